From an optimization exercise on the open Yosys and OpenROAD flow, aimed at small area; shortcuts taken in it are not production practice.
Function was checked by simulation only, so behaviour that the tests miss may differ from the original.
Runs are listed by start time; runs that overlapped did not see each other's results, and the first one shown may already differ from the original design.
Not every run is shown, and edits may drop behaviour that the tests do not exercise.
The clock cells of runs 5 to 9 come from the design's own scripts or RTL, not from TritonCTS.
The clock input has no modelled driver; a real chip could not lean on it and would need a root buffer or a full tree.
Power figures rest on the tool's default switching activity, not on a simulated workload.

File: design.v
module FPGA (
	input  wire       MAX10_CLK1_50,  
   input  wire       rst,            
   input  wire       uart_rx,        
   output wire [3:0] VGA_R,          
   output wire [3:0] VGA_G,          
   output wire [3:0] VGA_B,          
   output wire       VGA_HS,         
   output wire       VGA_VS,         
   output wire [9:0] LEDR            
);
   reg pixclk;  
   wire pix_ce = ~pixclk;  
	always @(posedge MAX10_CLK1_50)
	begin
       if (rst)
          pixclk <= 1'b0;
       else
          pixclk <= ~pixclk;
   end
   wire [9:0] hcount;  
   wire [9:0] vcount;  
   wire       hsync, vsync, visible;
   vga_sync_640x480_60 u_sync (
        .clk    (MAX10_CLK1_50),  
        .rst    (rst),
        .ce     (pix_ce),
        .hcount (hcount),  
        .vcount (vcount),  
        .hsync  (hsync),   
        .vsync  (vsync),   
        .visible(visible)  
   );
   assign VGA_HS = hsync;
   assign VGA_VS = vsync;
   wire       rx_dv;    
   wire [7:0] rx_byte;  
   uart_rx_simple #(
       .CLKS_PER_BIT(434)           
   ) u_rx (
       .i_Clock    (MAX10_CLK1_50),
       .i_Reset    (rst),
       .i_Rx_Serial(uart_rx),
       .o_Rx_DV    (rx_dv),
       .o_Rx_Byte  (rx_byte)
   );
   localparam S_IDLE  = 2'd0;  
   localparam S_DATA  = 2'd1;  
   localparam S_END   = 2'd2;  
   reg [1:0]  pkt_state;  
   reg [3:0]  byte_idx;    
   reg [15:0] p1_y_next;
   reg [15:0] p2_y_next;
   reg [15:0] ball_x_next;
   reg [15:0] ball_y_next;
	reg [15:0] score;
   reg [9:0]  p1_y_reg;
   reg [9:0]  p2_y_reg;
   reg [9:0]  ball_x_reg;
   reg [9:0]  ball_y_reg;
   reg [7:0] last_rx_byte;
   function [9:0] clamp_y;
      input [15:0] val;  
      reg   [15:0] tmp;  
   begin
		tmp = val;  
		if (tmp[15])
		begin
			tmp = 16'd0;
		end
		if (tmp > 16'd479)
		begin
			tmp = 16'd479;
		end
      clamp_y = tmp[9:0];
	end
   endfunction
   function [9:0] clamp_x;
      input [15:0] val;
      reg   [15:0] tmp;
   begin
      tmp = val;
      if (tmp[15])
		begin
			tmp = 16'd0;
		end
      if (tmp > 16'd639)
		begin
			tmp = 16'd639;
		end
      clamp_x = tmp[9:0];
   end
   endfunction
   always @(posedge MAX10_CLK1_50)  
	begin
      if (rst)
      begin
         pkt_state    <= S_IDLE;
         byte_idx     <= 4'd0;
         p1_y_next    <= 16'd0;
         p2_y_next    <= 16'd0;
         ball_x_next  <= 16'd0;
         ball_y_next  <= 16'd0;
         score        <= 16'd0;
         p1_y_reg     <= 10'd200;
         p2_y_reg     <= 10'd200;
         ball_x_reg   <= 10'd320;
         ball_y_reg   <= 10'd240;
         last_rx_byte <= 8'd0;
      end
      else if (rx_dv)
		begin
         last_rx_byte <= rx_byte;
         case (pkt_state)
            S_IDLE:
				begin
					if (rx_byte == 8'hA5)
					begin
						pkt_state <= S_DATA;
                  byte_idx  <= 4'd0;  
               end
            end
            S_DATA:
				begin
					case (byte_idx)
                  4'd0: p1_y_next[15:8]   <= rx_byte;  
                  4'd1: p1_y_next[7:0]    <= rx_byte;  
                  4'd2: p2_y_next[15:8]   <= rx_byte;  
                  4'd3: p2_y_next[7:0]    <= rx_byte;  
                  4'd4: ball_x_next[15:8] <= rx_byte;  
                  4'd5: ball_x_next[7:0]  <= rx_byte;  
                  4'd6: ball_y_next[15:8] <= rx_byte;  
                  4'd7: ball_y_next[7:0]  <= rx_byte;  
						4'd8: score[15:8]       <= rx_byte;  
                  4'd9: score[7:0]  <= rx_byte;  
					default: ;
					endcase
					if (byte_idx == 4'd9)
					begin
						pkt_state <= S_END;
					end
						byte_idx <= byte_idx + 1'b1;
				end
				S_END:
				begin
					if (rx_byte == 8'h5A)
					begin
						p1_y_reg   <= clamp_y(p1_y_next);
						p2_y_reg   <= clamp_y(p2_y_next);
						ball_x_reg <= clamp_x(ball_x_next);
						ball_y_reg <= clamp_y(ball_y_next);
					end
					pkt_state <= S_IDLE;
				end
				default: pkt_state <= S_IDLE;
			endcase
		end
	end
   localparam PADDLE_W   = 10;  
   localparam PADDLE_H   = 60;  
   localparam BALL_SIZE  = 8;   
	localparam tick_W = 3;
	localparam tick_H = 10;
   localparam P1_X = 20;                
   localparam P2_X = 640-20-PADDLE_W;   
	localparam tickp1_x1 = 20;
	localparam tickp1_x2 = tickp1_x1 + 8;
	localparam tickp1_x3 = tickp1_x2 + 8;
	localparam tickp1_x4 = tickp1_x3 + 8;
	localparam tickp2_x1 = 640-20-tick_W;
	localparam tickp2_x2 = tickp2_x1 - 8;
	localparam tickp2_x3 = tickp2_x2 - 8;
	localparam tickp2_x4 = tickp2_x3 - 8;
	localparam tick_y = 20;
   wire paddle1_on = (hcount >= P1_X) &&
                     (hcount <  P1_X + PADDLE_W) &&
                     (vcount >= p1_y_reg) &&
                     (vcount <  p1_y_reg + PADDLE_H);
   wire paddle2_on = (hcount >= P2_X) &&
                     (hcount <  P2_X + PADDLE_W) &&
                     (vcount >= p2_y_reg) &&
                     (vcount <  p2_y_reg + PADDLE_H);
   wire ball_on    = (hcount >= ball_x_reg) &&
                     (hcount <  ball_x_reg + BALL_SIZE) &&
                     (vcount >= ball_y_reg) &&
                     (vcount <  ball_y_reg + BALL_SIZE);
	wire score_on = (hcount >= tickp1_x1) &&
                    (hcount <  tickp1_x1 + tick_W) &&
                    (vcount >= tick_y) &&
                    (vcount <  tick_y + tick_H) && (score[7:0] < 8'd4) 
						  ||
						  (hcount >= tickp1_x2) &&
                    (hcount <  tickp1_x2 + tick_W) &&
                    (vcount >= tick_y) &&
                    (vcount <  tick_y + tick_H) && (score[7:0] < 8'd3) 
						  ||
						  (hcount >= tickp1_x3) &&
                    (hcount <  tickp1_x3 + tick_W) &&
                    (vcount >= tick_y) &&
                    (vcount <  tick_y + tick_H) && (score[7:0] < 8'd2) 
						  ||
						  (hcount >= tickp1_x4) &&
                    (hcount <  tickp1_x4 + tick_W) &&
                    (vcount >= tick_y) &&
                    (vcount <  tick_y + tick_H) && (score[7:0] < 8'd1) 
						  ||
						  (hcount >= tickp2_x1) &&
                    (hcount <  tickp2_x1 + tick_W) &&
                    (vcount >= tick_y) &&
                    (vcount <  tick_y + tick_H) && (score[15:8] < 8'd4)
						  ||
						  (hcount >= tickp2_x2) &&
                    (hcount <  tickp2_x2 + tick_W) &&
                    (vcount >= tick_y) &&
                    (vcount <  tick_y + tick_H) && (score[15:8] < 8'd3)
						  ||
						  (hcount >= tickp2_x3) &&
                    (hcount <  tickp2_x3 + tick_W) &&
                    (vcount >= tick_y) &&
                    (vcount <  tick_y + tick_H) && (score[15:8] < 8'd2)
						  ||
						  (hcount >= tickp2_x4) &&
                    (hcount <  tickp2_x4 + tick_W) &&
                    (vcount >= tick_y) &&
                    (vcount <  tick_y + tick_H) && (score[15:8] < 8'd1);
   reg [3:0] r, g, b;
   always @(posedge MAX10_CLK1_50)  
	begin
      if (rst)
      begin
         r <= 0;
         g <= 0;
         b <= 0;
      end
      else if (!pix_ce)
      begin
      end
      else if (!visible)
		begin
			r <= 0;
         g <= 0;
         b <= 0;
      end
		else if (paddle1_on || paddle2_on || ball_on)
		begin
         r <= 4'hF;
         g <= 4'hF;
         b <= 4'hF;
      end
		else if (score_on)
		begin
			r <= (4'hF) / 2;
			g <= (4'hF) / 2;
			b <= (4'hF) / 2;
		end
		else
		begin
         r <= 0;
         g <= 0;
         b <= 0;
      end
   end
   assign VGA_R = r;
   assign VGA_G = g;
   assign VGA_B = b;
   assign LEDR[7:0] = last_rx_byte;
   assign LEDR[9:8] = 2'b0;
endmodule
module vga_sync_640x480_60(
   input  wire       clk,         
   input  wire       rst,         
   input  wire       ce,          
   output reg  [9:0] hcount,      
   output reg  [9:0] vcount,      
   output wire       hsync,       
   output wire       vsync,       
   output wire       visible      
);
	localparam H_VISIBLE = 640;  
   localparam H_FP      = 16;   
   localparam H_SYNC    = 96;   
   localparam H_BP      = 48;   
   localparam H_TOTAL   = H_VISIBLE + H_FP + H_SYNC + H_BP;  
   localparam V_VISIBLE = 480;  
   localparam V_FP      = 10;   
   localparam V_SYNC    = 2;    
   localparam V_BP      = 33;   
   localparam V_TOTAL   = V_VISIBLE + V_FP + V_SYNC + V_BP;  
   always @(posedge clk)
	begin
      if (rst)
      begin
         hcount <= 0;
         vcount <= 0;
      end
      else if (!ce)
      begin
      end
		else if (hcount == H_TOTAL-1)  
		begin
			hcount <= 0;  
         if (vcount == V_TOTAL-1)  
			begin
				vcount <= 0;  
			end
			else
			begin
				vcount <= vcount + 1;
			end
	   end
	   else
	   begin
			hcount <= hcount + 1;
      end
	end
   assign hsync   = ~((hcount >= (H_VISIBLE + H_FP)) &&
                      (hcount <  (H_VISIBLE + H_FP + H_SYNC)));
   assign vsync   = ~((vcount >= (V_VISIBLE + V_FP)) &&
                      (vcount <  (V_VISIBLE + V_FP + V_SYNC)));
   assign visible = (hcount < H_VISIBLE) && (vcount < V_VISIBLE);
endmodule
module uart_rx_simple
#(
	parameter CLKS_PER_BIT = 434  
)
(
   input  wire       i_Clock,           
   input  wire       i_Reset,           
   input  wire       i_Rx_Serial,       
   output reg        o_Rx_DV,           
   output reg [7:0]  o_Rx_Byte          
);
   localparam s_IDLE         = 3'b000;  
   localparam s_RX_START_BIT = 3'b001;  
   localparam s_RX_DATA_BITS = 3'b010;  
   localparam s_RX_STOP_BIT  = 3'b011;  
   localparam s_CLEANUP      = 3'b100;  
   reg [2:0] r_SM_Main;  
   reg [8:0] r_Clock_Count;    
   reg [2:0] r_Bit_Index;    
   reg       r_Rx_Data;    
   always @(posedge i_Clock) 
	begin
      if (i_Reset)
         r_Rx_Data <= 1'b1;
      else
		   r_Rx_Data <= i_Rx_Serial;
   end
   always @(posedge i_Clock)
	begin
      if (i_Reset)
      begin
         r_SM_Main     <= s_IDLE;
         r_Clock_Count <= 9'd0;
         r_Bit_Index   <= 3'd0;
         o_Rx_DV       <= 1'b0;
         o_Rx_Byte     <= 8'd0;
      end
      else
		case (r_SM_Main)
			s_IDLE:
			begin
				o_Rx_DV       <= 1'b0;  
            r_Clock_Count <= 0;     
            r_Bit_Index   <= 0;     
            if (r_Rx_Data == 1'b0)
				begin
					r_SM_Main <= s_RX_START_BIT;
            end
				else
				begin
					r_SM_Main <= s_IDLE;
            end
         end
         s_RX_START_BIT:
			begin
				if (r_Clock_Count == (CLKS_PER_BIT-1)/2)
				begin
					if (r_Rx_Data == 1'b0)
					begin
						r_Clock_Count <= 0;
                  r_SM_Main     <= s_RX_DATA_BITS;
               end
					else
					begin
						r_SM_Main <= s_IDLE;
					end
				end
				else
				begin
					r_Clock_Count <= r_Clock_Count + 1;
               r_SM_Main     <= s_RX_START_BIT;
            end
         end
         s_RX_DATA_BITS:
			begin
				if (r_Clock_Count == CLKS_PER_BIT-1)
				begin
					r_Clock_Count <= 0;
               o_Rx_Byte[r_Bit_Index] <= r_Rx_Data;
               if (r_Bit_Index == 3'd7)
					begin
						r_Bit_Index <= 0;
                  r_SM_Main   <= s_RX_STOP_BIT;
               end
					else
					begin
						r_Bit_Index <= r_Bit_Index + 1;
						r_SM_Main   <= s_RX_DATA_BITS;
					end
				end
				else
				begin
					r_Clock_Count <= r_Clock_Count + 1;
               r_SM_Main     <= s_RX_DATA_BITS;
            end
         end
         s_RX_STOP_BIT:
			begin
				if (r_Clock_Count == CLKS_PER_BIT-1)
				begin
					o_Rx_DV       <= 1'b1;
					r_Clock_Count <= 0;
					r_SM_Main     <= s_CLEANUP;
				end
				else
				begin
					r_Clock_Count <= r_Clock_Count + 1;
					r_SM_Main     <= s_RX_STOP_BIT;
            end
         end
			s_CLEANUP:
			begin
				r_SM_Main <= s_IDLE;
				o_Rx_DV   <= 1'b0;
			end
			default: r_SM_Main <= s_IDLE;
		endcase
   end
endmodule
File: run.sh
#!/bin/bash
# synth_recipe.tcl (not shown) runs the flow's synth.tcl, then flattens the netlist and writes it again
# the make line also repeats each setting of config.mk as NAME=value (left out here)
make -C /OpenROAD-flow-scripts/flow DESIGN_CONFIG=/design/flow/config.mk WORK_HOME=/design/flow/orfs CLKGATE_MAP_FILE= SYNTH_SCRIPT=/design/flow/synth_recipe.tcl finish
File: config.mk
export PLATFORM = sky130hd
export DESIGN_NAME = FPGA
export DESIGN_NICKNAME = FPGA
export VERILOG_FILES = /design/flow/design.v
export SDC_FILE = /design/flow/constraint.sdc
export NUM_CORES = 4
export LEC_CHECK = 0
export CAP_MARGIN = 20
export CORE_MARGIN = 2
export CORE_UTILIZATION = 40
export SLEW_MARGIN = 20
File: constraint.sdc
create_clock -name core_clock -period 10.0 [get_ports {MAX10_CLK1_50}]
set_input_delay 2.0000 -clock core_clock [delete_from_list [all_inputs] [get_ports {MAX10_CLK1_50}]]
set_output_delay 2.0000 -clock core_clock [all_outputs]
set_load 0.01 [all_outputs]
==> run_results.csv, run 1 <==
group,metric,value,unit
logic_synthesis,synth_edf_count,0,
clocking,cts_tree,"yes",
logic_synthesis,yosys.area.top_type,"dfxtp_1",
placement,place_ws,5970,ps
clocking,clk_latency,440,ps
timing,setup_viol,0,
floorplan,core,24200,µm²
min_path,min_to,"score[6]",
clocking,clockBufferDepth,2,
floorplan,die_width,161,µm
logic_synthesis,yosysMostFrequentCell,"dfxtp_1",
timing,fmax,223,MHz
drt,wl_per_cell,15.1,µm
clocking,clkTransAtPathRegs,70,ps
placement,numPortBuffers,24,
run,cap_violations,0,
cells_and_area,antennaDiodeCount,0,
grt,grt-ovfl-total,0,
clocking,hold_buffers,0,
cells_and_area,multiInputGateArea,5630,µm²
placement,dp_hpwl,15800,µm
cells_and_area,syn2layout_area_growth,9.26,%
drt,via_count,8220,
logic_synthesis,synth_top_area_share,36.9,%
clocking,cts_resized,0,
placement,place_congestion,0.796,
drt,drtIter0Drc,608,
grt,grt_pass1_wl,38900,µm
timing,clock_skew,10.6,ps
critical_path,cp-end-kind,"output port",
drt,final_antenna_net_count,0,
min_path,hold_start,"score[6]",
clocking,cts_made_buffers,17,
timing,setup_tns,0,ps
critical_path,critPathRequiredTime,8000,ps
logic_synthesis,synth_cell_type_count,66,
timing,timing.final.crit_share,44.9,%
timing,hold_viol,0,
logic_synthesis,yosys_warnings,3,
critical_path,setup.worst_path.class,"reg -> out",
critical_path,r2r_cells,6,
cells_and_area,final_util,44.5,%
pwr,p_per_area,132,nW/µm²
logic_synthesis,synth_seq_cells,182,
timing,period_minus_slack,4490,ps
floorplan,die_h,161,µm
critical_path,ff2ff_setup_slack,7120,ps
critical_path,r2r_end,"p1_y_reg[5]",
cells_and_area,layout-drive-gt1-share,4.49,%
floorplan,row_count,57,
cells_and_area,finalNetCount,1306,
logic_synthesis,synthArstFlopShare,0,%
clocking,cts_htree_levels,4,
logic_synthesis,synth_common_cells,"182 x dfxtp_1, 146 x nand2_1, 144 x a21oi_1, 134 x nor2_1, 117 x nand3_1",
clocking,post-cts-setup-buffers,0,
logic_synthesis,yosysSeqAreaShare,36.9,%
outcome,status,"timing/DRC/antenna clean",
pwr,cellLeakagePower,3.92,nW
floorplan,start_util,40.7,%
logic_synthesis,synth_area_leaders,"dfxtp_1 37%, ha_1 12%, a21oi_1 7.3%",
cells_and_area,final-seq-area,3640,µm²
critical_path,cp_max_fo,8,
critical_path,worstSetupStartpointType,"register",
timing,tightestPinTransition,1020,ps
floorplan,dieArea,25900,µm²
critical_path,reg2reg_from,"u_rx.o_Rx_DV",
logic_synthesis,syn_avg_cell_area,7.94,µm²
logic_synthesis,synth_area,9870,µm²
min_path,min_path_type,"reg -> reg",
logic_synthesis,ys.flop_type,"dfxtp_1",
drt,remaining_drc_errors,0,
drt,vias_per_cell,5.31,
grt,grt_max_degree,99,
floorplan,ios,27,
timing,maxSlewHeadroom,31.8,%
critical_path,critPathArrivalTime,2490,ps
timing,rsz0062_at_grt,"false",
logic_synthesis,synth_cells,1242,
clocking,root_buffer,"clkbuf_16",
grt,antenna_found_initial,0,
timing,layout_setup_ws,5510,ps
cells_and_area,nFillCells,2459,
grt,grt_usage,18.3,%
drt,routed_wl,23300,µm
min_path,hold_depth,2,
pwr,peakVddDrop,75.2,µV
drt,dr.pass1.iters,5,
clocking,cts_sinks,182,
grt,grt_pass1_vias,7563,
timing,report.final.slew_viol_count,0,
## through the flow
stage / power [mW] / instance area (µm²) / std cells / hold WS, ps
floorplan: 0.773 / 9870 / 1243 / 431
global placement: 0.780 / 10200 / 1516 / 441
detailed placement: 0.780 / 10200 / 1516 / 447
CTS: 1.44 / 10800 / 1548 / 457
global route: 1.48 / 10800 / 1548 / 474
finish: 1.43 / 10800 / 1548 / 454
## layer usage
| metal | share of wire, % | up-vias | track usage [%] |
|---|---|---|---|
| met5 | 0 | - | 0 |
| met4 | 0.92 | 0 | 4.71 |
| met3 | 3.4 | 18 | 3.49 |
| met2 | 44 | 123 | 28.0 |
| met1 | 51 | 3816 | 26.5 |
| li1 | - | 4263 | - |
## worst max-delay path by stage
stage | startpoint | depth (start not counted) | endpoint
floorplan | u_sync.vcount[2] | 3 | VGA_VS
global placement | u_sync.vcount[1] | 4 | VGA_VS
detailed placement | u_sync.vcount[1] | 4 | VGA_VS
CTS | u_sync.vcount[1] | 4 | VGA_VS
global route | u_sync.vcount[1] | 4 | VGA_VS
finish | u_sync.vcount[1] | 4 | VGA_VS
## cell families (layout without fill, tap and decap cells)
group                    count (synthesis)  count (layout)  share of synthesized area, %
AND/OR/NAND/NOR                        520             520                          24.8
XOR/XNOR                                47              47                          4.17
buffers and inverters                  142             123                          6.16
adder cells (fa/ha/maj)                 92              92                          11.7
multiplexers                            13              13                          1.32
AO/OA/AOI/OAI                          245             245                          14.9
other                                    1               2                        0.0380
flip-flops                             182             182                          36.9
## power breakdown
part / total [mW] / leakage (nW) / switching, mW / internal [mW]
registers: 0.732 / 1.47 / 0.00552 / 0.727
logic: 0.0310 / 2.17 / 0.0219 / 0.00912
clock network: 0.664 / 0.289 / 0.328 / 0.336
## critical path, stage by stage, from the launching register on
cell             delay, ps
dfxtp_1                490
inv_1                  100
or4b_2                 670
or3_1                  320
clkdlybuf4s50_1        490
## final cells by class
type                    instances  area share (%)
inverters                      60            2.11
repair buffers                 31            2.69
flip-flops and latches        182            33.8
clock buffers                  17            3.95
well taps                     324            3.76
multi-input cells             919            52.2
clock inverters                15            1.46
## placed cells by master, fill, tap and decap left out, types with 23 or more instances in the layout
cell type          n
a21oi_1          144
clkdlybuf4s50_1   23
dfxtp_1          182
ha_1              92
inv_1             59
nand2_1          146
nand3_1          117
nor2_1           134
nor3_1            41
o21ai_0           25
xnor2_1           33
==> run 2: changes to the inputs <==
==> design.v (replaced) <==
module FPGA (
   input  wire       MAX10_CLK1_50,
   input  wire       rst,
   input  wire       uart_rx,
   output wire [3:0] VGA_R,
   output wire [3:0] VGA_G,
   output wire [3:0] VGA_B,
   output wire       VGA_HS,
   output wire       VGA_VS,
   output wire [9:0] LEDR
);
   wire clk = MAX10_CLK1_50;
   reg  [10:0] hc;
   reg  [9:0]  vc;
   wire [9:0]  h  = hc[10:1];
   wire        ce = hc[0];
   wire        hend = hc[10] & hc[9] & (&hc[5:0]);    
   wire        vend = vc[9] & vc[3] & vc[2];           
   always @(posedge clk) begin
      if (rst) begin
         hc <= 11'd1;
         vc <= 10'd0;
      end else begin
         hc <= hend ? 11'd0 : hc + 11'd1;
         if (hend) vc <= vend ? 10'd0 : vc + 10'd1;
      end
   end
   assign VGA_HS = ~((h >= 10'd656) && (h < 10'd752));
   assign VGA_VS = ~((vc >= 10'd490) && (vc < 10'd492));
   wire visible = (h < 10'd640) && (vc < 10'd480);
   reg       rxs;
   reg       mode;
   reg [8:0] cnt;
   reg [8:0] sr;
   wire c216 = ~cnt[8] & cnt[7] & cnt[6] & cnt[4] & cnt[3];
   wire c433 = cnt[8] & cnt[7] & cnt[5] & cnt[4] & cnt[0];
   wire c434 = cnt[8] & cnt[7] & cnt[5] & cnt[4] & cnt[1];
   wire rx_dv = mode & c434;
   wire [7:0] rb = sr[8:1];
   always @(posedge clk) begin
      if (rst) begin
         rxs  <= 1'b1;
         mode <= 1'b0;
         cnt  <= 9'd511;
      end else begin
         rxs <= uart_rx;
         if (!mode) begin
            if (cnt[8]) begin
               if (!rxs) cnt <= 9'd0;
            end else if (c216) begin
               if (!rxs) begin
                  mode <= 1'b1;
                  cnt  <= 9'd0;
               end else
                  cnt <= 9'd511;
            end else
               cnt <= cnt + 9'd1;
         end else begin
            if (c434) begin
               mode <= 1'b0;
               cnt  <= 9'd511;
            end else if (c433 && !sr[0])
               cnt <= 9'd0;
            else
               cnt <= cnt + 9'd1;
         end
      end
   end
   always @(posedge clk) begin
      if (!mode && !cnt[8] && c216 && !rxs)
         sr <= 9'h100;
      else if (mode && c433 && !sr[0])
         sr <= {rxs, sr[8:1]};
   end
   reg [3:0] ps;
   reg [8:0] p1s, p2s, bys;
   reg [9:0] bxs;
   reg [8:0] p1y, p2y, by;
   reg [9:0] bx;
   reg [2:0] sa, sb;
   reg [7:0] led;
   wire hi_ge2 = |rb[6:1];
   wire y8   = ~rb[7] & (hi_ge2 | rb[0]);
   wire ysat = rb[7] | hi_ge2;
   wire x9   = ~rb[7] & hi_ge2;
   wire x8   = ~rb[7] & ~hi_ge2 & rb[0];
   wire xsat = rb[7] | (|rb[6:2]) | (rb[1] & rb[0]);
   function [7:0] ylo;
      input       top, sat;
      input [7:0] lo;
   begin
      if (sat) ylo = top ? 8'hDF : 8'h00;
      else if (top && lo[7] && lo[6] && lo[5]) ylo = 8'hDF;
      else ylo = lo;
   end
   endfunction
   function [7:0] xlo;
      input       top, sat;
      input [7:0] lo;
   begin
      if (sat) xlo = top ? 8'h7F : 8'h00;
      else if (top && lo[7]) xlo = 8'h7F;
      else xlo = lo;
   end
   endfunction
   always @(posedge clk) begin
      if (rst)
         ps <= 4'd0;
      else if (rx_dv) begin
         if (ps == 4'd0)
            ps <= (rb == 8'hA5) ? 4'd1 : 4'd0;
         else if (ps == 4'd11)
            ps <= 4'd0;
         else
            ps <= ps + 4'd1;
      end
   end
   always @(posedge clk) begin
      if (rx_dv) begin
         case (ps)
            4'd1: begin p1s[8] <= y8; p1s[7] <= ysat; end
            4'd2: p1s[7:0] <= ylo(p1s[8], p1s[7], rb);
            4'd3: begin p2s[8] <= y8; p2s[7] <= ysat; end
            4'd4: p2s[7:0] <= ylo(p2s[8], p2s[7], rb);
            4'd5: begin bxs[9] <= x9; bxs[8] <= x8; bxs[7] <= xsat; end
            4'd6: bxs[7:0] <= xlo(bxs[9], bxs[7], rb);
            4'd7: begin bys[8] <= y8; bys[7] <= ysat; end
            4'd8: bys[7:0] <= ylo(bys[8], bys[7], rb);
            default: ;
         endcase
      end
   end
   always @(posedge clk) begin
      if (rst) begin
         p1y <= 9'd200;
         p2y <= 9'd200;
         bx  <= 10'd320;
         by  <= 9'd240;
         sa  <= 3'd0;
         sb  <= 3'd0;
         led <= 8'd0;
      end else if (rx_dv) begin
         led <= rb;
         if (ps == 4'd9)  sa <= {|rb[7:2], rb[1:0]};
         if (ps == 4'd10) sb <= {|rb[7:2], rb[1:0]};
         if (ps == 4'd11 && rb == 8'h5A) begin
            p1y <= p1s;
            p2y <= p2s;
            bx  <= bxs;
            by  <= bys;
         end
      end
   end
   wire [9:0] v = vc;
   wire [10:0] d1 = {1'b0, v} - {2'b0, p1y};
   wire [10:0] d2 = {1'b0, v} - {2'b0, p2y};
   wire [10:0] dbx = {1'b0, h} - {1'b0, bx};
   wire [10:0] dby = {1'b0, v} - {2'b0, by};
   wire paddle1_on = (h >= 10'd20)  && (h < 10'd30)  && !d1[10] && (d1[9:0] < 10'd60);
   wire paddle2_on = (h >= 10'd610) && (h < 10'd620) && !d2[10] && (d2[9:0] < 10'd60);
   wire ball_on    = (dbx[10:3] == 8'd0) && (dby[10:3] == 8'd0);
   wire b_lt4 = ~sb[2];
   wire b_lt3 = ~sb[2] & ~(sb[1] & sb[0]);
   wire b_lt2 = ~sb[2] & ~sb[1];
   wire b_lt1 = ~sb[2] & ~sb[1] & ~sb[0];
   wire a_lt4 = ~sa[2];
   wire a_lt3 = ~sa[2] & ~(sa[1] & sa[0]);
   wire a_lt2 = ~sa[2] & ~sa[1];
   wire a_lt1 = ~sa[2] & ~sa[1] & ~sa[0];
   wire tick_row = (v >= 10'd20) && (v < 10'd30);
   wire score_on = tick_row && (
        ((h >= 10'd20)  && (h < 10'd23)  && b_lt4) ||
        ((h >= 10'd28)  && (h < 10'd31)  && b_lt3) ||
        ((h >= 10'd36)  && (h < 10'd39)  && b_lt2) ||
        ((h >= 10'd44)  && (h < 10'd47)  && b_lt1) ||
        ((h >= 10'd617) && (h < 10'd620) && a_lt4) ||
        ((h >= 10'd609) && (h < 10'd612) && a_lt3) ||
        ((h >= 10'd601) && (h < 10'd604) && a_lt2) ||
        ((h >= 10'd593) && (h < 10'd596) && a_lt1));
   reg white, lit;
   always @(posedge clk) begin
      if (rst) begin
         white <= 1'b0;
         lit   <= 1'b0;
      end else if (ce) begin
         white <= visible & (paddle1_on | paddle2_on | ball_on);
         lit   <= visible & (paddle1_on | paddle2_on | ball_on | score_on);
      end
   end
   assign VGA_R = {white, lit, lit, lit};
   assign VGA_G = {white, lit, lit, lit};
   assign VGA_B = {white, lit, lit, lit};
   assign LEDR  = {2'b00, led};
endmodule
==> run_results.csv, run 2 <==
group,metric,value,unit
floorplan,row_count,49,
min_path,min_path_type,"reg -> reg",
clocking,clockBufferDepth,2,
pwr,p_sw_share,23.7,%
logic_synthesis,yosys.area.top_type,"dfxtp_1",
drt,vias_per_cell,5.33,
clocking,cts_tree,"yes",
clocking,clk_latency,420,ps
clocking,cts_sinks,135,
pwr,p_per_area,157,nW/µm²
floorplan,die_width,140,µm
pwr,power.switching,0.309,mW
cells_and_area,layout-drive-gt1-share,5.97,%
logic_synthesis,synth_seq_cells,135,
cells_and_area,mostFrequentLayoutCells,"126 x nand2_1, 112 x nor2_1, 98 x dfxtp_1, 84 x a21oi_1, 59 x inv_1",
placement,dp_hpwl,11800,µm
placement,numPortBuffers,24,
run,cap_violations,0,
timing,period_minus_slack,4030,ps
timing,clock_skew,12.8,ps
cells_and_area,syn2layout_area_growth,12.1,%
floorplan,ios,27,
clocking,root_buffer,"clkbuf_16",
clocking,clkTransAtPathRegs,60,ps
pwr,p_int,0.993,mW
timing,tightestPinTransition,1090,ps
logic_synthesis,synth_area,7390,µm²
cells_and_area,nFillCells,1771,
pwr,peakVddDrop,119,µV
floorplan,dieArea,19600,µm²
drt,remaining_drc_errors,0,
drt,drtIter0Drc,428,
grt,grt_pass1_vias,5734,
drt,routed_wl,17100,µm
grt,grt_pass1_wl,28700,µm
clocking,hold_buffers,0,
critical_path,critPathRequiredTime,8000,ps
timing,rsz0062_at_grt,"false",
cells_and_area,multiInputGateArea,3830,µm²
pwr,cellLeakagePower,3.04,nW
drt,wl_per_cell,15.1,µm
clocking,cts_made_buffers,17,
logic_synthesis,synth_top_area_share,26.5,%
grt,grt_usage,18.0,%
cells_and_area,final-seq-area,3070,µm²
logic_synthesis,synth_cell_type_count,70,
floorplan,start_util,41.0,%
outcome,status,"timing/DRC/antenna clean",
timing,maxSlewHeadroom,26.7,%
logic_synthesis,synth_edf_count,37,
grt,grt_max_degree,72,
grt,grt-ovfl-total,0,
cells_and_area,final_util,46.0,%
clocking,cts_resized,0,
critical_path,setup.worst_path.class,"reg -> out",
pwr,pwr-share-clk,48.4,%
grt,antenna_found_initial,0,
timing,fmax,248,MHz
cells_and_area,largest_reg_flops,11,
placement,place_congestion,0.859,
logic_synthesis,syn_avg_cell_area,8.20,µm²
logic_synthesis,yosys_warnings,1,
cells_and_area,largest-register,"hc",
floorplan,core,18000,µm²
cells_and_area,layout_commonest_cell,"nand2_1",
timing,report.final.slew_viol_count,0,
cells_and_area,antennaDiodeCount,0,
timing,hold_viol,0,
logic_synthesis,yosysSeqAreaShare,41.6,%
logic_synthesis,synth_cells,901,
drt,via_count,6039,
drt,dr.pass1.iters,6,
floorplan,die_h,140,µm
drt,final_antenna_net_count,0,
timing,setup_viol,0,
clocking,cts_htree_levels,4,
timing,setup_tns,0,ps
logic_synthesis,synthArstFlopShare,0,%
timing,layout_setup_ws,5970,ps
cells_and_area,finalNetCount,936,
timing,timing.final.crit_share,40.3,%
logic_synthesis,ys.flop_type,"dfxtp_1",
critical_path,cp_max_fo,8,
critical_path,worstSetupStartpointType,"register",
clocking,post-cts-setup-buffers,0,
logic_synthesis,synth_common_cells,"126 x nand2_1, 113 x nor2_1, 98 x dfxtp_1, 84 x a21oi_1, 59 x inv_1",
critical_path,cp-end-kind,"output port",
logic_synthesis,synth_area_leaders,"dfxtp_1 27%, edfxtp_1 15%, ha_1 7.1%",
pwr,pwr-share-comb,6.2,%
critical_path,critPathArrivalTime,2030,ps
logic_synthesis,yosysMostFrequentCell,"nand2_1",
pwr,seqPwrFrac,45.4,%
placement,place_ws,6400,ps
## run 2: cell count changes after synthesis, moves of 29 or more
cell,change
edfxtp_1,+37
nor3_1,-29
a21oi_1,-60
dfxtp_1,-84
nand3_1,-87
ha_1,-50
## run 2: per-layer routing
metal / GRT usage, % / up-vias / routed length (µm)
met3: 3.56 / 18 / 527
li1: - / 3121 / -
met5: 0 / - / 0
met1: 24.9 / 2792 / 8560
met4: 5.05 / 0 / 231
met2: 28.9 / 108 / 7780
## run 2: power groups by stage
stage	Combinational, mW	Clock, mW	Sequential [mW]
after floorplan	0.0678	0	0.593
after global placement	0.0791	0	0.602
after detailed placement	0.0799	0	0.602
after CTS	0.0804	0.644	0.591
after global routing	0.0915	0.668	0.593
final	0.0804	0.630	0.591
## run 2: through the flow
stage,cells,area (µm²),hold WS (ps),power [mW]
floorplan,902,7400,428,0.661
global placement,1100,7660,434,0.681
detailed placement,1100,7660,440,0.682
CTS,1132,8270,454,1.31
global route,1133,8280,467,1.35
finish,1133,8280,449,1.30
## run 2: cells by family after synthesis
kind of cell	Yosys count	synth area share, %
other	1	0.0507
buffers and inverters	116	6.79
muxes	7	0.965
AOI/OAI and AO/OA	214	18.3
adders and majority gates	42	7.11
DFF	135	41.6
and+or+nand+nor	368	23.1
xor gates and xnor gates	18	2.13
## run 2: worst max-delay path, cell delays in order, from the launching register on
cell and delay (ps):
dfxtp_1 500, nand4_1 230, nor4_1 250, o21ai_0 140, clkdlybuf4s50_1 500
## run 2: final timing paths
kind | depth (start not counted) | startpoint | slack (ps) | endpoint
hold / removal | 1 | p2s[3] | 450 | p2y[3]
hold reg to reg | 1 | p2s[3] | 450 | p2y[3]
setup reg to reg | 7 | cnt[4] | 7060 | p1y[7]
setup / recovery | 4 | vc[6] | 5970 | VGA_VS
## run 2: layout make-up
cell class,count,area share [%]
Inverter,59,2.67
Tap cell,229,3.46
Timing Repair Buffer,27,3.20
Multi-Input combinational cell,651,46.2
Clock inverter,9,1.04
Clock buffer,23,6.30
Sequential cell,135,37.1
==> run 3: changes to the inputs <==
--- a/design.v
+++ b/design.v
@@ -9,25 +9,57 @@
    output wire       VGA_VS,
    output wire [9:0] LEDR
 );
-   wire clk = MAX10_CLK1_50;
+   wire       clk = MAX10_CLK1_50;
+   wire [9:0] h, v;
+   wire       ce, visible;
+   wire       rx_dv;
+   wire [7:0] rb;
+   wire [8:0] p1y, p2y, by;
+   wire [9:0] bx;
+   wire [2:0] sa, sb;
+   wire       white, lit;
+   pv_timing u_t (.clk(clk), .rst(rst), .h(h), .v(v), .ce(ce),
+                  .hs(VGA_HS), .vs(VGA_VS), .visible(visible));
+   pv_uart   u_u (.clk(clk), .rst(rst), .rx(uart_rx), .dv(rx_dv), .rb(rb));
+   pv_parser u_p (.clk(clk), .rst(rst), .dv(rx_dv), .rb(rb), .p1y(p1y), .p2y(p2y),
+                  .bx(bx), .by(by), .sa(sa), .sb(sb), .led(LEDR[7:0]));
+   pv_render u_r (.clk(clk), .rst(rst), .ce(ce), .visible(visible), .h(h), .v(v),
+                  .p1y(p1y), .p2y(p2y), .bx(bx), .by(by), .sa(sa), .sb(sb),
+                  .white(white), .lit(lit));
+   assign VGA_R = {white, lit, lit, lit};
+   assign VGA_G = {white, lit, lit, lit};
+   assign VGA_B = {white, lit, lit, lit};
+   assign LEDR[9:8] = 2'b00;
+endmodule
+module pv_timing (
+   input  wire       clk, rst,
+   output wire [9:0] h,
+   output reg  [9:0] v,
+   output wire       ce, hs, vs, visible
+);
    reg  [10:0] hc;
-   reg  [9:0]  vc;
-   wire [9:0]  h  = hc[10:1];
-   wire        ce = hc[0];
-   wire        hend = hc[10] & hc[9] & (&hc[5:0]);    
-   wire        vend = vc[9] & vc[3] & vc[2];           
+   assign h  = hc[10:1];
+   assign ce = hc[0];
+   wire hend = hc[10] & hc[9] & (&hc[5:0]);    
+   wire vend = v[9] & v[3] & v[2];             
    always @(posedge clk) begin
       if (rst) begin
          hc <= 11'd1;
-         vc <= 10'd0;
+         v  <= 10'd0;
       end else begin
          hc <= hend ? 11'd0 : hc + 11'd1;
-         if (hend) vc <= vend ? 10'd0 : vc + 10'd1;
-      end
-   end
-   assign VGA_HS = ~((h >= 10'd656) && (h < 10'd752));
-   assign VGA_VS = ~((vc >= 10'd490) && (vc < 10'd492));
-   wire visible = (h < 10'd640) && (vc < 10'd480);
+         if (hend) v <= vend ? 10'd0 : v + 10'd1;
+      end
+   end
+   assign hs = ~((h >= 10'd656) && (h < 10'd752));
+   assign vs = ~((v >= 10'd490) && (v < 10'd492));
+   assign visible = (h < 10'd640) && (v < 10'd480);
+endmodule
+module pv_uart (
+   input  wire       clk, rst, rx,
+   output wire       dv,
+   output wire [7:0] rb
+);
    reg       rxs;
    reg       mode;
    reg [8:0] cnt;
@@ -35,15 +67,15 @@
    wire c216 = ~cnt[8] & cnt[7] & cnt[6] & cnt[4] & cnt[3];
    wire c433 = cnt[8] & cnt[7] & cnt[5] & cnt[4] & cnt[0];
    wire c434 = cnt[8] & cnt[7] & cnt[5] & cnt[4] & cnt[1];
-   wire rx_dv = mode & c434;
-   wire [7:0] rb = sr[8:1];
+   assign dv = mode & c434;
+   assign rb = sr[8:1];
    always @(posedge clk) begin
       if (rst) begin
          rxs  <= 1'b1;
          mode <= 1'b0;
          cnt  <= 9'd511;
       end else begin
-         rxs <= uart_rx;
+         rxs <= rx;
          if (!mode) begin
             if (cnt[8]) begin
                if (!rxs) cnt <= 9'd0;
@@ -72,13 +104,18 @@
       else if (mode && c433 && !sr[0])
          sr <= {rxs, sr[8:1]};
    end
+endmodule
+module pv_parser (
+   input  wire       clk, rst, dv,
+   input  wire [7:0] rb,
+   output reg  [8:0] p1y, p2y, by,
+   output reg  [9:0] bx,
+   output reg  [2:0] sa, sb,
+   output reg  [7:0] led
+);
    reg [3:0] ps;
    reg [8:0] p1s, p2s, bys;
    reg [9:0] bxs;
-   reg [8:0] p1y, p2y, by;
-   reg [9:0] bx;
-   reg [2:0] sa, sb;
-   reg [7:0] led;
    wire hi_ge2 = |rb[6:1];
    wire y8   = ~rb[7] & (hi_ge2 | rb[0]);
    wire ysat = rb[7] | hi_ge2;
@@ -106,7 +143,7 @@
    always @(posedge clk) begin
       if (rst)
          ps <= 4'd0;
-      else if (rx_dv) begin
+      else if (dv) begin
          if (ps == 4'd0)
             ps <= (rb == 8'hA5) ? 4'd1 : 4'd0;
          else if (ps == 4'd11)
@@ -116,7 +153,7 @@
       end
    end
    always @(posedge clk) begin
-      if (rx_dv) begin
+      if (dv) begin
          case (ps)
             4'd1: begin p1s[8] <= y8; p1s[7] <= ysat; end
             4'd2: p1s[7:0] <= ylo(p1s[8], p1s[7], rb);
@@ -139,7 +176,7 @@
          sa  <= 3'd0;
          sb  <= 3'd0;
          led <= 8'd0;
-      end else if (rx_dv) begin
+      end else if (dv) begin
          led <= rb;
          if (ps == 4'd9)  sa <= {|rb[7:2], rb[1:0]};
          if (ps == 4'd10) sb <= {|rb[7:2], rb[1:0]};
@@ -151,14 +188,46 @@
          end
       end
    end
-   wire [9:0] v = vc;
-   wire [10:0] d1 = {1'b0, v} - {2'b0, p1y};
-   wire [10:0] d2 = {1'b0, v} - {2'b0, p2y};
-   wire [10:0] dbx = {1'b0, h} - {1'b0, bx};
-   wire [10:0] dby = {1'b0, v} - {2'b0, by};
-   wire paddle1_on = (h >= 10'd20)  && (h < 10'd30)  && !d1[10] && (d1[9:0] < 10'd60);
-   wire paddle2_on = (h >= 10'd610) && (h < 10'd620) && !d2[10] && (d2[9:0] < 10'd60);
-   wire ball_on    = (dbx[10:3] == 8'd0) && (dby[10:3] == 8'd0);
+endmodule
+module pv_render (
+   input  wire       clk, rst, ce, visible,
+   input  wire [9:0] h, v,
+   input  wire [8:0] p1y, p2y, by,
+   input  wire [9:0] bx,
+   input  wire [2:0] sa, sb,
+   output reg        white, lit
+);
+   function [9:0] sub10;
+      input [9:0] a, b;
+      integer i;
+      reg c;
+   begin
+      c = 1'b1;
+      for (i = 0; i < 10; i = i + 1) begin
+         sub10[i] = a[i] ^ ~b[i] ^ c;
+         c = (a[i] & ~b[i]) | (c & (a[i] | ~b[i]));
+      end
+   end
+   endfunction
+   function [8:0] sub9;
+      input [8:0] a, b;
+      integer i;
+      reg c;
+   begin
+      c = 1'b1;
+      for (i = 0; i < 9; i = i + 1) begin
+         sub9[i] = a[i] ^ ~b[i] ^ c;
+         c = (a[i] & ~b[i]) | (c & (a[i] | ~b[i]));
+      end
+   end
+   endfunction
+   wire [8:0] py  = h[9] ? p2y : p1y;
+   wire [9:0] dp  = sub10({1'b0, v[8:0]}, {1'b0, py});
+   wire [9:0] dbx = sub10(h, bx);
+   wire [8:0] dby = sub9(v[8:0], by);
+   wire pcol = ((h >= 10'd20) && (h < 10'd30)) || ((h >= 10'd610) && (h < 10'd620));
+   wire paddle_on = pcol && (dp[9:6] == 4'd0) && (dp[5:2] != 4'hF);
+   wire ball_on   = (dbx[9:3] == 7'd0) && (dby[8:3] == 6'd0);
    wire b_lt4 = ~sb[2];
    wire b_lt3 = ~sb[2] & ~(sb[1] & sb[0]);
    wire b_lt2 = ~sb[2] & ~sb[1];
@@ -177,18 +246,13 @@
         ((h >= 10'd609) && (h < 10'd612) && a_lt3) ||
         ((h >= 10'd601) && (h < 10'd604) && a_lt2) ||
         ((h >= 10'd593) && (h < 10'd596) && a_lt1));
-   reg white, lit;
    always @(posedge clk) begin
       if (rst) begin
          white <= 1'b0;
          lit   <= 1'b0;
       end else if (ce) begin
-         white <= visible & (paddle1_on | paddle2_on | ball_on);
-         lit   <= visible & (paddle1_on | paddle2_on | ball_on | score_on);
-      end
-   end
-   assign VGA_R = {white, lit, lit, lit};
-   assign VGA_G = {white, lit, lit, lit};
-   assign VGA_B = {white, lit, lit, lit};
-   assign LEDR  = {2'b00, led};
-endmodule
+         white <= visible & (paddle_on | ball_on);
+         lit   <= visible & (paddle_on | ball_on | score_on);
+      end
+   end
+endmodule
==> flow/run.sh (new file) <==
#!/bin/bash
# Standard ORFS flow (standard.sh, unchanged synthesis, floorplan and power
# grid), with smaller port buffers and a clock tree without dummy loads.
set -euo pipefail
bash standard.sh \
  "BUFFER_PORTS_ARGS=-buffer_cell sky130_fd_sc_hd__buf_1" \
  "CTS_ARGS=-sink_clustering_enable -repair_clock_nets -dont_use_dummy_load -buf_list sky130_fd_sc_hd__clkbuf_8" \
  finish > flow_make.log 2>&1
==> standard.sh (new file) <==
#!/bin/bash
# synth_recipe.tcl (not shown) runs the flow's synth.tcl, then flattens the netlist and writes it again
# the make line also repeats each setting of config.mk as NAME=value (left out here)
make -C /OpenROAD-flow-scripts/flow DESIGN_CONFIG=/design/flow/config.mk WORK_HOME=/design/flow/orfs CLKGATE_MAP_FILE= SYNTH_SCRIPT=/design/flow/synth_recipe.tcl "${@:-finish}"
removed: run.sh
==> run_results.csv, run 3 <==
group,metric,value,unit
floorplan,core,16400,µm²
grt,antenna_found_initial,0,
logic_synthesis,yosysMostFrequentCell,"nand2_1",
logic_synthesis,synth_area_leaders,"dfxtp_1 30%, edfxtp_1 17%, nand2_1 7.1%",
floorplan,start_util,40.5,%
pwr,p_sw_share,24.4,%
critical_path,path_delay_family,"adder cells",
min_path,min_path_type,"reg -> reg",
pwr,cellLeakagePower,2.39,nW
cells_and_area,nFillCells,1600,
clocking,cts_resized,0,
logic_synthesis,synth_common_cells,"125 x nand2_1, 98 x dfxtp_1, 60 x a21oi_1, 56 x nor2_1, 41 x o21ai_0",
critical_path,critPathRequiredTime,10370,ps
grt,use_met1,22.7,%
cells_and_area,postLayoutCellArea,6950,µm²
clocking,cts_tree,"yes",
clocking,clkTransAtPathRegs,60,ps
grt,grt_use_met2,26.5,%
timing,hold_ws,453,ps
critical_path,worstSetupStartpointType,"register",
timing,report.final.slew_viol_count,0,
grt,gr-max-usage-layer,"met2",
logic_synthesis,synth_cell_type_count,56,
grt,grt-ovfl-total,0,
placement,numPortBuffers,24,
pwr,p_int,0.757,mW
critical_path,cp-end-kind,"register",
timing,rsz0062_at_grt,"false",
critical_path,worstPathCellList,"mux2_2 -> maj3_1 -> fa_1 -> inv_1 -> fa_1 -> fa_1 -> fa_1 -> inv_1 -> fa_1 -> fa_1 -> inv_1 -> fa_1 -> nand4b_1 -> a2111oi_0 -> o21bai_1 -> nand3_1",
min_path,hold_depth,2,
grt,grt_max_degree,70,
grt,grt_pass1_vias,4778,
critical_path,worst-path-buf-inv,3,
critical_path,cp_common_cell,"fa_1",
timing,fmax,217,MHz
logic_synthesis,yosys.area.top_type,"dfxtp_1",
run,cap_violations,0,
critical_path,r2r_end,"u_r.lit",
pwr,seqPwrFrac,59.8,%
pwr,peakVddDrop,80.1,µV
timing,setup_viol,0,
critical_path,cp_max_fo,17,
timing,maxSlewHeadroom,37.8,%
grt,grt_usage,16.9,%
timing,timing.final.crit_share,46.1,%
clocking,hold_buffers,0,
logic_synthesis,synth_area,6640,µm²
placement,postPlaceCellArea,6710,µm²
logic_synthesis,syn_avg_cell_area,9.01,µm²
floorplan,ios,27,
floorplan,row_count,47,
pwr,power.switching,0.245,mW
pwr,pwr-share-comb,8.0,%
logic_synthesis,synth_top_area_share,29.6,%
critical_path,setup.worst_path.class,"reg -> reg",
critical_path,slowest_delay,800,ps
floorplan,die_width,133,µm
drt,vias_per_cell,5.27,
timing,clock_skew,25.0,ps
logic_synthesis,synth_cells,737,
floorplan,dieArea,17600,µm²
min_path,min_to,"u_p.p1y[0]",
critical_path,reg2reg_from,"u_t.hc[10]",
grt,grt_pass1_wl,23800,µm
logic_synthesis,yosys_warnings,4,
cells_and_area,largest_reg_flops,11,
outcome,status,"timing/DRC/antenna clean",
drt,routed_wl,14200,µm
critical_path,critPathArrivalTime,4980,ps
logic_synthesis,synth_seq_cells,135,
critical_path,ff2ff_setup_slack,5390,ps
cells_and_area,layout-drive-gt1-share,5.12,%
floorplan,die_h,133,µm
drt,remaining_drc_errors,0,
logic_synthesis,synthArstFlopShare,0,%
critical_path,r2r_cells,16,
drt,via_count,4964,
grt,grt.met3_usage,4.37,%
clocking,cts_htree_levels,4,
drt,drtIter0Drc,291,
pwr,pwr-share-clk,32.2,%
logic_synthesis,ys.flop_type,"dfxtp_1",
timing,tightestPinTransition,925,ps
cells_and_area,antennaDiodeCount,0,
drt,dr.pass1.iters,5,
cells_and_area,layout_commonest_cell,"nand2_1",
clocking,root_buffer,"clkbuf_8",
timing,period_minus_slack,4610,ps
timing,hold_viol,0,
clocking,post-cts-setup-buffers,0,
clocking,clk_latency,440,ps
critical_path,cpMaxStageDelayCell,"dfxtp_1",
clocking,cts_made_buffers,17,
cells_and_area,finalNetCount,753,
pwr,p_per_area,144,nW/µm²
clocking,cts_sinks,135,
cells_and_area,mostFrequentLayoutCells,"125 x nand2_1, 98 x dfxtp_1, 60 x a21oi_1, 56 x nor2_1, 41 x o21ai_0",
clocking,clockBufferDepth,2,
min_path,hold_start,"u_p.p1y[0]",
placement,place_congestion,0.815,
cells_and_area,syn2layout_area_growth,4.66,%
timing,setup_tns,0,ps
placement,dp_hpwl,10100,µm
logic_synthesis,yosysSeqAreaShare,46.3,%
drt,final_antenna_net_count,0,
drt,wl_per_cell,15.0,µm
logic_synthesis,synth_edf_count,37,
cells_and_area,largest-register,"u_t.hc",
run 3: area by class of cell:
class                           instances  area (µm²)  share of cell area, %
Tap cell                              220         275                   3.96
Timing Repair Buffer                   26         106                   1.53
Clock buffer                           17         234                   3.37
Sequential cell                       135        3070                   44.2
Inverter                               40         150                   2.16
Multi-Input combinational cell        504        3110                   44.8
run 3: power groups by stage:
stage                     sequential, mW  combinational (mW)  clock [mW]
after CTS                          0.598              0.0792       0.331
after detailed placement           0.610              0.0788           0
after global routing               0.601              0.0879       0.355
final                              0.599              0.0800       0.322
after floorplan                    0.594              0.0755           0
after global placement             0.610              0.0750           0
run 3: through the flow:
step / total power [mW] / worst slack, ps / std cells / util (%)
3_5_place_dp: 0.689 / 5390 / 925 / 40.9
4_1_cts: 1.01 / 5380 / 942 / 42.3
2_1_floorplan: 0.670 / 5880 / 738 / -
3_3_place_gp: 0.685 / 5420 / 925 / 40.9
6_report: 1.00 / 5390 / 942 / 42.3
5_1_grt: 1.04 / 5020 / 942 / 42.3
run 3: worst max path at each step:
stage | cells after the start | to | startpoint
2_1_floorplan | 17 | u_r.lit | u_t.hc[10]
3_3_place_gp | 16 | u_r.lit | u_t.hc[10]
3_5_place_dp | 16 | u_r.lit | u_t.hc[10]
4_1_cts | 16 | u_r.lit | u_t.hc[10]
5_1_grt | 16 | u_r.lit | u_t.hc[10]
6_report | 16 | u_r.lit | u_t.hc[10]
run 3: cell families after synthesis:
logic type / share of synthesized area (%)
and+or+nand+nor: 22.2
muxes: 2.49
xor gates and xnor gates: 2.64
other: 0.0565
DFF: 46.3
buffers and inverters: 6.94
adders and majority gates: 7.69
AOI/OAI and AO/OA: 11.7
run 3: metal layers:
layer	vias to the layer above	wire [µm]
met1	2366	6830
li1	2459	-
met4	0	214
met3	17	598
met5	-	0
met2	122	6520
run 3: worst reg2reg max path, cell delays in order, from the launching register on:
cell and delay [ps]:
dfxtp_1 800, mux2_2 420, maj3_1 370, fa_1 360, inv_1 70, fa_1 170, fa_1 180, fa_1 170
inv_1 50, fa_1 370, fa_1 360, inv_1 80, fa_1 390, nand4b_1 170, a2111oi_0 360, o21bai_1 150
nand3_1 90
==> run 4: changes to the inputs <==
--- a/design.v
+++ b/design.v
@@ -48,7 +48,7 @@
          v  <= 10'd0;
       end else begin
          hc <= hend ? 11'd0 : hc + 11'd1;
-         if (hend) v <= vend ? 10'd0 : v + 10'd1;
+         v  <= (hend & vend) ? 10'd0 : v + {9'd0, hend};
       end
    end
    assign hs = ~((h >= 10'd656) && (h < 10'd752));
@@ -60,46 +60,50 @@
    output wire       dv,
    output wire [7:0] rb
 );
+   localparam [8:0] S0 = 9'd27;
    reg       rxs;
    reg       mode;
    reg [8:0] cnt;
    reg [8:0] sr;
-   wire c216 = ~cnt[8] & cnt[7] & cnt[6] & cnt[4] & cnt[3];
-   wire c433 = cnt[8] & cnt[7] & cnt[5] & cnt[4] & cnt[0];
-   wire c434 = cnt[8] & cnt[7] & cnt[5] & cnt[4] & cnt[1];
+   wire idle = ~cnt[0] & ~cnt[1] & ~cnt[2] & ~cnt[3] & ~cnt[6] & ~cnt[8];            
+   wire c216 = ~cnt[0] & ~cnt[1] & ~cnt[2] & ~cnt[5] & ~cnt[7] & cnt[8];             
+   wire c433 = ~cnt[0] & ~cnt[1] & cnt[3] & cnt[4] & ~cnt[5] & ~cnt[7] & cnt[8];     
+   wire c434 = ~cnt[0] & ~cnt[1] & ~cnt[2] & cnt[4] & cnt[5] & ~cnt[6] & ~cnt[8];    
+   wire [8:0] step = {cnt[7:0], cnt[8] ^ cnt[4]};
    assign dv = mode & c434;
    assign rb = sr[8:1];
+   wire start_ok = ~mode & c216 & ~rxs;
    always @(posedge clk) begin
       if (rst) begin
          rxs  <= 1'b1;
          mode <= 1'b0;
-         cnt  <= 9'd511;
+         cnt  <= 9'd0;
       end else begin
          rxs <= rx;
          if (!mode) begin
-            if (cnt[8]) begin
-               if (!rxs) cnt <= 9'd0;
+            if (idle) begin
+               if (!rxs) cnt <= S0;
             end else if (c216) begin
                if (!rxs) begin
                   mode <= 1'b1;
-                  cnt  <= 9'd0;
+                  cnt  <= S0;
                end else
-                  cnt <= 9'd511;
+                  cnt <= 9'd0;
             end else
-               cnt <= cnt + 9'd1;
+               cnt <= step;
          end else begin
             if (c434) begin
                mode <= 1'b0;
-               cnt  <= 9'd511;
+               cnt  <= 9'd0;
             end else if (c433 && !sr[0])
-               cnt <= 9'd0;
+               cnt <= S0;
             else
-               cnt <= cnt + 9'd1;
+               cnt <= step;
          end
       end
    end
    always @(posedge clk) begin
-      if (!mode && !cnt[8] && c216 && !rxs)
+      if (start_ok)
          sr <= 9'h100;
       else if (mode && c433 && !sr[0])
          sr <= {rxs, sr[8:1]};
==> flow/run.sh (replaced) <==
#!/bin/bash
# ORFS flow through standard.sh. Changes from the standard layout:
#  - synthesis maps logic with an area-oriented ABC script (flow/abc_area_deep.script,
#    installed as the speed script in a private copy of the ORFS scripts); the Yosys
#    steps, register mapping, flattening and renaming are the standard ones;
#  - port buffers are buf_1;
#  - the clock tree uses clkbuf_8 and no dummy loads.
set -euo pipefail
rm -rf scripts_abc
cp -r "$FLOW_HOME/scripts" scripts_abc
cp flow/abc_area_deep.script scripts_abc/abc_speed.script
ARGS=(
  "SCRIPTS_DIR=$PWD/scripts_abc"
  "BUFFER_PORTS_ARGS=-buffer_cell sky130_fd_sc_hd__buf_1"
  "CTS_ARGS=-sink_clustering_enable -repair_clock_nets -dont_use_dummy_load -buf_list sky130_fd_sc_hd__clkbuf_8"
)
bash standard.sh "${ARGS[@]}" synth > flow_synth.log 2>&1
bash standard.sh "${ARGS[@]}" finish > flow_finish.log 2>&1
==> flow/abc_area_deep.script (new file) <==
&get -n
&st
&deepsyn -T 30 -S 7
&dch
&nf -R 1000 -p
&put
==> run_results.csv, run 4 <==
group,metric,value,unit
clocking,cts_sinks,135,
logic_synthesis,ys.flop_type,"dfxtp_1",
pwr,pwr-share-clk,33.8,%
drt,final_antenna_net_count,0,
clocking,cts_htree_levels,4,
clocking,cts_tree,"yes",
pwr,p_int,0.738,mW
placement,place_congestion,0.900,
cells_and_area,nFillCells,1375,
drt,routed_wl,12600,µm
min_path,min_to,"u_p.p1y[7]",
critical_path,ff2ff_setup_slack,5450,ps
drt,dr.pass1.iters,5,
clocking,clkTransAtPathRegs,50,ps
placement,numPortBuffers,24,
critical_path,slowest_delay,480,ps
drt,remaining_drc_errors,0,
drt,wl_per_cell,16.8,µm
cells_and_area,mostFrequentLayoutCells,"98 x dfxtp_1, 47 x nor2_1, 47 x a22o_1, 37 x edfxtp_1",
cells_and_area,finalNetCount,599,
logic_synthesis,synth_area_leaders,"dfxtp_1 34%, edfxtp_1 19%, a22o_1 7.0%",
logic_synthesis,synth_edf_count,37,
drt,vias_per_cell,5.56,
placement,dp_hpwl,9240,µm
grt,grt_max_degree,27,
placement,postPlaceCellArea,6100,µm²
grt,grt_pass1_wl,21200,µm
clocking,post-cts-setup-buffers,0,
drt,drtIter0Drc,303,
outcome,status,"timing/DRC/antenna clean",
clocking,cts_made_buffers,17,
logic_synthesis,synth-compound-area-share,16.9,%
timing,setup_tns,0,ps
logic_synthesis,yosysSeqAreaShare,52.6,%
critical_path,critPathArrivalTime,4920,ps
logic_synthesis,synth_top_family_by_area,"compound AO/OA/AOI/OAI gates",
critical_path,worstSetupStartpointType,"register",
logic_synthesis,synth_common_cells,"98 x dfxtp_1, 47 x a22o_1, 47 x nor2_1, 37 x edfxtp_1",
timing,tightestPinTransition,831,ps
timing,rsz0062_at_grt,"false",
logic_synthesis,synth-simple-area-share,13.8,%
min_path,min_path_type,"reg -> reg",
critical_path,cp_common_cell,"fa_1",
logic_synthesis,syn_avg_cell_area,10.9,µm²
logic_synthesis,yosys_warnings,4,
logic_synthesis,synthMuxAreaShare,2.89,%
pwr,p_per_area,150,nW/µm²
critical_path,cp-end-kind,"register",
critical_path,critPathRequiredTime,10370,ps
pwr,power.switching,0.214,mW
cells_and_area,final_util,43.9,%
pwr,seqPwrFrac,61.0,%
pwr,p_sw_share,22.5,%
timing,timing.final.crit_share,45.5,%
min_path,hold_start,"u_p.p1y[7]",
logic_synthesis,synthArstFlopShare,0,%
logic_synthesis,synthAdderAreaFrac,8.35,%
cells_and_area,syn2layout_area_growth,8.38,%
grt,grt-ovfl-total,0,
floorplan,die_width,125,µm
critical_path,cpMaxStageDelayCell,"dfxtp_1",
critical_path,worstPathCellList,"clkinv_1 -> maj3_1 -> o21ai_0 -> a21boi_0 -> fa_1 -> clkinv_1 -> fa_1 -> fa_1 -> fa_1 -> fa_1 -> clkinv_1 -> fa_1 -> or3_1 -> nor3_1 -> a31oi_1 -> nor3_1 -> a211o_1",
cells_and_area,layout_commonest_cell,"dfxtp_1",
critical_path,cp_max_fo,10,
logic_synthesis,synth-xor-area-share,1.20,%
cells_and_area,antennaDiodeCount,0,
timing,maxSlewHeadroom,44.4,%
grt,antenna_found_initial,0,
timing,setup_viol,0,
logic_synthesis,synth_cells,537,
logic_synthesis,yosys.area.top_type,"dfxtp_1",
clocking,cts_resized,0,
critical_path,reg2reg_from,"u_t.hc[2]",
clocking,clockBufferDepth,2,
min_path,hold_depth,1,
timing,period_minus_slack,4550,ps
grt,grt_usage,17.1,%
timing,hold_viol,0,
cells_and_area,postLayoutCellArea,6330,µm²
critical_path,r2r_end,"u_r.lit",
pwr,pwr-share-comb,5.2,%
grt,grt_pass1_vias,4103,
floorplan,row_count,44,
logic_synthesis,synth_cell_type_count,47,
critical_path,r2r_cells,17,
floorplan,dieArea,15600,µm²
pwr,peakVddDrop,80.9,µV
floorplan,die_h,125,µm
logic_synthesis,synth_top_area_share,33.6,%
cells_and_area,largest-register,"u_t.hc",
clocking,root_buffer,"clkbuf_8",
run,cap_violations,0,
timing,report.final.slew_viol_count,0,
logic_synthesis,synth_area,5840,µm²
floorplan,ios,27,
logic_synthesis,yosysMostFrequentCell,"dfxtp_1",
floorplan,core,14400,µm²
critical_path,setup.worst_path.class,"reg -> reg",
clocking,hold_buffers,0,
pwr,cellLeakagePower,2.23,nW
logic_synthesis,synth_seq_cells,135,
drt,via_count,4185,
timing,clock_skew,27.8,ps
timing,fmax,220,MHz
clocking,clk_latency,440,ps
cells_and_area,layout-drive-gt1-share,3.87,%
cells_and_area,largest_reg_flops,11,
floorplan,start_util,40.5,%
==> run 4: layer usage <==
metal  routed length, µm  part of all wire (%)  track usage (%)  vias to the layer above
met5                   0                     0                0                        -
met2                5710                    45             25.6                      108
met3                 558                   4.4             5.03                       15
met4                 201                   1.6             5.62                        0
met1                6180                    49             23.8                     2030
li1                    -                     -                -                     2032
==> run 4: how the worst max path moves through the flow <==
stage	start	to	slack [ps]
floorplan	rst	u_p.bx[0]	4140
global placement	rst	u_p.by[4]	5510
detailed placement	rst	u_p.by[4]	5370
CTS	u_t.hc[2]	u_r.lit	5450
global route	u_t.hc[2]	u_r.lit	5110
finish	u_t.hc[2]	u_r.lit	5450
==> run 4: final cells by class <==
cell class,instances,area [µm²],area share (%)
Tap cell,184,230,3.64
Multi-Input combinational cell,353,2540,40.1
Sequential cell,135,3070,48.5
Clock buffer,17,234,3.70
Timing Repair Buffer,28,120,1.90
Inverter,36,135,2.13
==> run 4: cell families (layout without fill, tap and decap cells) <==
| group | Yosys count | count (layout) |
|---|---|---|
| flip-flops | 135 | 135 |
| AO/OA/AOI/OAI | 140 | 140 |
| multiplexers | 16 | 16 |
| XOR/XNOR | 8 | 8 |
| adder cells (fa/ha/maj) | 29 | 29 |
| AND/OR/NAND/NOR | 158 | 158 |
| buffers and inverters | 50 | 81 |
| other | 1 | 2 |
==> run 4: per-stage QoR <==
| stage | instances | hold WS (ps) | setup WS (ps) | power [mW] |
|---|---|---|---|---|
| 6_report | 753 | 463 | 5450 | 0.952 |
| 5_1_grt | 753 | 468 | 5110 | 0.995 |
| 4_1_cts | 753 | 462 | 5450 | 0.963 |
| 3_5_place_dp | 736 | 442 | 5370 | 0.641 |
| 3_3_place_gp | 736 | 432 | 5510 | 0.640 |
| 2_1_floorplan | 538 | 418 | 4140 | 0.628 |
==> run 4: critical path, delay by kind of cell (launching register included) <==
kind | cells | cell delay (ps)
DFF | 1 | 480
and+or+nand+nor | 3 | 750
AOI/OAI and AO/OA | 4 | 520
adders and majority gates | 7 | 2470
buffers and inverters | 3 | 280
==> run 4: power groups by stage <==
stage                     logic, mW  clock network (mW)  registers (mW)
after global placement       0.0485                   0           0.592
after detailed placement     0.0497                   0           0.592
after floorplan              0.0388                   0           0.589
final                        0.0498               0.322           0.581
after global routing         0.0569               0.356           0.582
after CTS                    0.0499               0.333           0.580
==> run 5: changes to the inputs <==
--- a/design.v
+++ b/design.v
@@ -159,24 +159,24 @@
    always @(posedge clk) begin
       if (dv) begin
          case (ps)
-            4'd1: begin p1s[8] <= y8; p1s[7] <= ysat; end
-            4'd2: p1s[7:0] <= ylo(p1s[8], p1s[7], rb);
-            4'd3: begin p2s[8] <= y8; p2s[7] <= ysat; end
-            4'd4: p2s[7:0] <= ylo(p2s[8], p2s[7], rb);
-            4'd5: begin bxs[9] <= x9; bxs[8] <= x8; bxs[7] <= xsat; end
-            4'd6: bxs[7:0] <= xlo(bxs[9], bxs[7], rb);
-            4'd7: begin bys[8] <= y8; bys[7] <= ysat; end
-            4'd8: bys[7:0] <= ylo(bys[8], bys[7], rb);
+            4'd1: begin p1s[8] <= ~y8; p1s[7] <= ~ysat; end
+            4'd2: p1s[7:0] <= ~ylo(~p1s[8], ~p1s[7], rb);
+            4'd3: begin p2s[8] <= ~y8; p2s[7] <= ~ysat; end
+            4'd4: p2s[7:0] <= ~ylo(~p2s[8], ~p2s[7], rb);
+            4'd5: begin bxs[9] <= ~x9; bxs[8] <= ~x8; bxs[7] <= ~xsat; end
+            4'd6: bxs[7:0] <= ~xlo(~bxs[9], ~bxs[7], rb);
+            4'd7: begin bys[8] <= ~y8; bys[7] <= ~ysat; end
+            4'd8: bys[7:0] <= ~ylo(~bys[8], ~bys[7], rb);
             default: ;
          endcase
       end
    end
    always @(posedge clk) begin
       if (rst) begin
-         p1y <= 9'd200;
-         p2y <= 9'd200;
-         bx  <= 10'd320;
-         by  <= 9'd240;
+         p1y <= ~9'd200;
+         p2y <= ~9'd200;
+         bx  <= ~10'd320;
+         by  <= ~9'd240;
          sa  <= 3'd0;
          sb  <= 3'd0;
          led <= 8'd0;
@@ -202,31 +202,31 @@
    output reg        white, lit
 );
    function [9:0] sub10;
-      input [9:0] a, b;
+      input [9:0] a, bn;
       integer i;
       reg c;
    begin
       c = 1'b1;
       for (i = 0; i < 10; i = i + 1) begin
-         sub10[i] = a[i] ^ ~b[i] ^ c;
-         c = (a[i] & ~b[i]) | (c & (a[i] | ~b[i]));
+         sub10[i] = a[i] ^ bn[i] ^ c;
+         c = (a[i] & bn[i]) | (c & (a[i] | bn[i]));
       end
    end
    endfunction
    function [8:0] sub9;
-      input [8:0] a, b;
+      input [8:0] a, bn;
       integer i;
       reg c;
    begin
       c = 1'b1;
       for (i = 0; i < 9; i = i + 1) begin
-         sub9[i] = a[i] ^ ~b[i] ^ c;
-         c = (a[i] & ~b[i]) | (c & (a[i] | ~b[i]));
+         sub9[i] = a[i] ^ bn[i] ^ c;
+         c = (a[i] & bn[i]) | (c & (a[i] | bn[i]));
       end
    end
    endfunction
    wire [8:0] py  = h[9] ? p2y : p1y;
-   wire [9:0] dp  = sub10({1'b0, v[8:0]}, {1'b0, py});
+   wire [9:0] dp  = sub10({1'b0, v[8:0]}, {1'b1, py});
    wire [9:0] dbx = sub10(h, bx);
    wire [8:0] dby = sub9(v[8:0], by);
    wire pcol = ((h >= 10'd20) && (h < 10'd30)) || ((h >= 10'd610) && (h < 10'd620));
==> flow/run.sh (replaced) <==
#!/bin/bash
# ORFS flow through standard.sh, with a private copy of the ORFS
# scripts that differs in two places:
#  - abc_speed.script is replaced by flow/abc_area_deep.script, an
#    area-oriented ABC script (the Yosys steps, register mapping, flattening
#    and renaming stay the standard ones);
#  - cts.tcl builds the clock tree with flow/manual_cts.tcl (port -> one root
#    clkbuf_8 -> 8 leaf clkbuf_8, each driving a compact cluster of about 17
#    flip-flops) instead of TritonCTS; the rest of the CTS step (timing
#    repair, placement legalisation) is unchanged.
# Port buffers are buf_1. Each make run logs to its own file here, and ORFS
# keeps its per-step logs under orfs/logs.
set -euo pipefail
rm -rf scripts_abc
cp -r "$FLOW_HOME/scripts" scripts_abc
cp flow/abc_area_deep.script scripts_abc/abc_speed.script
sed -i "s#log_cmd clock_tree_synthesis {\*}\$cts_args#source $PWD/flow/manual_cts.tcl; manual_cts MAX10_CLK1_50 sky130_fd_sc_hd__clkbuf_8 sky130_fd_sc_hd__clkbuf_8 3#" scripts_abc/cts.tcl
grep -q "manual_cts MAX10_CLK1_50" scripts_abc/cts.tcl
ARGS=(
  "SCRIPTS_DIR=$PWD/scripts_abc"
  "BUFFER_PORTS_ARGS=-buffer_cell sky130_fd_sc_hd__buf_1"
)
bash standard.sh "${ARGS[@]}" synth > flow_synth.log 2>&1
bash standard.sh "${ARGS[@]}" finish > flow_finish.log 2>&1
==> flow/manual_cts.tcl (new file) <==
# Clock tree built directly: the clock port drives one root buffer, which
# drives one leaf buffer per cluster of flip-flops. Clusters come from
# recursive median bisection of the flip-flop positions (alternating x/y),
# so they are balanced in size and compact. Leaves sit at their cluster's
# centroid, the root at the centroid of the leaves.
proc mcts_split {pts depth} {
  # pts: list of {iterm x y}; returns list of clusters
  if {$depth == 0 || [llength $pts] < 2} { return [list $pts] }
  set xs [lsort -integer [lmap p $pts {lindex $p 1}]]
  set ys [lsort -integer [lmap p $pts {lindex $p 2}]]
  set dx [expr {[lindex $xs end] - [lindex $xs 0]}]
  set dy [expr {[lindex $ys end] - [lindex $ys 0]}]
  set idx [expr {$dx >= $dy ? 1 : 2}]
  set sorted [lsort -integer -index $idx $pts]
  set n [llength $sorted]
  set h [expr {$n / 2}]
  set a [lrange $sorted 0 [expr {$h - 1}]]
  set b [lrange $sorted $h end]
  return [concat [mcts_split $a [expr {$depth - 1}]] [mcts_split $b [expr {$depth - 1}]]]
}

proc manual_cts {clk_net_name leaf_master root_master depth} {
  set db [ord::get_db]
  set block [ord::get_db_block]
  set net [$block findNet $clk_net_name]
  set pts {}
  foreach it [$net getITerms] {
    set inst [$it getInst]
    set bb [$inst getBBox]
    lappend pts [list $it [expr {([$bb xMin] + [$bb xMax]) / 2}] [expr {([$bb yMin] + [$bb yMax]) / 2}]]
  }
  puts "manual_cts: [llength $pts] sinks on $clk_net_name"
  set clusters [mcts_split $pts $depth]
  set lm [$db findMaster $leaf_master]
  set rm [$db findMaster $root_master]
  set rnet [odb::dbNet_create $block "clknet_root"]
  $rnet setSigType CLOCK
  set root [odb::dbInst_create $block $rm "clkbuf_root"]
  [$root findITerm A] connect $net
  [$root findITerm X] connect $rnet
  set i 0
  set sx 0; set sy 0
  foreach c $clusters {
    set lnet [odb::dbNet_create $block "clknet_leaf_$i"]
    $lnet setSigType CLOCK
    set leaf [odb::dbInst_create $block $lm "clkbuf_leaf_$i"]
    [$leaf findITerm A] connect $rnet
    [$leaf findITerm X] connect $lnet
    set cx 0; set cy 0
    foreach p $c {
      set it [lindex $p 0]
      $it disconnect
      $it connect $lnet
      incr cx [lindex $p 1]; incr cy [lindex $p 2]
    }
    set cx [expr {$cx / [llength $c]}]; set cy [expr {$cy / [llength $c]}]
    $leaf setLocation $cx $cy
    $leaf setPlacementStatus PLACED
    puts "manual_cts: leaf $i drives [llength $c] sinks at ($cx, $cy)"
    incr sx $cx; incr sy $cy
    incr i
  }
  $root setLocation [expr {$sx / $i}] [expr {$sy / $i}]
  $root setPlacementStatus PLACED
  global_connect
  set_propagated_clock [all_clocks]
}
--- a/config.mk
+++ b/config.mk
@@ -7,5 +7,5 @@
 export LEC_CHECK = 0
 export CAP_MARGIN = 20
 export CORE_MARGIN = 2
-export CORE_UTILIZATION = 40
+export CORE_UTILIZATION = 65
 export SLEW_MARGIN = 20
==> run_results.csv, run 5 <==
group,metric,value,unit
cells_and_area,finalNetCount,586,
drt,vias_per_cell,6.27,
critical_path,critPathArrivalTime,5280,ps
floorplan,start_util,66.7,%
timing,clock_skew,12.8,ps
cells_and_area,largest-register,"u_t.hc",
timing,fmax,202,MHz
floorplan,ios,27,
logic_synthesis,synth_common_cells,"98 x dfxtp_1, 51 x a21oi_1, 42 x nor2_1, 37 x edfxtp_1, 33 x nand2_1",
clocking,hold_buffers,0,
logic_synthesis,synth_area_leaders,"dfxtp_1 34%, edfxtp_1 19%, fa_1 6.2%",
critical_path,cp_max_fo,16,
pwr,cellLeakagePower,1.93,nW
placement,dp_hpwl,8890,µm
logic_synthesis,yosys.area.top_type,"dfxtp_1",
placement,numPortBuffers,24,
floorplan,die_h,98.3,µm
timing,tightestPinTransition,928,ps
logic_synthesis,synthArstFlopShare,0,%
critical_path,setup.worst_path.class,"reg -> reg",
logic_synthesis,ys.flop_type,"dfxtp_1",
critical_path,cp-end-kind,"register",
grt,grt_pass1_wl,19800,µm
critical_path,worstSetupStartpointType,"register",
pwr,p_total,0.861,mW
logic_synthesis,synth_top_area_share,33.9,%
pwr,peakVddDrop,92.6,µV
cells_and_area,nFillCells,696,
timing,maxSlewHeadroom,37.5,%
placement,place_congestion,0.894,
floorplan,dieArea,9670,µm²
logic_synthesis,synth_edf_count,37,
logic_synthesis,synth_cells,534,
timing,hold_viol,0,
drt,dr.pass1.iters,5,
timing,setup_tns,0,ps
logic_synthesis,yosysSeqAreaShare,53.1,%
grt,grt_usage,25.0,%
drt,remaining_drc_errors,0,
cells_and_area,largest_reg_flops,11,
clocking,clk_latency,400,ps
min_path,min_path_type,"reg -> reg",
floorplan,core,8680,µm²
grt,grt-ovfl-total,0,
clocking,clkTransAtPathRegs,100,ps
timing,timing.final.crit_share,49.5,%
drt,drtIter0Drc,177,
grt,antenna_found_initial,0,
cells_and_area,layout-drive-gt1-share,2.16,%
timing,report.final.slew_viol_count,0,
drt,final_antenna_net_count,0,
grt,grt_max_degree,27,
cells_and_area,syn2layout_area_growth,4.65,%
timing,setup_viol,0,
grt,grt_pass1_vias,3887,
clocking,cts_resized,0,
clocking,post-cts-setup-buffers,0,
logic_synthesis,synth_area,5780,µm²
critical_path,critPathRequiredTime,10330,ps
drt,via_count,4165,
drt,routed_wl,12200,µm
timing,rsz0062_at_grt,"false",
logic_synthesis,syn_avg_cell_area,10.8,µm²
logic_synthesis,yosys_warnings,4,
drt,wl_per_cell,18.4,µm
logic_synthesis,yosysMostFrequentCell,"dfxtp_1",
cells_and_area,layout_commonest_cell,"dfxtp_1",
logic_synthesis,synth_cell_type_count,44,
outcome,status,"timing/DRC/antenna clean",
pwr,p_per_area,142,nW/µm²
cells_and_area,antennaDiodeCount,0,
cells_and_area,mostFrequentLayoutCells,"98 x dfxtp_1, 51 x a21oi_1, 42 x nor2_1, 37 x edfxtp_1, 33 x nand2_1",
floorplan,die_width,98.3,µm
logic_synthesis,synth_seq_cells,135,
run,cap_violations,0,
timing,period_minus_slack,4950,ps
floorplan,row_count,34,
[run 5: changes by cell type after synthesis, sizes merged, moves of 4 or more]
cell,delta
nand4,-5
maj3,-4
o211ai,+5
o21ai,-26
nor2,-5
clkinv,-10
a21oi,+33
nand2,+13
a22o,-15
o22a,+11
[run 5: area by class of cell]
| type | count | area [µm²] | area share [%] |
|---|---|---|---|
| sequential | 135 | 3070 | 50.8 |
| multi-input combinational | 360 | 2520 | 41.6 |
| tap | 108 | 135 | 2.23 |
| buffer | 9 | 124 | 2.05 |
| timing repair buffer | 26 | 105 | 1.74 |
| inverter | 26 | 97.6 | 1.61 |
[run 5: worst paths after layout]
kind,from,endpoint,slack [ps],cells past startpoint
worst max-delay path,u_t.hc[10],u_r.lit,5050,19
worst min-delay path,u_p.led[4],u_p.led[4],460,2
worst max register to register,u_t.hc[10],u_r.lit,5050,19
worst min register to register,u_p.led[4],u_p.led[4],460,2
[run 5: critical path: stages (launching register included)]
cell and delay, ps:
dfxtp_1 780, mux2_1 260, o22ai_1 80, nand2_1 100, fa_1 180, clkinv_1 80, fa_1 390, fa_1 390
fa_1 370, clkinv_1 60, fa_1 180, fa_1 180, clkinv_1 70, fa_1 470, nor4b_1 230, o21ai_0 150
nor4_1 320, a31oi_1 70, or3_1 380, a21oi_1 140
[run 5: cells by family (layout without fill, tap and decap cells)]
group,count (synthesis),in the layout,synth area share (%)
buffers and inverters,40,61,3.50
AOI/OAI and AO/OA,149,149,17.8
other,1,2,0.0648
DFF,135,135,53.1
muxes,15,15,2.70
adders and majority gates,25,25,7.74
and+or+nand+nor,159,159,13.5
xor gates and xnor gates,10,10,1.51
[run 5: metal layers]
layer	global-route usage (%)	share of wire, %	up-vias
li1	-	-	2009
met1	34.8	43	2006
met2	42.6	49	122
met3	2.08	5.1	28
met4	6.32	2.6	0
met5	0	0	-
[run 5: power breakdown]
group          switching [mW]  total, mW  internal (mW)  leakage (nW)
clock network           0.155      0.236         0.0816        0.0647
logic                  0.0287     0.0456         0.0169         0.846
registers              0.0106      0.579          0.568          1.02
[run 5: per-stage QoR]
step / cells / area (µm²) / hold WS (ps) / utilization [%] / setup slack, ps
2_1_floorplan: 535 / 5790 / 418 / - / 5420
3_3_place_gp: 655 / 5930 / 436 / 68.3 / 4990
3_5_place_dp: 655 / 5930 / 439 / 68.3 / 4930
4_1_cts: 664 / 6050 / 453 / 69.8 / 5080
5_1_grt: 664 / 6050 / 486 / 69.8 / 4680
6_report: 664 / 6050 / 455 / 69.8 / 5050
==> run 6: changes to the inputs <==
--- a/design.v
+++ b/design.v
@@ -61,52 +61,49 @@
    output wire [7:0] rb
 );
    localparam [8:0] S0 = 9'd27;
-   reg       rxs;
    reg       mode;
    reg [8:0] cnt;
    reg [8:0] sr;
-   wire idle = ~cnt[0] & ~cnt[1] & ~cnt[2] & ~cnt[3] & ~cnt[6] & ~cnt[8];            
-   wire c216 = ~cnt[0] & ~cnt[1] & ~cnt[2] & ~cnt[5] & ~cnt[7] & cnt[8];             
-   wire c433 = ~cnt[0] & ~cnt[1] & cnt[3] & cnt[4] & ~cnt[5] & ~cnt[7] & cnt[8];     
-   wire c434 = ~cnt[0] & ~cnt[1] & ~cnt[2] & cnt[4] & cnt[5] & ~cnt[6] & ~cnt[8];    
+   wire idle  = ~cnt[0] & ~cnt[1] & ~cnt[2] & ~cnt[3] & ~cnt[6] & ~cnt[8];           
+   wire idle1 = cnt[0] & ~cnt[2] & cnt[4] & cnt[5] & cnt[6] & ~cnt[7];               
+   wire c216  = ~cnt[0] & ~cnt[1] & ~cnt[2] & ~cnt[5] & ~cnt[7] & cnt[8];            
+   wire c433  = ~cnt[0] & ~cnt[1] & cnt[3] & cnt[4] & ~cnt[5] & ~cnt[7] & cnt[8];    
+   wire c434  = ~cnt[0] & ~cnt[1] & ~cnt[2] & cnt[4] & cnt[5] & ~cnt[6] & ~cnt[8];   
    wire [8:0] step = {cnt[7:0], cnt[8] ^ cnt[4]};
-   assign dv = mode & c434;
+   assign dv = ~mode & idle1;
    assign rb = sr[8:1];
-   wire start_ok = ~mode & c216 & ~rxs;
-   always @(posedge clk) begin
-      if (rst) begin
-         rxs  <= 1'b1;
+   always @(posedge clk) begin
+      if (rst) begin
          mode <= 1'b0;
          cnt  <= 9'd0;
+      end else if (!mode) begin
+         if (idle) begin
+            if (!rx) cnt <= S0;
+         end else if (idle1)
+            cnt <= rx ? 9'd0 : S0;
+         else if (c216) begin
+            if (!rx) begin
+               mode <= 1'b1;
+               cnt  <= S0;
+            end else
+               cnt <= 9'd0;
+         end else
+            cnt <= step;
       end else begin
-         rxs <= rx;
-         if (!mode) begin
-            if (idle) begin
-               if (!rxs) cnt <= S0;
-            end else if (c216) begin
-               if (!rxs) begin
-                  mode <= 1'b1;
-                  cnt  <= S0;
-               end else
-                  cnt <= 9'd0;
-            end else
-               cnt <= step;
-         end else begin
-            if (c434) begin
-               mode <= 1'b0;
-               cnt  <= 9'd0;
-            end else if (c433 && !sr[0])
-               cnt <= S0;
-            else
-               cnt <= step;
-         end
-      end
-   end
-   always @(posedge clk) begin
-      if (start_ok)
+         if (c434) begin
+            mode <= 1'b0;
+            cnt  <= step;
+         end else if (c433 && !sr[0])
+            cnt <= S0;
+         else
+            cnt <= step;
+      end
+   end
+   always @(posedge clk) begin
+      if (!mode && c216 && !rx)
          sr <= 9'h100;
       else if (mode && c433 && !sr[0])
-         sr <= {rxs, sr[8:1]};
+         sr <= {rx, sr[8:1]};
    end
 endmodule
 module pv_parser (
@@ -206,10 +203,10 @@
       integer i;
       reg c;
    begin
-      c = 1'b1;
+      c = 1'b0;
       for (i = 0; i < 10; i = i + 1) begin
-         sub10[i] = a[i] ^ bn[i] ^ c;
-         c = (a[i] & bn[i]) | (c & (a[i] | bn[i]));
+         sub10[i] = ~(~a[i] ^ ~bn[i] ^ c);
+         c = (~a[i] & ~bn[i]) | (c & (~a[i] | ~bn[i]));
       end
    end
    endfunction
@@ -218,10 +215,10 @@
       integer i;
       reg c;
    begin
-      c = 1'b1;
+      c = 1'b0;
       for (i = 0; i < 9; i = i + 1) begin
-         sub9[i] = a[i] ^ bn[i] ^ c;
-         c = (a[i] & bn[i]) | (c & (a[i] | bn[i]));
+         sub9[i] = ~(~a[i] ^ ~bn[i] ^ c);
+         c = (~a[i] & ~bn[i]) | (c & (~a[i] | ~bn[i]));
       end
    end
    endfunction
==> flow/run.sh (replaced) <==
#!/bin/bash
# ORFS flow through standard.sh, with a private copy of the ORFS
# scripts that differs in two places:
#  - abc_speed.script is replaced by flow/abc_area_deep.script, an
#    area-oriented ABC script (deepsyn, then area mapping); synthesis is run
#    once per deepsyn seed below and the netlist with the least cell area
#    (ABC's buffers not counted, placement removes them) is kept. The Yosys
#    steps, register mapping, flattening and renaming are the standard ones.
#  - cts.tcl builds the clock tree with flow/manual_cts.tcl (port -> one root
#    clkbuf_8 -> 8 leaf clkbuf_8, each driving a compact cluster of about 17
#    flip-flops) instead of TritonCTS; the rest of the CTS step (timing
#    repair, placement legalisation) is unchanged.
# Port buffers are buf_1. Each make run logs to its own file here; ORFS keeps
# its per-step logs under orfs/logs, and each seed's synthesis log, report and
# netlist are kept under synth_runs/.
set -euo pipefail
rm -rf scripts_abc synth_runs
cp -r "$FLOW_HOME/scripts" scripts_abc
sed -i "s#log_cmd clock_tree_synthesis {\*}\$cts_args#source $PWD/flow/manual_cts.tcl; manual_cts MAX10_CLK1_50 sky130_fd_sc_hd__clkbuf_8 sky130_fd_sc_hd__clkbuf_8 3#" scripts_abc/cts.tcl
grep -q "manual_cts MAX10_CLK1_50" scripts_abc/cts.tcl
ARGS=(
  "SCRIPTS_DIR=$PWD/scripts_abc"
  "BUFFER_PORTS_ARGS=-buffer_cell sky130_fd_sc_hd__buf_1"
)
RES=orfs/results/sky130hd/FPGA/base
REP=orfs/reports/sky130hd/FPGA/base
LOGD=orfs/logs/sky130hd/FPGA/base
FILES="1_2_yosys.v 1_2_yosys.sdc 1_synth.odb 1_synth.sdc"
best=""
bestarea=""
for S in 1 2 3 5 7 11; do
  sed "s/@SEED@/$S/" flow/abc_area_deep.script > scripts_abc/abc_speed.script
  for f in $FILES; do rm -f "$RES/$f"; done
  bash standard.sh "${ARGS[@]}" synth > "flow_synth_seed$S.log" 2>&1
  mkdir -p "synth_runs/s$S"
  for f in $FILES; do cp -p "$RES/$f" "synth_runs/s$S/"; done
  cp -p "$REP/synth_stat.txt" "$LOGD/1_2_yosys.log" "synth_runs/s$S/"
  area=$(awk '$NF ~ /^sky130_fd_sc_hd__/ && $NF !~ /__(buf|clkbuf)_[0-9]+$/ {a += $2} END {printf "%.4f", a}' "$REP/synth_stat.txt")
  echo "seed $S area $area" | tee -a synth_runs/summary.txt
  if [[ -z "$best" ]] || awk -v a="$area" -v b="$bestarea" 'BEGIN {exit !(a < b)}'; then
    best=$S
    bestarea=$area
  fi
done
echo "best seed $best area $bestarea" | tee -a synth_runs/summary.txt
sed "s/@SEED@/$best/" flow/abc_area_deep.script > scripts_abc/abc_speed.script
for f in $FILES; do cp -p "synth_runs/s$best/$f" "$RES/$f"; done
cp -p "synth_runs/s$best/synth_stat.txt" "$REP/synth_stat.txt"
touch "$RES/1_2_yosys.v" "$RES/1_2_yosys.sdc"
sleep 1
touch "$RES/1_synth.odb" "$RES/1_synth.sdc"
bash standard.sh "${ARGS[@]}" finish > flow_finish.log 2>&1
==> flow/abc_area_deep.script (replaced) <==
&get -n
&st
&deepsyn -T 30 -S @SEED@
&dch
&nf -R 1000 -p
&put
==> run_results.csv, run 6 <==
group,metric,value,unit
outcome,status,"timing/DRC/antenna clean",
critical_path,path_delay_family,"adder cells",
clocking,clkTransAtPathRegs,100,ps
clocking,hold_buffers,0,
critical_path,slowest_delay,760,ps
logic_synthesis,synth_area_leaders,"dfxtp_1 34%, edfxtp_1 19%, fa_1 6.3%",
clocking,post-cts-setup-buffers,0,
critical_path,ff2ff_setup_slack,5020,ps
drt,routed_wl,12400,µm
min_path,hold_depth,2,
placement,place_congestion,0.913,
clocking,clk_latency,390,ps
drt,drtIter0Drc,217,
cells_and_area,largest_reg_flops,11,
critical_path,cp-end-kind,"register",
drt,remaining_drc_errors,0,
min_path,min_path_type,"reg -> reg",
grt,grt-ovfl-total,0,
critical_path,cpMaxStageDelayCell,"dfxtp_1",
critical_path,critPathArrivalTime,5330,ps
grt,grt_usage,26.1,%
timing,hold_viol,0,
logic_synthesis,synth_top_area_share,33.7,%
cells_and_area,mostFrequentLayoutCells,"97 x dfxtp_1, 44 x a21oi_1, 42 x nor2_1, 37 x edfxtp_1, 31 x a22o_1",
critical_path,r2r_end,"u_r.lit",
floorplan,die_h,98.1,µm
cells_and_area,layout_commonest_cell,"dfxtp_1",
floorplan,die_width,98.1,µm
critical_path,critPathRequiredTime,10340,ps
timing,tightestPinTransition,1030,ps
min_path,hold_start,"u_p.p1y[0]",
logic_synthesis,yosys_warnings,4,
cells_and_area,layout-drive-gt1-share,2.02,%
logic_synthesis,yosysSeqAreaShare,53.0,%
grt,grt_pass1_vias,4028,
logic_synthesis,synth_cells,522,
drt,wl_per_cell,19.0,µm
floorplan,ios,27,
timing,clock_skew,9.98,ps
logic_synthesis,synthArstFlopShare,0,%
timing,setup_viol,0,
timing,setup_tns,0,ps
critical_path,setup.worst_path.class,"reg -> reg",
critical_path,worstSetupStartpointType,"register",
drt,dr.pass1.iters,4,
pwr,p_total,0.880,mW
floorplan,start_util,66.7,%
floorplan,row_count,34,
clocking,cts_resized,0,
grt,grt_pass1_wl,20700,µm
pwr,p_per_area,146,nW/µm²
cells_and_area,syn2layout_area_growth,4.56,%
logic_synthesis,synth_common_cells,"97 x dfxtp_1, 44 x a21oi_1, 42 x nor2_1, 37 x edfxtp_1, 31 x a22o_1",
critical_path,cp-startpoint,"u_t.hc[10]",
grt,antenna_found_initial,0,
cells_and_area,largest-register,"u_t.hc",
timing,rsz0062_at_grt,"false",
logic_synthesis,ys.flop_type,"dfxtp_1",
grt,grt_max_degree,27,
timing,timing.final.crit_share,49.8,%
logic_synthesis,yosys.area.top_type,"dfxtp_1",
critical_path,cp_max_fo,17,
cells_and_area,finalNetCount,574,
placement,dp_hpwl,9010,µm
pwr,cellLeakagePower,2.04,nW
run,cap_violations,0,
logic_synthesis,synth_seq_cells,134,
critical_path,r2r_cells,17,
timing,period_minus_slack,4980,ps
timing,fmax,201,MHz
critical_path,reg2reg_from,"u_t.hc[10]",
critical_path,worst-path-buf-inv,2,
drt,via_count,4165,
drt,final_antenna_net_count,0,
floorplan,dieArea,9630,µm²
placement,numPortBuffers,24,
critical_path,cp_common_cell,"fa_1",
floorplan,core,8640,µm²
min_path,min_to,"u_p.p1y[0]",
timing,maxSlewHeadroom,31.2,%
pwr,peakVddDrop,113,µV
logic_synthesis,syn_avg_cell_area,11.0,µm²
timing,report.final.slew_viol_count,0,
drt,vias_per_cell,6.39,
critical_path,worstPathCellList,"mux2_1 -> maj3_1 -> fa_1 -> clkinv_1 -> fa_1 -> fa_1 -> fa_1 -> clkinv_1 -> fa_1 -> fa_1 -> fa_1 -> nor4b_1 -> o21ai_0 -> nor3_1 -> a31oi_1 -> nor3_1 -> a211o_1",
logic_synthesis,synth_cell_type_count,50,
cells_and_area,antennaDiodeCount,0,
logic_synthesis,synth_area,5760,µm²
logic_synthesis,synth_edf_count,37,
logic_synthesis,yosysMostFrequentCell,"dfxtp_1",
run 6: cell types whose count changed after synthesis, sizes merged, moves of 4 or more:
cell,previous run,this run
nand2,33,20
mux2i,10,3
xnor2,8,3
clkinv,26,21
a21o,0,4
a21oi,51,44
run 6: how the worst max path moves through the flow:
stage	to	slack, ps	depth (start not counted)
6_report	u_r.lit	5020	17
5_1_grt	u_r.lit	4710	17
3_3_place_gp	u_p.by[0]	4870	6
3_5_place_dp	u_p.bx[5]	4700	6
4_1_cts	u_r.lit	4990	17
2_1_floorplan	u_r.lit	5430	17
run 6: final cells by class:
class | count | area, µm²
buffer | 9 | 124
fill | 684 | 2620
tap | 108 | 135
multi-input combinational | 354 | 2520
timing repair buffer | 26 | 105
sequential | 134 | 3050
inverter | 21 | 78.8
run 6: per-layer routing:
layer  GRT usage [%]  share of wire (%)
met3            1.93                4.2
met1            37.2                 46
met4            4.59                2.0
met5               0                  0
met2            45.1                 48
run 6: power breakdown:
part	internal [mW]	leakage [nW]	total, mW	switching [mW]
Sequential	0.569	1.13	0.584	0.0150
Combinational	0.0236	0.851	0.0594	0.0358
Clock	0.0817	0.0647	0.237	0.155
run 6: kinds of logic after synthesis:
| family | share of synthesized area, % |
|---|---|
| DFF | 53.0 |
| buffers and inverters | 3.19 |
| xor gates and xnor gates | 1.22 |
| adders and majority gates | 7.95 |
| muxes | 1.50 |
| other | 0.0651 |
| and+or+nand+nor | 13.7 |
| AOI/OAI and AO/OA | 19.4 |
run 6: tightest hold or removal path: stages, from the launching register on:
cell      delay (ps)
dfxtp_1          320
clkinv_1          60
a21oi_1           50
run 6: per-stage QoR:
step                hold WS, ps  std cells  setup WS, ps  utilization [%]  area (µm²)
detailed placement          446        643          4700             68.3        5900
CTS                         461        652          4990             69.7        6020
floorplan                   416        523          5430                -        5760
global placement            436        643          4870             68.3        5900
global route                491        652          4710             69.7        6020
finish                      470        652          5020             69.7        6020
==> run 7: changes to the inputs <==
--- a/design.v
+++ b/design.v
@@ -154,7 +154,12 @@
       end
    end
    always @(posedge clk) begin
-      if (dv) begin
+      if (rst) begin
+         p1s <= 9'd0;
+         p2s <= 9'd0;
+         bxs <= 10'd0;
+         bys <= 9'd0;
+      end else if (dv) begin
          case (ps)
             4'd1: begin p1s[8] <= ~y8; p1s[7] <= ~ysat; end
             4'd2: p1s[7:0] <= ~ylo(~p1s[8], ~p1s[7], rb);
--- a/flow/run.sh
+++ b/flow/run.sh
@@ -7,7 +7,7 @@
 #    (ABC's buffers not counted, placement removes them) is kept. The Yosys
 #    steps, register mapping, flattening and renaming are the standard ones.
 #  - cts.tcl builds the clock tree with flow/manual_cts.tcl (port -> one root
-#    clkbuf_8 -> 8 leaf clkbuf_8, each driving a compact cluster of about 17
+#    clkbuf_2 -> 8 leaf clkbuf_8, each driving a compact cluster of about 17
 #    flip-flops) instead of TritonCTS; the rest of the CTS step (timing
 #    repair, placement legalisation) is unchanged.
 # Port buffers are buf_1. Each make run logs to its own file here; ORFS keeps
@@ -16,7 +16,7 @@
 set -euo pipefail
 rm -rf scripts_abc synth_runs
 cp -r "$FLOW_HOME/scripts" scripts_abc
-sed -i "s#log_cmd clock_tree_synthesis {\*}\$cts_args#source $PWD/flow/manual_cts.tcl; manual_cts MAX10_CLK1_50 sky130_fd_sc_hd__clkbuf_8 sky130_fd_sc_hd__clkbuf_8 3#" scripts_abc/cts.tcl
+sed -i "s#log_cmd clock_tree_synthesis {\*}\$cts_args#source $PWD/flow/manual_cts.tcl; manual_cts MAX10_CLK1_50 sky130_fd_sc_hd__clkbuf_8 sky130_fd_sc_hd__clkbuf_2 3#" scripts_abc/cts.tcl
 grep -q "manual_cts MAX10_CLK1_50" scripts_abc/cts.tcl
 ARGS=(
   "SCRIPTS_DIR=$PWD/scripts_abc"
==> run_results.csv, run 7 <==
group,metric,value,unit
floorplan,dieArea,9490,µm²
logic_synthesis,yosys_warnings,4,
cells_and_area,multiInputGateArea,2790,µm²
drt,via_count,4502,
critical_path,critPathRequiredTime,10570,ps
cells_and_area,finalNetCount,626,
timing,report.final.slew_viol_count,0,
cells_and_area,largest_reg_flops,11,
cells_and_area,layout_commonest_cell,"dfxtp_1",
grt,grt_max_degree,30,
logic_synthesis,synth_top_area_share,47.3,%
floorplan,die_width,97.4,µm
clocking,clkTransAtPathRegs,110,ps
min_path,hold_start,"u_p.p1y[0]",
floorplan,core,8590,µm²
critical_path,setup.worst_path.class,"reg -> reg",
drt,drtIter0Drc,248,
timing,setup_tns,0,ps
outcome,status,"timing/DRC/antenna clean",
drt,remaining_drc_errors,0,
logic_synthesis,synth_common_cells,"134 x dfxtp_1, 44 x nor2_1, 42 x nand2_1, 40 x a21oi_1, 32 x a22o_1",
pwr,peakVddDrop,110,µV
critical_path,reg2reg_from,"u_t.hc[10]",
logic_synthesis,synth_cell_type_count,55,
cells_and_area,layout-drive-gt1-share,2.01,%
min_path,hold_depth,2,
min_path,min_to,"u_p.p1y[0]",
min_path,min_path_type,"reg -> reg",
timing,period_minus_slack,4790,ps
cells_and_area,syn2layout_area_growth,4.61,%
logic_synthesis,synth_area_leaders,"dfxtp_1 47%, fa_1 6.3%, a22o_1 4.9%",
placement,dp_hpwl,9140,µm
drt,dr.pass1.iters,5,
critical_path,critPathArrivalTime,5360,ps
timing,fmax,209,MHz
drt,final_antenna_net_count,0,
run,cap_violations,0,
cells_and_area,mostFrequentLayoutCells,"134 x dfxtp_1, 44 x nor2_1, 42 x nand2_1, 40 x a21oi_1, 32 x a22o_1",
logic_synthesis,synth_seq_cells,134,
grt,antenna_found_initial,0,
logic_synthesis,yosysMostFrequentCell,"dfxtp_1",
grt,grt_usage,26.3,%
drt,routed_wl,12800,µm
pwr,cellLeakagePower,2.14,nW
timing,clock_skew,16.9,ps
critical_path,r2r_cells,16,
grt,grt-ovfl-total,0,
grt,grt_pass1_wl,21000,µm
logic_synthesis,yosys.area.top_type,"dfxtp_1",
logic_synthesis,yosysSeqAreaShare,47.3,%
cells_and_area,final-seq-area,2680,µm²
grt,grt_pass1_vias,4108,
floorplan,start_util,66.0,%
pwr,p_per_area,144,nW/µm²
critical_path,cp-end-kind,"register",
critical_path,r2r_end,"u_r.lit",
timing,rsz0062_at_grt,"false",
clocking,post-cts-setup-buffers,0,
cells_and_area,antennaDiodeCount,0,
cells_and_area,largest-register,"u_t.hc",
logic_synthesis,synth_area,5680,µm²
critical_path,ff2ff_setup_slack,5210,ps
logic_synthesis,synth_cells,573,
clocking,hold_buffers,0,
placement,place_congestion,0.932,
clocking,cts_resized,0,
logic_synthesis,synthArstFlopShare,0,%
timing,maxSlewHeadroom,40.2,%
timing,tightestPinTransition,893,ps
floorplan,row_count,34,
floorplan,ios,27,
critical_path,cp_max_fo,16,
timing,setup_viol,0,
critical_path,worstSetupStartpointType,"register",
placement,numPortBuffers,24,
timing,hold_ws,457,ps
clocking,clk_latency,620,ps
timing,hold_viol,0,
logic_synthesis,syn_avg_cell_area,9.90,µm²
timing,timing.final.crit_share,47.9,%
logic_synthesis,synth_edf_count,0,
floorplan,die_h,97.4,µm
drt,wl_per_cell,18.2,µm
drt,vias_per_cell,6.39,
logic_synthesis,ys.flop_type,"dfxtp_1",
cells_and_area,nFillCells,711,
==> run 7: cell type report <==
type                            count  area share [%]
Timing Repair Buffer               27            1.90
Tap cell                          108            2.28
Multi-Input combinational cell    399            47.0
Buffer                              9            1.94
Inverter                           27            1.71
Sequential cell                   134            45.2
==> run 7: worst max path at each step <==
stage / slack (ps) / end / startpoint / cells after the start
final: 5210 / u_r.lit / u_t.hc[10] / 16
after global routing: 4870 / u_r.lit / u_t.hc[10] / 16
after CTS: 5150 / u_r.lit / u_t.hc[10] / 16
after detailed placement: 5080 / u_p.by[3] / rst / 8
after global placement: 5200 / u_p.p2y[1] / rst / 8
after floorplan: 5590 / u_r.lit / u_t.hc[10] / 16
==> run 7: worst max-delay path: stages, from the launching register on <==
cell and delay (ps):
dfxtp_1 790, mux2_1 380, maj3_1 350, fa_1 400, clkinv_1 70, fa_1 180
fa_1 200, fa_1 180, clkinv_1 80, fa_1 410, fa_1 430, fa_1 460
nor4b_1 300, o211ai_1 140, o22ai_1 180, nand3_1 120, nand3_1 90
==> run 7: logic make-up after synthesis <==
family,synth area share (%)
AO/OA/AOI/OAI,21.5
XOR/XNOR,1.85
adder cells (fa/ha/maj),8.07
buffers and inverters,3.64
flip-flops,47.3
multiplexers,1.90
other,0.0661
AND/OR/NAND/NOR,15.7
==> run 7: power breakdown <==
| part | switching [mW] | internal (mW) |
|---|---|---|
| combinational | 0.0377 | 0.0239 |
| sequential | 0.0154 | 0.547 |
| clock | 0.158 | 0.0734 |
| total | 0.211 | 0.644 |
==> run 7: through the flow <==
step / area, µm² / util (%) / instances / total power, mW / setup WS, ps
after global placement: 5820 / 67.7 / 695 / 0.633 / 5200
after CTS: 5940 / 69.1 / 704 / 0.861 / 5150
after global routing: 5940 / 69.1 / 704 / 0.885 / 4870
after detailed placement: 5820 / 67.7 / 695 / 0.636 / 5080
final: 5940 / 69.1 / 704 / 0.855 / 5210
after floorplan: 5680 / - / 574 / 0.618 / 5590
==> run 7: layer usage <==
layer	global-route usage, %	wire (µm)	vias to the layer above
met2	41.8	5740	138
li1	-	-	2156
met5	0	0	-
met3	2.30	658	25
met1	39.0	6050	2183
met4	7.26	339	0
==> run 8: changes to the inputs <==
--- a/design.v
+++ b/design.v
@@ -117,28 +117,20 @@
    reg [3:0] ps;
    reg [8:0] p1s, p2s, bys;
    reg [9:0] bxs;
-   wire hi_ge2 = |rb[6:1];
-   wire y8   = ~rb[7] & (hi_ge2 | rb[0]);
-   wire ysat = rb[7] | hi_ge2;
-   wire x9   = ~rb[7] & hi_ge2;
-   wire x8   = ~rb[7] & ~hi_ge2 & rb[0];
-   wire xsat = rb[7] | (|rb[6:2]) | (rb[1] & rb[0]);
-   function [7:0] ylo;
-      input       top, sat;
-      input [7:0] lo;
-   begin
-      if (sat) ylo = top ? 8'hDF : 8'h00;
-      else if (top && lo[7] && lo[6] && lo[5]) ylo = 8'hDF;
-      else ylo = lo;
-   end
-   endfunction
-   function [7:0] xlo;
-      input       top, sat;
-      input [7:0] lo;
-   begin
-      if (sat) xlo = top ? 8'h7F : 8'h00;
-      else if (top && lo[7]) xlo = 8'h7F;
-      else xlo = lo;
+   function [8:0] clamp_y;
+      input [7:0] hi, lo;
+   begin
+      if (hi[7]) clamp_y = 9'd0;
+      else if ((|hi[6:1]) || (hi[0] && lo[7] && lo[6] && lo[5])) clamp_y = 9'd479;
+      else clamp_y = {hi[0], lo};
+   end
+   endfunction
+   function [9:0] clamp_x;
+      input [7:0] hi, lo;
+   begin
+      if (hi[7]) clamp_x = 10'd0;
+      else if ((|hi[6:2]) || (hi[1] && (hi[0] || lo[7]))) clamp_x = 10'd639;
+      else clamp_x = {hi[1:0], lo};
    end
    endfunction
    always @(posedge clk) begin
@@ -161,14 +153,10 @@
          bys <= 9'd0;
       end else if (dv) begin
          case (ps)
-            4'd1: begin p1s[8] <= ~y8; p1s[7] <= ~ysat; end
-            4'd2: p1s[7:0] <= ~ylo(~p1s[8], ~p1s[7], rb);
-            4'd3: begin p2s[8] <= ~y8; p2s[7] <= ~ysat; end
-            4'd4: p2s[7:0] <= ~ylo(~p2s[8], ~p2s[7], rb);
-            4'd5: begin bxs[9] <= ~x9; bxs[8] <= ~x8; bxs[7] <= ~xsat; end
-            4'd6: bxs[7:0] <= ~xlo(~bxs[9], ~bxs[7], rb);
-            4'd7: begin bys[8] <= ~y8; bys[7] <= ~ysat; end
-            4'd8: bys[7:0] <= ~ylo(~bys[8], ~bys[7], rb);
+            4'd2: p1s <= ~clamp_y(led, rb);
+            4'd4: p2s <= ~clamp_y(led, rb);
+            4'd6: bxs <= ~clamp_x(led, rb);
+            4'd8: bys <= ~clamp_y(led, rb);
             default: ;
          endcase
       end
--- a/flow/run.sh
+++ b/flow/run.sh
@@ -7,7 +7,7 @@
 #    (ABC's buffers not counted, placement removes them) is kept. The Yosys
 #    steps, register mapping, flattening and renaming are the standard ones.
 #  - cts.tcl builds the clock tree with flow/manual_cts.tcl (port -> one root
-#    clkbuf_2 -> 8 leaf clkbuf_8, each driving a compact cluster of about 17
+#    clkbuf_4 -> 8 leaf clkbuf_8, each driving a compact cluster of about 17
 #    flip-flops) instead of TritonCTS; the rest of the CTS step (timing
 #    repair, placement legalisation) is unchanged.
 # Port buffers are buf_1. Each make run logs to its own file here; ORFS keeps
@@ -16,7 +16,7 @@
 set -euo pipefail
 rm -rf scripts_abc synth_runs
 cp -r "$FLOW_HOME/scripts" scripts_abc
-sed -i "s#log_cmd clock_tree_synthesis {\*}\$cts_args#source $PWD/flow/manual_cts.tcl; manual_cts MAX10_CLK1_50 sky130_fd_sc_hd__clkbuf_8 sky130_fd_sc_hd__clkbuf_2 3#" scripts_abc/cts.tcl
+sed -i "s#log_cmd clock_tree_synthesis {\*}\$cts_args#source $PWD/flow/manual_cts.tcl; manual_cts MAX10_CLK1_50 sky130_fd_sc_hd__clkbuf_8 sky130_fd_sc_hd__clkbuf_4 3#" scripts_abc/cts.tcl
 grep -q "manual_cts MAX10_CLK1_50" scripts_abc/cts.tcl
 ARGS=(
   "SCRIPTS_DIR=$PWD/scripts_abc"
@@ -28,7 +28,7 @@
 FILES="1_2_yosys.v 1_2_yosys.sdc 1_synth.odb 1_synth.sdc"
 best=""
 bestarea=""
-for S in 1 2 3 5 7 11; do
+for S in 1 2 3 5 7 11 13 17; do
   sed "s/@SEED@/$S/" flow/abc_area_deep.script > scripts_abc/abc_speed.script
   for f in $FILES; do rm -f "$RES/$f"; done
   bash standard.sh "${ARGS[@]}" synth > "flow_synth_seed$S.log" 2>&1
==> run_results.csv, run 8 <==
group,metric,value,unit
critical_path,worstPathCellList,"buf_4 -> mux2_1 -> maj3_1 -> fa_1 -> clkinv_1 -> fa_1 -> fa_1 -> fa_1 -> clkinv_1 -> fa_1 -> fa_1 -> fa_1 -> nor4b_1 -> o21ai_0 -> nor4_1 -> a31oi_1 -> nor3_1 -> a221o_1",
floorplan,row_count,33,
clocking,cts_resized,0,
cells_and_area,syn2layout_area_growth,5.12,%
critical_path,critPathRequiredTime,10430,ps
pwr,cellLeakagePower,2.10,nW
drt,via_count,4232,
timing,clock_skew,12.1,ps
drt,dr.pass1.iters,5,
timing,maxSlewHeadroom,34.2,%
timing,setup_viol,0,
logic_synthesis,synth_area_leaders,"dfxtp_1 49%, fa_1 6.5%, a22o_1 6.2%",
logic_synthesis,synth_common_cells,"134 x dfxtp_1, 54 x nand2_1, 45 x nor2_1, 39 x a22o_1, 38 x o21ai_0",
timing,report.final.slew_viol_count,0,
pwr,seqPwrFrac,66.4,%
grt,antenna_found_initial,0,
outcome,status,"timing/DRC/antenna clean",
logic_synthesis,yosys_warnings,4,
cells_and_area,layout-drive-gt1-share,2.57,%
min_path,min_path_type,"reg -> reg",
pwr,p_total,0.838,mW
cells_and_area,stdcell_count,689,
timing,hold_viol,0,
floorplan,die_h,96.2,µm
min_path,hold_start,"u_p.p1y[0]",
logic_synthesis,syn_avg_cell_area,9.91,µm²
critical_path,cp_max_fo,18,
critical_path,slowest_delay,430,ps
logic_synthesis,synth_seq_cells,134,
logic_synthesis,yosysMostFrequentCell,"dfxtp_1",
critical_path,cp-end-kind,"register",
timing,setup_tns,0,ps
placement,place_congestion,0.839,
cells_and_area,layout_commonest_cell,"dfxtp_1",
timing,fmax,204,MHz
drt,vias_per_cell,6.14,
critical_path,cp-startpoint,"u_t.hc[10]",
logic_synthesis,synth_area,5530,µm²
critical_path,path_delay_family,"adder cells",
logic_synthesis,ys.flop_type,"dfxtp_1",
cells_and_area,nFillCells,627,
grt,grt-ovfl-total,0,
clocking,post-cts-setup-buffers,0,
timing,tightestPinTransition,977,ps
timing,period_minus_slack,4890,ps
pwr,power.switching,0.200,mW
pwr,pwr-share-comb,6.2,%
placement,dp_hpwl,9060,µm
cells_and_area,finalNetCount,614,
placement,postPlaceCellArea,5690,µm²
critical_path,cp_common_cell,"fa_1",
min_path,min_to,"u_p.p1y[0]",
critical_path,r2r_cells,18,
cells_and_area,postLayoutCellArea,5810,µm²
timing,rsz0062_at_grt,"false",
floorplan,start_util,67.3,%
pwr,peakVddDrop,99.7,µV
logic_synthesis,yosysSeqAreaShare,48.5,%
pwr,p_int,0.638,mW
grt,grt_max_degree,27,
drt,wl_per_cell,17.7,µm
placement,numPortBuffers,24,
cells_and_area,largest_reg_flops,11,
grt,grt_usage,26.4,%
pwr,p_sw_share,23.9,%
pwr,pwr-share-clk,27.4,%
clocking,clk_latency,480,ps
critical_path,worst-path-buf-inv,3,
logic_synthesis,synth_edf_count,0,
cells_and_area,mostFrequentLayoutCells,"134 x dfxtp_1, 54 x nand2_1, 45 x nor2_1, 39 x a22o_1, 38 x o21ai_0",
critical_path,r2r_end,"u_r.lit",
clocking,clkTransAtPathRegs,110,ps
floorplan,core,8220,µm²
cells_and_area,final_util,70.7,%
critical_path,setup.worst_path.class,"reg -> reg",
critical_path,cpMaxStageDelayCell,"fa_1",
grt,grt_pass1_wl,19200,µm
drt,drtIter0Drc,186,
timing,timing.final.crit_share,48.9,%
critical_path,worstSetupStartpointType,"register",
floorplan,die_width,96.2,µm
logic_synthesis,synth_cell_type_count,46,
placement,place_inst,680,
cells_and_area,largest-register,"u_t.hc",
min_path,hold_depth,2,
critical_path,critPathArrivalTime,5320,ps
clocking,hold_buffers,0,
logic_synthesis,synthArstFlopShare,0,%
pwr,p_per_area,144,nW/µm²
floorplan,ios,27,
logic_synthesis,synth_cells,558,
cells_and_area,antennaDiodeCount,0,
logic_synthesis,yosys.area.top_type,"dfxtp_1",
drt,remaining_drc_errors,0,
grt,grt_pass1_vias,3855,
floorplan,dieArea,9260,µm²
run,cap_violations,0,
drt,routed_wl,12200,µm
critical_path,reg2reg_from,"u_t.hc[10]",
logic_synthesis,synth_top_area_share,48.5,%
critical_path,ff2ff_setup_slack,5110,ps
drt,final_antenna_net_count,0,
-- run 8: layout make-up --
class | instances | area, µm² | area share (%)
well taps | 105 | 131 | 2.26
plain buffers | 9 | 118 | 2.02
multi-input cells | 389 | 2660 | 45.8
flip-flops and latches | 134 | 2680 | 46.2
repair buffers | 30 | 135 | 2.33
inverters | 22 | 82.6 | 1.42
-- run 8: kinds of logic (layout without fill, tap and decap cells) --
group	Yosys count	in the layout	synth area share, %
simple gates	184	184	16.2
other cells	1	2	0.0678
xor+xnor	12	12	1.90
mux	8	8	1.56
fa+ha+maj	26	26	8.28
flops	134	134	48.5
buf+inv	36	61	3.40
compound gates	157	157	20.0
-- run 8: worst register-to-register path: stages, from the launching register on --
cell	delay, ps
dfxtp_1	340
buf_4	250
mux2_1	370
maj3_1	350
fa_1	370
clkinv_1	60
fa_1	170
fa_1	200
fa_1	180
clkinv_1	80
fa_1	380
fa_1	390
fa_1	430
nor4b_1	250
o21ai_0	130
nor4_1	290
a31oi_1	80
nor3_1	350
a221o_1	160
-- run 8: power groups by stage --
stage | logic [mW] | clock network, mW | registers [mW]
2_1_floorplan | 0.0391 | 0 | 0.565
3_3_place_gp | 0.0490 | 0 | 0.568
3_5_place_dp | 0.0508 | 0 | 0.568
4_1_cts | 0.0511 | 0.234 | 0.556
5_1_grt | 0.0591 | 0.251 | 0.558
6_report | 0.0519 | 0.230 | 0.556
-- run 8: how the worst max path moves through the flow --
stage	to	slack, ps	depth (start not counted)
3_5_place_dp	u_p.by[0]	4840	8
3_3_place_gp	u_p.by[0]	4940	8
5_1_grt	u_r.lit	4880	18
2_1_floorplan	u_r.lit	5480	17
6_report	u_r.lit	5110	18
4_1_cts	u_r.lit	5160	18
-- run 8: routing by layer --
| metal | vias up | global-route usage, % | wire length, µm |
|---|---|---|---|
| met2 | 102 | 45.6 | 5740 |
| met1 | 2024 | 35.9 | 5650 |
| li1 | 2077 | - | - |
| met5 | - | 0 | 0 |
| met3 | 29 | 1.88 | 458 |
| met4 | 0 | 6.79 | 316 |
-- run 8: stage by stage --
stage / hold WS [ps] / setup slack [ps]
3_3_place_gp: 435 / 4940
4_1_cts: 447 / 5160
5_1_grt: 460 / 4880
2_1_floorplan: 415 / 5480
3_5_place_dp: 431 / 4840
6_report: 446 / 5110
==> run 9: changes to the inputs <==
--- a/design.v
+++ b/design.v
@@ -133,16 +133,18 @@
       else clamp_x = {hi[1:0], lo};
    end
    endfunction
+   localparam [3:0] P1 = 4'd1,  P2 = 4'd2,  P3 = 4'd4,  P4 = 4'd9,  P5 = 4'd3, P6 = 4'd6,
+                    P7 = 4'd13, P8 = 4'd10, P9 = 4'd5, P10 = 4'd11, P11 = 4'd7;
    always @(posedge clk) begin
       if (rst)
          ps <= 4'd0;
       else if (dv) begin
          if (ps == 4'd0)
-            ps <= (rb == 8'hA5) ? 4'd1 : 4'd0;
-         else if (ps == 4'd11)
+            ps <= (rb == 8'hA5) ? P1 : 4'd0;
+         else if (ps == P11)
             ps <= 4'd0;
          else
-            ps <= ps + 4'd1;
+            ps <= {ps[2:0], ps[3] ^ ps[2]};
       end
    end
    always @(posedge clk) begin
@@ -153,10 +155,10 @@
          bys <= 9'd0;
       end else if (dv) begin
          case (ps)
-            4'd2: p1s <= ~clamp_y(led, rb);
-            4'd4: p2s <= ~clamp_y(led, rb);
-            4'd6: bxs <= ~clamp_x(led, rb);
-            4'd8: bys <= ~clamp_y(led, rb);
+            P2: p1s <= ~clamp_y(led, rb);
+            P4: p2s <= ~clamp_y(led, rb);
+            P6: bxs <= ~clamp_x(led, rb);
+            P8: bys <= ~clamp_y(led, rb);
             default: ;
          endcase
       end
@@ -172,9 +174,9 @@
          led <= 8'd0;
       end else if (dv) begin
          led <= rb;
-         if (ps == 4'd9)  sa <= {|rb[7:2], rb[1:0]};
-         if (ps == 4'd10) sb <= {|rb[7:2], rb[1:0]};
-         if (ps == 4'd11 && rb == 8'h5A) begin
+         if (ps == P9)  sa <= {|rb[7:2], rb[1:0]};
+         if (ps == P10) sb <= {|rb[7:2], rb[1:0]};
+         if (ps == P11 && rb == 8'h5A) begin
             p1y <= p1s;
             p2y <= p2s;
             bx  <= bxs;
==> run_results.csv, run 9 <==
group,metric,value,unit
timing,report.final.slew_viol_count,0,
drt,dr.pass1.iters,5,
floorplan,ios,27,
critical_path,worstPathCellList,"mux2_1 -> maj3_1 -> fa_1 -> clkinv_1 -> fa_1 -> fa_1 -> fa_1 -> clkinv_1 -> fa_1 -> fa_1 -> fa_1 -> or4b_1 -> nor4_1 -> a31oi_1 -> or3_1 -> nand2_1",
drt,final_antenna_net_count,0,
logic_synthesis,synth_area_leaders,"dfxtp_1 49%, fa_1 6.6%, a22o_1 4.8%",
logic_synthesis,synth_common_cells,"134 x dfxtp_1, 59 x nand2_1, 48 x nor2_1, 38 x o21ai_0",
placement,place_ws,4680,ps
timing,setup_tns,0,ps
timing,layout_setup_ws,4950,ps
pwr,p_total,0.811,mW
clocking,hold_buffers,0,
critical_path,ff2ff_setup_slack,4950,ps
placement,place_congestion,0.835,
min_path,min_path_type,"reg -> reg",
critical_path,cp-end-kind,"register",
drt,drtIter0Drc,347,
floorplan,core,8180,µm²
run,cap_violations,0,
placement,place_inst,679,
critical_path,cp_max_fo,16,
timing,maxSlewHeadroom,33.2,%
drt,vias_per_cell,6.12,
cells_and_area,layout-drive-gt1-share,2.23,%
grt,grt_usage,26.8,%
timing,timing.final.crit_share,50.5,%
grt,antenna_found_initial,0,
critical_path,critPathRequiredTime,10430,ps
critical_path,slowest_delay,740,ps
floorplan,die_h,95.7,µm
logic_synthesis,synth_cell_type_count,49,
critical_path,r2r_cells,16,
clocking,post-cts-setup-buffers,0,
placement,postPlaceCellArea,5620,µm²
cells_and_area,syn2layout_area_growth,4.87,%
critical_path,cp.depth,16,
critical_path,worst-path-buf-inv,2,
timing,hold_ws,446,ps
timing,tightestPinTransition,999,ps
logic_synthesis,yosysMostFrequentCell,"dfxtp_1",
logic_synthesis,yosys.area.top_type,"dfxtp_1",
pwr,pwr-share-comb,3.9,%
clocking,clk_latency,480,ps
timing,period_minus_slack,5050,ps
grt,grt-ovfl-total,0,
grt,grt_pass1_wl,19600,µm
cells_and_area,mostFrequentLayoutCells,"134 x dfxtp_1, 59 x nand2_1, 48 x nor2_1, 38 x o21ai_0",
clocking,clkTransAtPathRegs,100,ps
pwr,pwr-share-clk,28.2,%
logic_synthesis,synth_edf_count,0,
floorplan,die_width,95.7,µm
critical_path,cp_common_cell,"fa_1",
cells_and_area,finalNetCount,609,
pwr,power.switching,0.183,mW
critical_path,cpMaxStageDelayCell,"dfxtp_1",
outcome,status,"timing/DRC/antenna clean",
pwr,p_int,0.628,mW
floorplan,start_util,66.9,%
floorplan,dieArea,9170,µm²
drt,routed_wl,12100,µm
logic_synthesis,synth_area,5470,µm²
logic_synthesis,synth_cells,560,
logic_synthesis,synth_top_area_share,49.0,%
timing,hold_viol,0,
min_path,hold_depth,2,
timing,clock_skew,11.5,ps
logic_synthesis,yosys_warnings,4,
cells_and_area,largest_reg_flops,11,
placement,dp_hpwl,9050,µm
logic_synthesis,ys.flop_type,"dfxtp_1",
cells_and_area,layout_commonest_cell,"dfxtp_1",
pwr,p_sw_share,22.6,%
critical_path,setup.worst_path.class,"reg -> reg",
logic_synthesis,synth_seq_cells,134,
timing,setup_viol,0,
drt,remaining_drc_errors,0,
pwr,peakVddDrop,80.5,µV
cells_and_area,postLayoutCellArea,5740,µm²
drt,via_count,4209,
cells_and_area,largest-register,"u_t.hc",
cells_and_area,stdcell_count,688,
critical_path,worstSetupStartpointType,"register",
cells_and_area,antennaDiodeCount,0,
logic_synthesis,synthArstFlopShare,0,%
floorplan,row_count,33,
pwr,p_per_area,141,nW/µm²
grt,grt_pass1_vias,3904,
critical_path,critPathArrivalTime,5490,ps
pwr,cellLeakagePower,1.99,nW
critical_path,path_delay_family,"adder cells",
pwr,seqPwrFrac,67.9,%
cells_and_area,final_util,70.2,%
grt,grt_max_degree,27,
timing,rsz0062_at_grt,"false",
placement,numPortBuffers,24,
clocking,cts_resized,0,
logic_synthesis,yosysSeqAreaShare,49.0,%
logic_synthesis,syn_avg_cell_area,9.77,µm²
timing,fmax,198,MHz
drt,wl_per_cell,17.6,µm
-- run 9: kinds of logic after synthesis --
kind of cell / after synthesis / share of synthesized area, %
xor+xnor: 11 / 1.76
mux: 8 / 1.58
simple gates: 196 / 17.5
compound gates: 152 / 19.2
other cells: 1 / 0.0686
flops: 134 / 49.0
buf+inv: 36 / 3.43
fa+ha+maj: 22 / 7.46
-- run 9: worst register-to-register path: cells and delay by family, from the launching register on --
kind                     cells  cell delay [ps]
adder cells (fa/ha/maj)      8             2540
AND/OR/NAND/NOR              4             1140
flip-flops                   1              740
multiplexers                 1              400
buffers and inverters        2              140
AO/OA/AOI/OAI                1               50
-- run 9: final cells by class --
type,count,area [µm²]
sequential,134,2680
multi-input combinational,391,2610
fill,671,2440
tap,105,131
buffer,9,118
timing repair buffer,27,113
inverter,22,82.6
-- run 9: path summary, 6_finish.rpt --
kind / to / start
max reg2reg: u_r.lit / u_t.hc[10]
min: u_p.p1y[0] / u_p.p1y[0]
min reg2reg: u_p.p1y[0] / u_p.p1y[0]
max: u_r.lit / u_t.hc[10]
-- run 9: power by group through the flow --
stage / registers (mW) / clock network (mW) / logic, mW
3_3_place_gp: 0.562 / 0 / 0.0302
3_5_place_dp: 0.562 / 0 / 0.0312
4_1_cts: 0.550 / 0.233 / 0.0314
2_1_floorplan: 0.560 / 0 / 0.0237
6_report: 0.550 / 0.229 / 0.0316
5_1_grt: 0.552 / 0.248 / 0.0357
-- run 9: layer usage --
metal  GRT usage, %  part of all wire (%)  routed length [µm]
met5              0                     0                   0
met4           7.26                   2.9                 346
met3           1.72                   4.1                 494
met2           44.3                    46                5610
met1           38.4                    47                5630

==> what the ideal ports hide <==
The flow's constraints put no driver on any port. The routed layouts listed below were extracted and timed again, unchanged, in two steps. Step 1: set_driving_cell puts a clkbuf_16 on MAX10_CLK1_50 and a buf_2 on each other input, an assumption about the parent block. Step 2 moves the port delays by t, midway between the first and last clock arrival at a register: inputs arrive t later, outputs are due t later. That takes back most of the time a late clock gives input paths. Slacks: ideal / step 1 / step 2; pairs: ideal / step 1.
| run | t, ns | setup slack, ns | worst slew at a driven data input, ns |
|---|---|---|---|
| run 1 | 0.479 | 5.512 / 5.464 / 5.943 | 0.03 |
| run 2 | 0.457 | 5.965 / 5.926 / 6.383 | 0.03 |
| run 3 | 0.469 | 5.385 / 5.385 / 5.385 | 0.03 |
| run 4 | 0.465 | 5.450 / 5.450 / 5.328 | 0.03 |
| run 5 | 0.423 | 5.046 / 5.046 / 4.910 | 0.03 |
| run 6 | 0.419 | 5.018 / 5.018 / 4.646 | 0.03 |
| run 7 | 0.639 | 5.209 / 5.209 / 5.091 | 0.03 |
| run 8 | 0.497 | 5.107 / 5.107 / 4.728 | 0.03 |
| run 9 | 0.505 | 4.945 / 4.945 / 4.640 | 0.03 |
After both steps every run listed still meets setup and hold. The setup slack of run 8, which loses most, moves by 0.000 ns with the drivers and by -0.379 ns with both steps.
